This design comes from an exercise in tuning for small area, a short achievable clock period and few clock cycles on the open sky130 flow, not from production work. Order is by start time. A run may have started before the one above it ended, and the first run may already hold edits. Some runs may be left out. An edit can pass the tests and still lose a function that they never use. Function was not checked in any run shown here: the RTL went through the layout flow alone. No activity file was given, so power comes from the tool's default toggle rates.

$ cat flow/design.v
`timescale 1ns/1ns
module FullAdder( input a,input b, input cin , output S, output cout);
wire  p,r,s,t;
	xor (p,a,b);
	xor (S,p,cin);
	or (t,a,b);
	and(r,t,cin);
	and(s,a,b);
	or(cout,r,s);
endmodule
`timescale 1ns/1ns
module mux2to1( input dataA, input dataB, input sel, output dataOut );
wire selb ;
wire output1 ;
wire output2 ;
wire out ;
and (output1, dataA, ~sel);
and (output2, dataB, sel);
or (out, output1, output2);
assign dataOut = out ;
endmodule
`timescale 1ns/1ns
module mux4to1( input dataA, input dataB, input dataC, input dataD, input [1:0]control, output dataOut );
wire Jmux1 ;  
wire Jmux2 ;  
wire out;
mux2to1 mux1( .dataA(dataA), .dataB(dataB), .sel(control[0]), .dataOut(Jmux1) ) ;  
mux2to1 mux2( .dataA(dataC), .dataB(dataD), .sel(control[0]), .dataOut(Jmux2) ) ;  
mux2to1 mux3( .dataA(Jmux1), .dataB(Jmux2), .sel(control[1]), .dataOut(out) ) ;  
assign dataOut = out;
endmodule
`timescale 1ns/1ns
module ALU1bit( input dataA, input dataB, input carryin, input [2:0]control, input less, output dataOut, output carryOut );
wire  Tand ;  
wire  Tor ;  
wire  Tadder ;  
wire  Tslt ;  
wire  temp ;  
wire  Tless  ;  
wire  selB  ;  
assign temp = 1'b0 ;
wire out;
buf( Tless, less) ;
mux2to1 mux1( .dataA(dataB), .dataB(~dataB), .sel(control[2]), .dataOut(selB) ) ;  
and ( Tand, dataA, selB ) ;
or ( Tor, dataA, selB);
FullAdder al( .a(dataA), .b(selB), .cin(carryin), .S(Tadder), .cout(carryOut) ) ;  
mux2to1 mux2(  .dataA(temp), .dataB(Tless), .sel(control[2]), .dataOut(Tslt) );  
mux4to1 mux3( .dataA(Tand), .dataB(Tor), .dataC(Tadder), .dataD(Tslt), .control(control[1:0]), .dataOut(out) );  
assign dataOut = out;
endmodule
`timescale 1ns/1ns
module ALU( input [31:0]dataA, input [31:0]dataB, input [2:0]control, output [31:0]sum, output Cout );
wire [30:0]tempCout ;
wire Cin=1'b0;
wire Cinsel ;
wire Tless ;
wire [31:0]tempsum ;
assign Tless = 1'b0 ;
mux2to1 mux87(Cin,~Cin,control[2],Cinsel);
ALU1bit ALUbit1( .dataA(dataA[0]), .dataB(dataB[0]), .carryin(Cinsel),      .control(control[2:0]),.less(~Cout), .dataOut(tempsum[0]), .carryOut(tempCout[0]));
ALU1bit ALUbit2( .dataA(dataA[1]), .dataB(dataB[1]), .carryin(tempCout[0]), .control(control[2:0]),.less(Tless), .dataOut(tempsum[1]), .carryOut(tempCout[1]));
ALU1bit ALUbit3( .dataA(dataA[2]), .dataB(dataB[2]), .carryin(tempCout[1]), .control(control[2:0]),.less(Tless), .dataOut(tempsum[2]), .carryOut(tempCout[2]));
ALU1bit ALUbit4( .dataA(dataA[3]), .dataB(dataB[3]), .carryin(tempCout[2]), .control(control[2:0]),.less(Tless), .dataOut(tempsum[3]), .carryOut(tempCout[3]));
ALU1bit ALUbit5( .dataA(dataA[4]), .dataB(dataB[4]), .carryin(tempCout[3]), .control(control[2:0]),.less(Tless), .dataOut(tempsum[4]), .carryOut(tempCout[4]));
ALU1bit ALUbit6( .dataA(dataA[5]), .dataB(dataB[5]), .carryin(tempCout[4]), .control(control[2:0]),.less(Tless), .dataOut(tempsum[5]), .carryOut(tempCout[5]));
ALU1bit ALUbit7( .dataA(dataA[6]), .dataB(dataB[6]), .carryin(tempCout[5]), .control(control[2:0]),.less(Tless), .dataOut(tempsum[6]), .carryOut(tempCout[6]));
ALU1bit ALUbit8( .dataA(dataA[7]), .dataB(dataB[7]), .carryin(tempCout[6]), .control(control[2:0]),.less(Tless), .dataOut(tempsum[7]), .carryOut(tempCout[7]));
ALU1bit ALUbit9( .dataA(dataA[8]), .dataB(dataB[8]), .carryin(tempCout[7]), .control(control[2:0]),.less(Tless), .dataOut(tempsum[8]), .carryOut(tempCout[8]));
ALU1bit ALUbit10(.dataA(dataA[9]), .dataB(dataB[9]), .carryin(tempCout[8]), .control(control[2:0]),.less(Tless), .dataOut(tempsum[9]), .carryOut(tempCout[9]));
ALU1bit ALUbit11(.dataA(dataA[10]),.dataB(dataB[10]),.carryin(tempCout[9]), .control(control[2:0]),.less(Tless), .dataOut(tempsum[10]),.carryOut(tempCout[10]));
ALU1bit ALUbit12(.dataA(dataA[11]),.dataB(dataB[11]),.carryin(tempCout[10]),.control(control[2:0]),.less(Tless), .dataOut(tempsum[11]),.carryOut(tempCout[11]));
ALU1bit ALUbit13(.dataA(dataA[12]),.dataB(dataB[12]),.carryin(tempCout[11]),.control(control[2:0]),.less(Tless), .dataOut(tempsum[12]),.carryOut(tempCout[12]));
ALU1bit ALUbit14(.dataA(dataA[13]),.dataB(dataB[13]),.carryin(tempCout[12]),.control(control[2:0]),.less(Tless), .dataOut(tempsum[13]),.carryOut(tempCout[13]));
ALU1bit ALUbit15(.dataA(dataA[14]),.dataB(dataB[14]),.carryin(tempCout[13]),.control(control[2:0]),.less(Tless), .dataOut(tempsum[14]),.carryOut(tempCout[14]));
ALU1bit ALUbit16(.dataA(dataA[15]),.dataB(dataB[15]),.carryin(tempCout[14]),.control(control[2:0]),.less(Tless), .dataOut(tempsum[15]),.carryOut(tempCout[15]));
ALU1bit ALUbit17(.dataA(dataA[16]),.dataB(dataB[16]),.carryin(tempCout[15]),.control(control[2:0]),.less(Tless), .dataOut(tempsum[16]),.carryOut(tempCout[16]));
ALU1bit ALUbit18(.dataA(dataA[17]),.dataB(dataB[17]),.carryin(tempCout[16]),.control(control[2:0]),.less(Tless), .dataOut(tempsum[17]),.carryOut(tempCout[17]));
ALU1bit ALUbit19(.dataA(dataA[18]),.dataB(dataB[18]),.carryin(tempCout[17]),.control(control[2:0]),.less(Tless), .dataOut(tempsum[18]),.carryOut(tempCout[18]));
ALU1bit ALUbit20(.dataA(dataA[19]),.dataB(dataB[19]),.carryin(tempCout[18]),.control(control[2:0]),.less(Tless), .dataOut(tempsum[19]),.carryOut(tempCout[19]));
ALU1bit ALUbit21(.dataA(dataA[20]),.dataB(dataB[20]),.carryin(tempCout[19]),.control(control[2:0]),.less(Tless), .dataOut(tempsum[20]),.carryOut(tempCout[20]));
ALU1bit ALUbit22(.dataA(dataA[21]),.dataB(dataB[21]),.carryin(tempCout[20]),.control(control[2:0]),.less(Tless), .dataOut(tempsum[21]),.carryOut(tempCout[21]));
ALU1bit ALUbit23(.dataA(dataA[22]),.dataB(dataB[22]),.carryin(tempCout[21]),.control(control[2:0]),.less(Tless), .dataOut(tempsum[22]),.carryOut(tempCout[22]));
ALU1bit ALUbit24(.dataA(dataA[23]),.dataB(dataB[23]),.carryin(tempCout[22]),.control(control[2:0]),.less(Tless), .dataOut(tempsum[23]),.carryOut(tempCout[23]));
ALU1bit ALUbit25(.dataA(dataA[24]),.dataB(dataB[24]),.carryin(tempCout[23]),.control(control[2:0]),.less(Tless), .dataOut(tempsum[24]),.carryOut(tempCout[24]));
ALU1bit ALUbit26(.dataA(dataA[25]),.dataB(dataB[25]),.carryin(tempCout[24]),.control(control[2:0]),.less(Tless), .dataOut(tempsum[25]),.carryOut(tempCout[25]));
ALU1bit ALUbit27(.dataA(dataA[26]),.dataB(dataB[26]),.carryin(tempCout[25]),.control(control[2:0]),.less(Tless), .dataOut(tempsum[26]),.carryOut(tempCout[26]));
ALU1bit ALUbit28(.dataA(dataA[27]),.dataB(dataB[27]),.carryin(tempCout[26]),.control(control[2:0]),.less(Tless), .dataOut(tempsum[27]),.carryOut(tempCout[27]));
ALU1bit ALUbit29(.dataA(dataA[28]),.dataB(dataB[28]),.carryin(tempCout[27]),.control(control[2:0]),.less(Tless), .dataOut(tempsum[28]),.carryOut(tempCout[28]));
ALU1bit ALUbit30(.dataA(dataA[29]),.dataB(dataB[29]),.carryin(tempCout[28]),.control(control[2:0]),.less(Tless), .dataOut(tempsum[29]),.carryOut(tempCout[29]));
ALU1bit ALUbit31(.dataA(dataA[30]),.dataB(dataB[30]),.carryin(tempCout[29]),.control(control[2:0]),.less(Tless), .dataOut(tempsum[30]),.carryOut(tempCout[30]));
ALU1bit ALUbit32(.dataA(dataA[31]),.dataB(dataB[31]),.carryin(tempCout[30]),.control(control[2:0]),.less(Tless), .dataOut(tempsum[31]),.carryOut(Cout));
assign sum = tempsum ;
endmodule
`timescale 1ns/1ns
module shifter ( input[31:0]datain, input[31:0] shiftnum, output[31:0] dataout ) ;
wire[4:0] shift_num ;
wire[31:0] temp1 ;
wire[31:0] temp2 ;
wire[31:0] temp3 ;
wire[31:0] temp4 ;
assign shift_num = shiftnum[4:0] ;
mux2to1 a0 (datain[0], 1'b0, shift_num[0], temp1[0]); 
mux2to1 a1 (datain[1], datain[0], shift_num[0], temp1[1]); 
mux2to1 a2 (datain[2], datain[1], shift_num[0], temp1[2]); 
mux2to1 a3 (datain[3], datain[2], shift_num[0], temp1[3]); 
mux2to1 a4 (datain[4], datain[3], shift_num[0], temp1[4]); 
mux2to1 a5 (datain[5], datain[4], shift_num[0], temp1[5]); 
mux2to1 a6 (datain[6], datain[5], shift_num[0], temp1[6]); 
mux2to1 a7 (datain[7], datain[6], shift_num[0], temp1[7]); 
mux2to1 a8 (datain[8], datain[7], shift_num[0], temp1[8]);
mux2to1 a9 (datain[9], datain[8], shift_num[0], temp1[9]);
mux2to1 a10 (datain[10], datain[9], shift_num[0], temp1[10]);
mux2to1 a11 (datain[11], datain[10], shift_num[0], temp1[11]);
mux2to1 a12 (datain[12], datain[11], shift_num[0], temp1[12]);
mux2to1 a13 (datain[13], datain[12], shift_num[0], temp1[13]);
mux2to1 a14 (datain[14], datain[13], shift_num[0], temp1[14]);
mux2to1 a15 (datain[15], datain[14], shift_num[0], temp1[15]);
mux2to1 a16 (datain[16], datain[15], shift_num[0], temp1[16]);
mux2to1 a17 (datain[17], datain[16], shift_num[0], temp1[17]);
mux2to1 a18 (datain[18], datain[17], shift_num[0], temp1[18]);
mux2to1 a19 (datain[19], datain[18], shift_num[0], temp1[19]);
mux2to1 a20 (datain[20], datain[19], shift_num[0], temp1[20]);
mux2to1 a21 (datain[21], datain[20], shift_num[0], temp1[21]);
mux2to1 a22 (datain[22], datain[21], shift_num[0], temp1[22]);
mux2to1 a23 (datain[23], datain[22], shift_num[0], temp1[23]);
mux2to1 a24 (datain[24], datain[23], shift_num[0], temp1[24]);
mux2to1 a25 (datain[25], datain[24], shift_num[0], temp1[25]);
mux2to1 a26 (datain[26], datain[25], shift_num[0], temp1[26]);
mux2to1 a27 (datain[27], datain[26], shift_num[0], temp1[27]);
mux2to1 a28 (datain[28], datain[27], shift_num[0], temp1[28]);
mux2to1 a29 (datain[29], datain[28], shift_num[0], temp1[29]);
mux2to1 a30 (datain[30], datain[29], shift_num[0], temp1[30]);
mux2to1 a31 (datain[31], datain[30], shift_num[0], temp1[31]);
mux2to1 b0 (temp1[0], 1'b0, shift_num[1], temp2[0]); 
mux2to1 b1 (temp1[1], 1'b0, shift_num[1], temp2[1]); 
mux2to1 b2 (temp1[2], temp1[0], shift_num[1], temp2[2]); 
mux2to1 b3 (temp1[3], temp1[1], shift_num[1], temp2[3]); 
mux2to1 b4 (temp1[4], temp1[2], shift_num[1], temp2[4]); 
mux2to1 b5 (temp1[5], temp1[3], shift_num[1], temp2[5]); 
mux2to1 b6 (temp1[6], temp1[4], shift_num[1], temp2[6]); 
mux2to1 b7 (temp1[7], temp1[5], shift_num[1], temp2[7]);
mux2to1 b8 (temp1[8], temp1[6], shift_num[1], temp2[8]);
mux2to1 b9 (temp1[9], temp1[7], shift_num[1], temp2[9]);
mux2to1 b10 (temp1[10], temp1[8], shift_num[1], temp2[10]);
mux2to1 b11 (temp1[11], temp1[9], shift_num[1], temp2[11]);
mux2to1 b12 (temp1[12], temp1[10], shift_num[1], temp2[12]);
mux2to1 b13 (temp1[13], temp1[11], shift_num[1], temp2[13]);
mux2to1 b14 (temp1[14], temp1[12], shift_num[1], temp2[14]);
mux2to1 b15 (temp1[15], temp1[13], shift_num[1], temp2[15]);
mux2to1 b16 (temp1[16], temp1[14], shift_num[1], temp2[16]);
mux2to1 b17 (temp1[17], temp1[15], shift_num[1], temp2[17]);
mux2to1 b18 (temp1[18], temp1[16], shift_num[1], temp2[18]);
mux2to1 b19 (temp1[19], temp1[17], shift_num[1], temp2[19]);
mux2to1 b20 (temp1[20], temp1[18], shift_num[1], temp2[20]);
mux2to1 b21 (temp1[21], temp1[19], shift_num[1], temp2[21]);
mux2to1 b22 (temp1[22], temp1[20], shift_num[1], temp2[22]);
mux2to1 b23 (temp1[23], temp1[21], shift_num[1], temp2[23]);
mux2to1 b24 (temp1[24], temp1[22], shift_num[1], temp2[24]);
mux2to1 b25 (temp1[25], temp1[23], shift_num[1], temp2[25]);
mux2to1 b26 (temp1[26], temp1[24], shift_num[1], temp2[26]);
mux2to1 b27 (temp1[27], temp1[25], shift_num[1], temp2[27]);
mux2to1 b28 (temp1[28], temp1[26], shift_num[1], temp2[28]);
mux2to1 b29 (temp1[29], temp1[27], shift_num[1], temp2[29]);
mux2to1 b30 (temp1[30], temp1[28], shift_num[1], temp2[30]);
mux2to1 b31 (temp1[31], temp1[29], shift_num[1], temp2[31]);
mux2to1 c0 ( temp2[0], 1'b0, shift_num[2], temp3[0]); 
mux2to1 c1 ( temp2[1], 1'b0, shift_num[2], temp3[1]); 
mux2to1 c2 ( temp2[2], 1'b0, shift_num[2], temp3[2]); 
mux2to1 c3 ( temp2[3], 1'b0, shift_num[2], temp3[3]); 
mux2to1 c4 (temp2[4], temp2[0], shift_num[2], temp3[4]); 
mux2to1 c5 (temp2[5], temp2[1], shift_num[2], temp3[5]); 
mux2to1 c6 (temp2[6], temp2[2], shift_num[2], temp3[6]); 
mux2to1 c7 (temp2[7], temp2[3], shift_num[2], temp3[7]);
mux2to1 c8 (temp2[8], temp2[4], shift_num[2], temp3[8]);
mux2to1 c9 (temp2[9], temp2[5], shift_num[2], temp3[9]);
mux2to1 c10 (temp2[10], temp2[6], shift_num[2], temp3[10]);
mux2to1 c11 (temp2[11], temp2[7], shift_num[2], temp3[11]);
mux2to1 c12 (temp2[12], temp2[8], shift_num[2], temp3[12]);
mux2to1 c13 (temp2[13], temp2[9], shift_num[2], temp3[13]);
mux2to1 c14 (temp2[14], temp2[10], shift_num[2], temp3[14]);
mux2to1 c15 (temp2[15], temp2[11], shift_num[2], temp3[15]);
mux2to1 c16 (temp2[16], temp2[12], shift_num[2], temp3[16]);
mux2to1 c17 (temp2[17], temp2[13], shift_num[2], temp3[17]);
mux2to1 c18 (temp2[18], temp2[14], shift_num[2], temp3[18]);
mux2to1 c19 (temp2[19], temp2[15], shift_num[2], temp3[19]);
mux2to1 c20 (temp2[20], temp2[16], shift_num[2], temp3[20]);
mux2to1 c21 (temp2[21], temp2[17], shift_num[2], temp3[21]);
mux2to1 c22 (temp2[22], temp2[18], shift_num[2], temp3[22]);
mux2to1 c23 (temp2[23], temp2[19], shift_num[2], temp3[23]);
mux2to1 c24 (temp2[24], temp2[20], shift_num[2], temp3[24]);
mux2to1 c25 (temp2[25], temp2[21], shift_num[2], temp3[25]);
mux2to1 c26 (temp2[26], temp2[22], shift_num[2], temp3[26]);
mux2to1 c27 (temp2[27], temp2[23], shift_num[2], temp3[27]);
mux2to1 c28 (temp2[28], temp2[24], shift_num[2], temp3[28]);
mux2to1 c29 (temp2[29], temp2[25], shift_num[2], temp3[29]);
mux2to1 c30 (temp2[30], temp2[26], shift_num[2], temp3[30]);
mux2to1 c31 (temp2[31], temp2[27], shift_num[2], temp3[31]);
mux2to1 d0 (temp3[0], 1'b0, shift_num[3], temp4[0]); 
mux2to1 d1 (temp3[1], 1'b0, shift_num[3], temp4[1]); 
mux2to1 d2 (temp3[2], 1'b0, shift_num[3], temp4[2]); 
mux2to1 d3 (temp3[3], 1'b0, shift_num[3], temp4[3]); 
mux2to1 d4 (temp3[4], 1'b0, shift_num[3], temp4[4]); 
mux2to1 d5 (temp3[5], 1'b0, shift_num[3], temp4[5]); 
mux2to1 d6 (temp3[6], 1'b0, shift_num[3], temp4[6]); 
mux2to1 d7 (temp3[7], 1'b0, shift_num[3], temp4[7]);
mux2to1 d8 (temp3[8], temp3[0], shift_num[3], temp4[8]);
mux2to1 d9 (temp3[9], temp3[1], shift_num[3], temp4[9]);
mux2to1 d10 (temp3[10], temp3[2], shift_num[3], temp4[10]);
mux2to1 d11 (temp3[11], temp3[3], shift_num[3], temp4[11]);
mux2to1 d12 (temp3[12], temp3[4], shift_num[3], temp4[12]);
mux2to1 d13 (temp3[13], temp3[5], shift_num[3], temp4[13]);
mux2to1 d14 (temp3[14], temp3[6], shift_num[3], temp4[14]);
mux2to1 d15 (temp3[15], temp3[7], shift_num[3], temp4[15]);
mux2to1 d16 (temp3[16], temp3[8], shift_num[3], temp4[16]);
mux2to1 d17 (temp3[17], temp3[9], shift_num[3], temp4[17]);
mux2to1 d18 (temp3[18], temp3[10], shift_num[3], temp4[18]);
mux2to1 d19 (temp3[19], temp3[11], shift_num[3], temp4[19]);
mux2to1 d20 (temp3[20], temp3[12], shift_num[3], temp4[20]);
mux2to1 d21 (temp3[21], temp3[13], shift_num[3], temp4[21]);
mux2to1 d22 (temp3[22], temp3[14], shift_num[3], temp4[22]);
mux2to1 d23 (temp3[23], temp3[15], shift_num[3], temp4[23]);
mux2to1 d24 (temp3[24], temp3[16], shift_num[3], temp4[24]);
mux2to1 d25 (temp3[25], temp3[17], shift_num[3], temp4[25]);
mux2to1 d26 (temp3[26], temp3[18], shift_num[3], temp4[26]);
mux2to1 d27 (temp3[27], temp3[19], shift_num[3], temp4[27]);
mux2to1 d28 (temp3[28], temp3[20], shift_num[3], temp4[28]);
mux2to1 d29 (temp3[29], temp3[21], shift_num[3], temp4[29]);
mux2to1 d30 (temp3[30], temp3[22], shift_num[3], temp4[30]);
mux2to1 d31 (temp3[31], temp3[23], shift_num[3], temp4[31]);
mux2to1 e0 (temp4[0], 1'b0, shift_num[4], dataout[0]); 
mux2to1 e1 (temp4[1], 1'b0, shift_num[4], dataout[1]); 
mux2to1 e2 (temp4[2], 1'b0, shift_num[4], dataout[2]); 
mux2to1 e3 (temp4[3], 1'b0, shift_num[4], dataout[3]); 
mux2to1 e4 (temp4[4], 1'b0, shift_num[4], dataout[4]); 
mux2to1 e5 (temp4[5], 1'b0, shift_num[4], dataout[5]); 
mux2to1 e6 (temp4[6], 1'b0, shift_num[4], dataout[6]); 
mux2to1 e7 (temp4[7], 1'b0, shift_num[4], dataout[7]);
mux2to1 e8 (temp4[8], 1'b0, shift_num[4], dataout[8]);
mux2to1 e9 (temp4[9], 1'b0, shift_num[4], dataout[9]);
mux2to1 e10 (temp4[10], 1'b0, shift_num[4], dataout[10]);
mux2to1 e11 (temp4[11], 1'b0, shift_num[4], dataout[11]);
mux2to1 e12 (temp4[12], 1'b0, shift_num[4], dataout[12]);
mux2to1 e13 (temp4[13], 1'b0, shift_num[4], dataout[13]);
mux2to1 e14 (temp4[14], 1'b0, shift_num[4], dataout[14]);
mux2to1 e15 (temp4[15], 1'b0, shift_num[4], dataout[15]);
mux2to1 e16 (temp4[16], temp4[0], shift_num[4], dataout[16]);
mux2to1 e17 (temp4[17], temp4[1], shift_num[4], dataout[17]);
mux2to1 e18 (temp4[18], temp4[2], shift_num[4], dataout[18]);
mux2to1 e19 (temp4[19], temp4[3], shift_num[4], dataout[19]);
mux2to1 e20 (temp4[20], temp4[4], shift_num[4], dataout[20]);
mux2to1 e21 (temp4[21], temp4[5], shift_num[4], dataout[21]);
mux2to1 e22 (temp4[22], temp4[6], shift_num[4], dataout[22]);
mux2to1 e23 (temp4[23], temp4[7], shift_num[4], dataout[23]);
mux2to1 e24 (temp4[24], temp4[8], shift_num[4], dataout[24]);
mux2to1 e25 (temp4[25], temp4[9], shift_num[4], dataout[25]);
mux2to1 e26 (temp4[26], temp4[10], shift_num[4], dataout[26]);
mux2to1 e27 (temp4[27], temp4[11], shift_num[4], dataout[27]);
mux2to1 e28 (temp4[28], temp4[12], shift_num[4], dataout[28]);
mux2to1 e29 (temp4[29], temp4[13], shift_num[4], dataout[29]);
mux2to1 e30 (temp4[30], temp4[14], shift_num[4], dataout[30]);
mux2to1 e31 (temp4[31], temp4[15], shift_num[4], dataout[31]);
endmodule
`timescale 1ns/1ns
module multiplier ( input[31:0] multiplicand, input[31:0] multiplier, input clk, input start, output[63:0] dataout, input reset ) ;
	reg [63:0]    tempproduct;
	reg [31:0]    multiplier_copy;
	reg [63:0]    multiplicand_copy;
	reg [5:0]     nowbit;
	always @( posedge clk )
	begin
		if ( reset )
		begin
			tempproduct <= 64'b0 ;
			nowbit <= 6'd0;
		end
		else
		begin
			if ( start )
				begin
					nowbit <= 6'd32;
					tempproduct <= 64'd0;
					multiplicand_copy <= { 32'd0, multiplicand };
					multiplier_copy <= multiplier;
				end
			else if ( nowbit != 6'd0 )
				begin
					if ( multiplier_copy[0] == 1'b1 )
						tempproduct <= tempproduct + multiplicand_copy;
					multiplier_copy <= multiplier_copy >> 1;
					multiplicand_copy <= multiplicand_copy << 1;
					nowbit <= nowbit - 6'd1;
				end
		end
	end
	assign dataout = tempproduct ;
endmodule
`timescale 1ns/1ns
module HiLo( clk, MulAns, HiOut, LoOut, reset );
input clk ;
input reset ;
input [63:0] MulAns ;
output [31:0] HiOut ;
output [31:0] LoOut ;
reg [63:0] HiLo ;
always@( posedge clk )
begin
  if ( reset )
    HiLo <= 64'b0 ;
  else
    HiLo <= MulAns ;
end
assign HiOut = HiLo[63:32] ;
assign LoOut = HiLo[31:0] ;
endmodule
`timescale 1ns/1ns
module MUX( ALUOut, HiOut, LoOut, Shifter, Cout, Signal, dataOut );
input [31:0] ALUOut ;
input [31:0] HiOut ;
input [31:0] LoOut ;
input [31:0] Shifter ;
input Cout ;
input [5:0] Signal ;
output [31:0] dataOut ;
reg [31:0] temp ;
reg[31:0] tempSlt ;
parameter AND = 6'b100100;
parameter OR  = 6'b100101;
parameter ADD = 6'b100000;
parameter SUB = 6'b100010;
parameter SLT = 6'b101010;
parameter SLL = 6'b000000;
parameter MULTU= 6'b011001;
parameter MFHI= 6'b010000;
parameter MFLO= 6'b010010;
always@( ALUOut or HiOut or LoOut or Shifter or Signal or Cout )
begin
	tempSlt = 32'd0 ;
	tempSlt[0] = ~Cout ;
	case ( Signal )
	AND:  temp = ALUOut ;
	OR:   temp = ALUOut ;
	ADD:  temp = ALUOut ;
	SUB:  temp = ALUOut ;
	SLT:  temp = tempSlt ;
	MFHI: temp = HiOut ;
	MFLO: temp = LoOut ;
	SLL:  temp = Shifter ;
	default: temp = 32'b0 ;
	endcase
end
assign dataOut = temp ;
endmodule
`timescale 1ns/1ns
module ALUControl( clk, reset, Signal, busy, mulStart, SignaltoMUX );
input clk ;
input reset ;
input [5:0] Signal ;
output busy ;
output mulStart ;
output [5:0] SignaltoMUX ;
reg [6:0] counter ;
parameter MULTU= 6'b011001;
always@( posedge clk )
begin
  if ( reset )
    counter <= 7'd0 ;
  else if ( counter != 7'd0 )
    counter <= counter - 7'd1 ;
  else if ( Signal == MULTU )
    counter <= 7'd33 ;
end
assign busy = ( counter != 7'd0 ) ;
assign mulStart = ( Signal == MULTU ) && !busy ;
assign SignaltoMUX = Signal ;
endmodule
`timescale 1ns/1ns
module TotalALU( clk, dataA, dataB, Signal, control, Output, Busy, reset );
input reset ;
input clk ;
input[2:0] control ;
input [31:0] dataA ;
input [31:0] dataB ;
input [5:0] Signal ;
output [31:0] Output ;
output Busy ;
wire Cout ;
wire mulStart ;
wire [5:0]  SignaltoMUX ;
wire [31:0] ALUOut, HiOut, LoOut, ShifterOut ;
wire [31:0] dataOut ;
wire [63:0] MulAns ;
ALUControl ALUControl( .clk(clk), .reset(reset), .Signal(Signal), .busy(Busy), .mulStart(mulStart), .SignaltoMUX(SignaltoMUX) );
ALU alu( .dataA(dataA), .dataB(dataB), .control(control), .sum(ALUOut), .Cout(Cout) );
multiplier multiplier( .multiplicand(dataA), .multiplier(dataB), .clk(clk), .start(mulStart), .dataout(MulAns), .reset(reset) ) ;
shifter shifter( .datain(dataA), .shiftnum(dataB), .dataout(ShifterOut) ) ;
HiLo HiLo( .clk(clk), .MulAns(MulAns), .HiOut(HiOut), .LoOut(LoOut), .reset(reset) );
MUX MUX( .ALUOut(ALUOut), .HiOut(HiOut), .LoOut(LoOut), .Shifter(ShifterOut), .Cout(Cout), .Signal(SignaltoMUX), .dataOut(dataOut) );
assign Output = dataOut ;
endmodule
$ cat flow/run.sh
#!/bin/bash
# synth_recipe.tcl (not shown) runs the flow's synth.tcl, then flattens the netlist and writes it again
# the make line also repeats each setting of config.mk as NAME=value (left out here)
make -C /OpenROAD-flow-scripts/flow DESIGN_CONFIG=/design/flow/config.mk WORK_HOME=/design/flow/orfs CLKGATE_MAP_FILE= SYNTH_SCRIPT=/design/flow/synth_recipe.tcl finish
$ cat flow/config.mk
export PLATFORM = sky130hd
export DESIGN_NAME = TotalALU
export DESIGN_NICKNAME = TotalALU
export VERILOG_FILES = /design/flow/design.v
export SDC_FILE = /design/flow/constraint.sdc
export NUM_CORES = 4
export LEC_CHECK = 0
export CAP_MARGIN = 20
export CORE_MARGIN = 2
export CORE_UTILIZATION = 40
export SLEW_MARGIN = 20
$ cat flow/constraint.sdc
create_clock -name core_clock -period 24.0 [get_ports {clk}]
set_input_delay 4.8000 -clock core_clock [delete_from_list [all_inputs] [get_ports {clk}]]
set_output_delay 4.8000 -clock core_clock [all_outputs]
set_load 0.01 [all_outputs]
==> results of run 1 <==
==> power by group through the flow <==
stage | registers [mW] | clock network [mW] | logic, mW
after floorplan | 0.642 | 0 | 0.743
after detailed placement | 0.682 | 0 | 0.962
after CTS | 0.676 | 0.445 | 0.969
after global routing | 0.690 | 0.464 | 1.08
after global placement | 0.682 | 0 | 0.950
final | 0.676 | 0.435 | 0.976
==> state kept, by name, indices dropped and copies added (netlist names) <==
register and count:
HiLo.HiLo 64, multiplier.multiplier_copy 32, ALUControl.counter 7, multiplier.nowbit 6, multiplier.multiplicand_copy 64, multiplier.tempproduct 64
==> cell families (layout without fill, tap and decap cells) <==
family | count (synthesis) | in the layout
and+or+nand+nor | 633 | 633
AOI/OAI and AO/OA | 460 | 460
DFF | 237 | 237
buffers and inverters | 223 | 279
adders and majority gates | 161 | 161
xor gates and xnor gates | 89 | 89
muxes | 82 | 82
==> layer usage <==
layer / vias to the layer above / GRT usage (%) / wire [um] / share of wire [%]
li1: 6744 / - / - / -
met1: 6912 / 32.7 / 23500 / 45
met2: 400 / 39.4 / 24600 / 47
met3: 72 / 2.84 / 2710 / 5.1
met4: 0 / 8.14 / 1940 / 3.7
met5: - / 0 / 0 / 0
==> worst min path at each step <==
stage	start	to	cells after the start
detailed placement	multiplier.tempproduct[60]	multiplier.tempproduct[60]	2
floorplan	multiplier.tempproduct[60]	multiplier.tempproduct[60]	2
global route	multiplier.tempproduct[17]	multiplier.tempproduct[17]	2
global placement	multiplier.nowbit[3]	multiplier.nowbit[3]	2
CTS	multiplier.tempproduct[60]	multiplier.tempproduct[60]	2
finish	multiplier.tempproduct[60]	multiplier.tempproduct[60]	2
==> through the flow <==
step	power, mW	hold slack, ps
after CTS	2.09	468
after global routing	2.24	484
final	2.09	471
after global placement	1.63	456
after floorplan	1.39	438
after detailed placement	1.64	459
==> cells in the final DEF, fill, tap and decap left out, types with 6 or more instances in the layout <==
cell type	netlist	final
o211ai_1	13	13
dfxtp_1	141	141
nand3_1	31	31
xnor2_1	38	38
nor2b_1	69	69
or3_1	7	7
a222oi_1	31	31
ha_1	129	129
xor2_1	51	51
edfxtp_1	96	96
inv_1	99	99
nor2_1	92	89
nand2_1	309	307
o21ai_0	98	98
a31oi_1	23	23
nand4_1	21	21
o22ai_1	36	36
clkbuf_16	0	31
and2_1	42	41
buf_4	1	20
a211oi_1	18	18
clkbuf_1	102	11
o21a_1	6	6
mux2i_1	54	54
o21bai_1	9	9
clkdlybuf4s50_1	0	101
o221ai_1	11	11
a21oi_1	128	128
nor3_1	17	17
mux4_2	20	20
a21o_1	39	39
and3_1	12	12
nand2b_1	7	6
mux2_2	8	8
fa_1	32	32
==> area by class of cell <==
class,instances,area [sq um],area share [%]
clock inverter,8,95.1,0.500
clock buffer,44,845,4.44
sequential,237,5710,30.0
timing repair buffer,127,1200,6.30
inverter,100,375,1.97
tap,532,666,3.50
multi-input combinational,1425,10100,53.3
==> tightest hold or removal path, cell delays in order (launching register included) <==
cell,delay [ps]
dfxtp_1,320
nand2_1,50
o21ai_1,50
==> cells in the mapped netlist, types with 20 or more instances <==
cell type / count / area share [%]
a21o_1: 39 / 1.8
a21oi_1: 128 / 3.9
a222oi_1: 31 / 1.9
a31oi_1: 23 / 0.87
and2_1: 42 / 1.6
clkbuf_1: 102 / 2.3
dfxtp_1: 141 / 17
edfxtp_1: 96 / 17
fa_1: 32 / 3.9
ha_1: 129 / 9.7
inv_1: 99 / 2.2
mux2i_1: 54 / 3.3
mux4_2: 20 / 2.7
nand2_1: 309 / 7.0
nand3_1: 31 / 0.93
nand4_1: 21 / 0.79
nor2_1: 92 / 2.1
nor2b_1: 69 / 2.6
o21ai_0: 98 / 3.0
o22ai_1: 36 / 1.4
xnor2_1: 38 / 2.0
xor2_1: 51 / 2.7
==> what timing repair did <==
item,4_1_cts,5_1_grt
resized for setup,0,2
setup buffers,0,0
hold buffers,0,0
endpoints found under the setup margin,0,2
==> impl_metrics.toml, run 1 <==
[global_route]
antenna_found_initial = 0
track_usage_pct = 24.0
grt_pass1_wl_mm = 81.7
grt_max_degree = 73
overflow = 0
grt_pass1_vias = 13700

[layout]
n_antenna_cell = 0
fin_util_pct = 46.5
fin_nets = 2155
layout.cells.non_filler = 2473
stdcell_area_sq_um = 19000
area_growth_pct = 14.4
fillers = 4037
drive_above_1_share_pct = 6.08

[sta]
worst_slew_pin_slew_ps = 1010
layout_min_cycle_time_ps = 23530
setup_viol = 0
setup_tns_ps = 0
period_share_pct = 98.1
drv_slew = 0
hold_viol_final = 0
max_slew_margin_pct = 32.6
max_freq_mhz = 42.5
rsz0062_at_grt = "false"
setup_ws_ps = 468
finClkSkew_ps = 19.0

[cts]
cts_sinks = 237
clock_path_buffers = 3
cts_tree = "yes"
worst_skew_pair.late_latency_ps = 560
h-tree-depth = 1
cts-root-buf = "clkbuf_16"
clkSlewWorstSetupHoldPaths_ps = 60
numCtsBuffers = 28

[detailed_routing]
drc = 0
wl_per_cell_um = 21.3
drt_first_pass_iters = 8
postRouteAntennaNets = 0
drt-total-wl_mm = 52.7
initialDrtViolationCount = 1138
post_drt_via_cell_ratio = 5.71
via_count = 14100

[power]
power_frac_seq_pct = 32.4
p_leak_nw = 8.08
p_int_mw = 1.23
swShare_pct = 41.2
power_density_nw_per_um2 = 110
vdd_ir_drop_max_mv = 0.0602
power.share.combinational_pct = 46.8
switching_power_uw = 860
power.share.clock_pct = 20.8

[placed_design]
gp_congestion = 0.941
preCtsSetupSlack_ps = 376
io_buffers = 107
place.detailed.hpwl_mm = 40.0
dp.cells = 2421
placed_cell_area_sq_um = 18100

[floorplan]
start_util_pct = 40.6
core_area_sq_um = 40900
die_x_um = 208
die_h_um = 208
rows = 74
die-area_sq_um = 43200
io_pins = 108

[setup_path]
critPathCaptureType = "output pin"
critical_path_class = "input pin to output pin"
r2r-start = "multiplier.multiplicand_copy[4]"
critPathBufInv = 6
setup.worst_path.start_class = "input pin"
crit_path_end = "Output[0]"
cpMostUsedCell = "fa_1"
reg2reg_depth = 12
r2r_end = "multiplier.tempproduct[57]"
cpMaxStageDelayCell = "clkdlybuf4s50_1"
cp_data_required_time_ps = 19200
cpPeakStageDelay_ps = 620
crit_start = "dataA[0]"
crit_cells = 43
rrSetupSlack_ps = 20180
critPathTopFamily = "adder cells"
crit_arrival_ps = 18730
cp_max_fo = 2

[flow_run]
drv_cap = 0

[yosys]
syn_inst = 1885
synth_fa_ha_area_share_pct = 13.6
synth_xor_xnor_area_share_pct = 4.69
synthMuxAreaShare_pct = 6.50
synth_top_family_by_area = "compound AO/OA/AOI/OAI gates"
synthArstFlopShare_pct = 0
ys_seq_elements = 237
ys_warn_count = 4
synth_seq_area_share_pct = 34.3
synth_edf_count = 96
synth-simple-area-share_pct = 17.7
syn_area_per_cell_sq_um = 8.82
ys.flop_type = "dfxtp_1"
syn-cell-area_sq_um = 16600
synth_cell_types = 78
synth_compound_area_share_pct = 18.2

[outcome]
status = "finished clean"

[min_path]
hp-class = "flop to flop"
==> run 2, diff against run 1 <==
==> flow/design.v (replaced) <==
`timescale 1ns/1ns
module FullAdder( input a, input b, input cin, output S, output cout );
assign S = a ^ b ^ cin;
assign cout = ( a & b ) | ( a & cin ) | ( b & cin );
endmodule
module HalfAdder( input a, input b, output S, output cout );
assign S = a ^ b;
assign cout = a & b;
endmodule
`timescale 1ns/1ns
module TotalALU( clk, dataA, dataB, Signal, control, Output, Busy, reset );
input reset ;
input clk ;
input [2:0] control ;
input [31:0] dataA ;
input [31:0] dataB ;
input [5:0] Signal ;
output [31:0] Output ;
output Busy ;
wire sub = control[2];
wire subH = Signal[1];
wire [31:0] bx = dataB ^ { {16{subH}}, {16{sub}} };
wire [31:0] sum;
wire cout;
wire [31:0] a_g = dataA & bx;
wire [31:0] a_p = dataA ^ bx;
wire a_g0c = sub ? ( dataA[0] | ~dataB[0] ) : ( dataA[0] & dataB[0] );
wire a_G1 = a_g[1] | (a_p[1] & a_g0c);
wire a_G2 = a_g[3] | (a_p[3] & a_g[2]);
wire a_P2 = a_p[3] & a_p[2];
wire a_G3 = a_g[5] | (a_p[5] & a_g[4]);
wire a_P3 = a_p[5] & a_p[4];
wire a_G4 = a_g[7] | (a_p[7] & a_g[6]);
wire a_P4 = a_p[7] & a_p[6];
wire a_G5 = a_g[9] | (a_p[9] & a_g[8]);
wire a_P5 = a_p[9] & a_p[8];
wire a_G6 = a_g[11] | (a_p[11] & a_g[10]);
wire a_P6 = a_p[11] & a_p[10];
wire a_G7 = a_g[13] | (a_p[13] & a_g[12]);
wire a_P7 = a_p[13] & a_p[12];
wire a_G8 = a_g[15] | (a_p[15] & a_g[14]);
wire a_P8 = a_p[15] & a_p[14];
wire a_G9 = a_g[17] | (a_p[17] & a_g[16]);
wire a_P9 = a_p[17] & a_p[16];
wire a_G10 = a_g[19] | (a_p[19] & a_g[18]);
wire a_P10 = a_p[19] & a_p[18];
wire a_G11 = a_g[21] | (a_p[21] & a_g[20]);
wire a_P11 = a_p[21] & a_p[20];
wire a_G12 = a_g[23] | (a_p[23] & a_g[22]);
wire a_P12 = a_p[23] & a_p[22];
wire a_G13 = a_g[25] | (a_p[25] & a_g[24]);
wire a_P13 = a_p[25] & a_p[24];
wire a_G14 = a_g[27] | (a_p[27] & a_g[26]);
wire a_P14 = a_p[27] & a_p[26];
wire a_G15 = a_g[29] | (a_p[29] & a_g[28]);
wire a_P15 = a_p[29] & a_p[28];
wire a_G16 = a_g[31] | (a_p[31] & a_g[30]);
wire a_P16 = a_p[31] & a_p[30];
wire a_G17 = a_g[2] | (a_p[2] & a_G1);
wire a_G18 = a_G2 | (a_P2 & a_G1);
wire a_G19 = a_g[6] | (a_p[6] & a_G3);
wire a_P19 = a_p[6] & a_P3;
wire a_G20 = a_G4 | (a_P4 & a_G3);
wire a_P20 = a_P4 & a_P3;
wire a_G21 = a_g[10] | (a_p[10] & a_G5);
wire a_P21 = a_p[10] & a_P5;
wire a_G22 = a_G6 | (a_P6 & a_G5);
wire a_P22 = a_P6 & a_P5;
wire a_G23 = a_g[14] | (a_p[14] & a_G7);
wire a_P23 = a_p[14] & a_P7;
wire a_G24 = a_G8 | (a_P8 & a_G7);
wire a_P24 = a_P8 & a_P7;
wire a_G25 = a_g[18] | (a_p[18] & a_G9);
wire a_P25 = a_p[18] & a_P9;
wire a_G26 = a_G10 | (a_P10 & a_G9);
wire a_P26 = a_P10 & a_P9;
wire a_G27 = a_g[22] | (a_p[22] & a_G11);
wire a_P27 = a_p[22] & a_P11;
wire a_G28 = a_G12 | (a_P12 & a_G11);
wire a_P28 = a_P12 & a_P11;
wire a_G29 = a_g[26] | (a_p[26] & a_G13);
wire a_P29 = a_p[26] & a_P13;
wire a_G30 = a_G14 | (a_P14 & a_G13);
wire a_P30 = a_P14 & a_P13;
wire a_G31 = a_g[30] | (a_p[30] & a_G15);
wire a_P31 = a_p[30] & a_P15;
wire a_G32 = a_G16 | (a_P16 & a_G15);
wire a_P32 = a_P16 & a_P15;
wire a_G33 = a_g[4] | (a_p[4] & a_G18);
wire a_G34 = a_G3 | (a_P3 & a_G18);
wire a_G35 = a_G19 | (a_P19 & a_G18);
wire a_G36 = a_G20 | (a_P20 & a_G18);
wire a_G37 = a_g[12] | (a_p[12] & a_G22);
wire a_P37 = a_p[12] & a_P22;
wire a_G38 = a_G7 | (a_P7 & a_G22);
wire a_P38 = a_P7 & a_P22;
wire a_G39 = a_G23 | (a_P23 & a_G22);
wire a_P39 = a_P23 & a_P22;
wire a_G40 = a_G24 | (a_P24 & a_G22);
wire a_P40 = a_P24 & a_P22;
wire a_G41 = a_g[20] | (a_p[20] & a_G26);
wire a_P41 = a_p[20] & a_P26;
wire a_G42 = a_G11 | (a_P11 & a_G26);
wire a_P42 = a_P11 & a_P26;
wire a_G43 = a_G27 | (a_P27 & a_G26);
wire a_P43 = a_P27 & a_P26;
wire a_G44 = a_G28 | (a_P28 & a_G26);
wire a_P44 = a_P28 & a_P26;
wire a_G45 = a_g[28] | (a_p[28] & a_G30);
wire a_P45 = a_p[28] & a_P30;
wire a_G46 = a_G15 | (a_P15 & a_G30);
wire a_P46 = a_P15 & a_P30;
wire a_G47 = a_G31 | (a_P31 & a_G30);
wire a_P47 = a_P31 & a_P30;
wire a_G48 = a_G32 | (a_P32 & a_G30);
wire a_P48 = a_P32 & a_P30;
wire a_G49 = a_g[8] | (a_p[8] & a_G36);
wire a_G50 = a_G5 | (a_P5 & a_G36);
wire a_G51 = a_G21 | (a_P21 & a_G36);
wire a_G52 = a_G22 | (a_P22 & a_G36);
wire a_G53 = a_G37 | (a_P37 & a_G36);
wire a_G54 = a_G38 | (a_P38 & a_G36);
wire a_G55 = a_G39 | (a_P39 & a_G36);
wire a_G56 = a_G40 | (a_P40 & a_G36);
wire a_G57 = a_g[24] | (a_p[24] & a_G44);
wire a_P57 = a_p[24] & a_P44;
wire a_G58 = a_G13 | (a_P13 & a_G44);
wire a_P58 = a_P13 & a_P44;
wire a_G59 = a_G29 | (a_P29 & a_G44);
wire a_P59 = a_P29 & a_P44;
wire a_G60 = a_G30 | (a_P30 & a_G44);
wire a_P60 = a_P30 & a_P44;
wire a_G61 = a_G45 | (a_P45 & a_G44);
wire a_P61 = a_P45 & a_P44;
wire a_G62 = a_G46 | (a_P46 & a_G44);
wire a_P62 = a_P46 & a_P44;
wire a_G63 = a_G47 | (a_P47 & a_G44);
wire a_P63 = a_P47 & a_P44;
wire a_G64 = a_G48 | (a_P48 & a_G44);
wire a_P64 = a_P48 & a_P44;
wire a_G65 = a_g[16] | (a_p[16] & a_G56);
wire a_G66 = a_G9 | (a_P9 & a_G56);
wire a_G67 = a_G25 | (a_P25 & a_G56);
wire a_G68 = a_G26 | (a_P26 & a_G56);
wire a_G69 = a_G41 | (a_P41 & a_G56);
wire a_G70 = a_G42 | (a_P42 & a_G56);
wire a_G71 = a_G43 | (a_P43 & a_G56);
wire a_G72 = a_G44 | (a_P44 & a_G56);
wire a_G73 = a_G57 | (a_P57 & a_G56);
wire a_G74 = a_G58 | (a_P58 & a_G56);
wire a_G75 = a_G59 | (a_P59 & a_G56);
wire a_G76 = a_G60 | (a_P60 & a_G56);
wire a_G77 = a_G61 | (a_P61 & a_G56);
wire a_G78 = a_G62 | (a_P62 & a_G56);
wire a_G79 = a_G63 | (a_P63 & a_G56);
wire a_G80 = a_G64 | (a_P64 & a_G56);
wire [31:0] a_c = {a_G79, a_G78, a_G77, a_G76, a_G75, a_G74, a_G73, a_G72, a_G71, a_G70, a_G69, a_G68, a_G67, a_G66, a_G65, a_G56, a_G55, a_G54, a_G53, a_G52, a_G51, a_G50, a_G49, a_G36, a_G35, a_G34, a_G33, a_G18, a_G17, a_G1, a_g0c, sub};
assign sum = a_p ^ a_c;
assign cout = a_G80;
wire lt = ~cout;
wire [31:0] shl = dataA << dataB[4:0];
reg [64:0] P;
reg [31:0] A;
reg [1:0]  cnt;
assign Busy = cnt != 2'd0;
wire accept = ( Signal == 6'd25 ) & ~Busy;
wire [31:0] mc = accept ? dataA : A;
wire [8:0] mb = Busy ? { P[8] & ( cnt != 2'd1 ), P[7:0] } : { dataB[8:1], 1'b0 };
wire [32:0] acc = Busy ? P[64:32] : { 1'b0, mc & {32{dataB[0]}} };
wire neg0 = mb[2];
wire one0 = mb[1] ^ mb[0];
wire two0 = ( mb[2] & ~mb[1] & ~mb[0] ) | ( ~mb[2] & mb[1] & mb[0] );
wire [32:0] x0 = ( ( {1'b0, mc} & {33{one0}} ) | ( {mc, 1'b0} & {33{two0}} ) ) ^ {33{neg0}};
wire neg1 = mb[4];
wire one1 = mb[3] ^ mb[2];
wire two1 = ( mb[4] & ~mb[3] & ~mb[2] ) | ( ~mb[4] & mb[3] & mb[2] );
wire [32:0] x1 = ( ( {1'b0, mc} & {33{one1}} ) | ( {mc, 1'b0} & {33{two1}} ) ) ^ {33{neg1}};
wire neg2 = mb[6];
wire one2 = mb[5] ^ mb[4];
wire two2 = ( mb[6] & ~mb[5] & ~mb[4] ) | ( ~mb[6] & mb[5] & mb[4] );
wire [32:0] x2 = ( ( {1'b0, mc} & {33{one2}} ) | ( {mc, 1'b0} & {33{two2}} ) ) ^ {33{neg2}};
wire neg3 = mb[8];
wire one3 = mb[7] ^ mb[6];
wire two3 = ( mb[8] & ~mb[7] & ~mb[6] ) | ( ~mb[8] & mb[7] & mb[6] );
wire [32:0] x3 = ( ( {1'b0, mc} & {33{one3}} ) | ( {mc, 1'b0} & {33{two3}} ) ) ^ {33{neg3}};
wire [23:0] rest = Busy ? P[31:8] : dataB[31:8];
wire s1;
wire c2;
wire s3;
wire c4;
wire s5;
wire c6;
wire s7;
wire c8;
wire s9;
wire c10;
wire s11;
wire c12;
wire s13;
wire c14;
wire s15;
wire c16;
wire s17;
wire c18;
wire s19;
wire c20;
wire s21;
wire c22;
wire s23;
wire c24;
wire s25;
wire c26;
wire s27;
wire c28;
wire s29;
wire c30;
wire s31;
wire c32;
wire s33;
wire c34;
wire s35;
wire c36;
wire s37;
wire c38;
wire s39;
wire c40;
wire s41;
wire c42;
wire s43;
wire c44;
wire s45;
wire c46;
wire s47;
wire c48;
wire s49;
wire c50;
wire s51;
wire c52;
wire s53;
wire c54;
wire s55;
wire c56;
wire s57;
wire c58;
wire s59;
wire c60;
wire s61;
wire c62;
wire s63;
wire c64;
wire s65;
wire c66;
wire s67;
wire c68;
wire s69;
wire c70;
wire s71;
wire c72;
wire s73;
wire c74;
wire s75;
wire c76;
wire s77;
wire c78;
wire s79;
wire c80;
wire s81;
wire c82;
wire s83;
wire c84;
wire s85;
wire c86;
wire s87;
wire c88;
wire s89;
wire c90;
wire s91;
wire c92;
wire s93;
wire c94;
wire s95;
wire c96;
wire s97;
wire c98;
wire s99;
wire c100;
wire s101;
wire c102;
wire s103;
wire c104;
wire s105;
wire c106;
wire s107;
wire c108;
wire s109;
wire c110;
wire s111;
wire c112;
wire s113;
wire c114;
wire s115;
wire c116;
wire s117;
wire c118;
wire s119;
wire c120;
wire s121;
wire c122;
wire s123;
wire c124;
wire s125;
wire c126;
wire s127;
wire c128;
wire s129;
wire c130;
wire s131;
wire c132;
wire s133;
wire c134;
wire s135;
wire c136;
wire s137;
wire c138;
wire s139;
wire c140;
wire s141;
wire c142;
wire s143;
wire c144;
wire s145;
wire c146;
wire s147;
wire c148;
wire s149;
wire c150;
wire s151;
wire c152;
wire s153;
wire c154;
wire s155;
wire c156;
wire s157;
wire c158;
wire s159;
wire c160;
wire s161;
wire c162;
wire s163;
wire c164;
wire s165;
wire c166;
wire s167;
wire c168;
wire s169;
wire c170;
wire s171;
wire c172;
wire s173;
wire c174;
wire s175;
wire c176;
wire s177;
wire c178;
wire s179;
wire c180;
wire s181;
wire c182;
wire s183;
wire c184;
wire s185;
wire c186;
wire s187;
wire c188;
wire s189;
wire c190;
wire s191;
wire c192;
wire s193;
wire c194;
wire s195;
wire c196;
wire s197;
wire c198;
wire s199;
wire c200;
wire s201;
wire c202;
wire s203;
wire c204;
wire s205;
wire c206;
wire s207;
wire c208;
wire s209;
wire c210;
wire s211;
wire c212;
wire s213;
wire c214;
wire s215;
wire c216;
wire s217;
wire c218;
wire s219;
wire c220;
wire s221;
wire c222;
wire s223;
wire c224;
wire s225;
wire c226;
wire s227;
wire c228;
wire s229;
wire c230;
wire s231;
wire c232;
wire s233;
wire c234;
wire s235;
wire c236;
wire s237;
wire c238;
wire s239;
wire c240;
wire s241;
wire c242;
wire s243;
wire c244;
wire s245;
wire c246;
wire s247;
wire c248;
wire s249;
wire c250;
wire s251;
wire c252;
wire s253;
wire c254;
wire s255;
wire c256;
wire s257;
wire c258;
wire s259;
wire c260;
wire s261;
wire c262;
wire s263;
wire c264;
wire s265;
wire c266;
wire s267;
wire c268;
wire s269;
wire c270;
wire s271;
wire c272;
HalfAdder u_s1 ( .a(acc[5]), .b(x0[4]), .S(s1), .cout(c2) );
HalfAdder u_s3 ( .a(acc[6]), .b(x0[5]), .S(s3), .cout(c4) );
FullAdder u_s5 ( .a(acc[7]), .b(x0[6]), .cin(x1[4]), .S(s5), .cout(c6) );
HalfAdder u_s7 ( .a(x2[2]), .b(x3[0]), .S(s7), .cout(c8) );
FullAdder u_s9 ( .a(acc[8]), .b(x0[7]), .cin(x1[5]), .S(s9), .cout(c10) );
HalfAdder u_s11 ( .a(x2[3]), .b(x3[1]), .S(s11), .cout(c12) );
FullAdder u_s13 ( .a(acc[9]), .b(x0[8]), .cin(x1[6]), .S(s13), .cout(c14) );
HalfAdder u_s15 ( .a(x2[4]), .b(x3[2]), .S(s15), .cout(c16) );
FullAdder u_s17 ( .a(acc[10]), .b(x0[9]), .cin(x1[7]), .S(s17), .cout(c18) );
HalfAdder u_s19 ( .a(x2[5]), .b(x3[3]), .S(s19), .cout(c20) );
FullAdder u_s21 ( .a(acc[11]), .b(x0[10]), .cin(x1[8]), .S(s21), .cout(c22) );
HalfAdder u_s23 ( .a(x2[6]), .b(x3[4]), .S(s23), .cout(c24) );
FullAdder u_s25 ( .a(acc[12]), .b(x0[11]), .cin(x1[9]), .S(s25), .cout(c26) );
HalfAdder u_s27 ( .a(x2[7]), .b(x3[5]), .S(s27), .cout(c28) );
FullAdder u_s29 ( .a(acc[13]), .b(x0[12]), .cin(x1[10]), .S(s29), .cout(c30) );
HalfAdder u_s31 ( .a(x2[8]), .b(x3[6]), .S(s31), .cout(c32) );
FullAdder u_s33 ( .a(acc[14]), .b(x0[13]), .cin(x1[11]), .S(s33), .cout(c34) );
HalfAdder u_s35 ( .a(x2[9]), .b(x3[7]), .S(s35), .cout(c36) );
FullAdder u_s37 ( .a(acc[15]), .b(x0[14]), .cin(x1[12]), .S(s37), .cout(c38) );
HalfAdder u_s39 ( .a(x2[10]), .b(x3[8]), .S(s39), .cout(c40) );
FullAdder u_s41 ( .a(acc[16]), .b(x0[15]), .cin(x1[13]), .S(s41), .cout(c42) );
HalfAdder u_s43 ( .a(x2[11]), .b(x3[9]), .S(s43), .cout(c44) );
FullAdder u_s45 ( .a(acc[17]), .b(x0[16]), .cin(x1[14]), .S(s45), .cout(c46) );
HalfAdder u_s47 ( .a(x2[12]), .b(x3[10]), .S(s47), .cout(c48) );
FullAdder u_s49 ( .a(acc[18]), .b(x0[17]), .cin(x1[15]), .S(s49), .cout(c50) );
HalfAdder u_s51 ( .a(x2[13]), .b(x3[11]), .S(s51), .cout(c52) );
FullAdder u_s53 ( .a(acc[19]), .b(x0[18]), .cin(x1[16]), .S(s53), .cout(c54) );
HalfAdder u_s55 ( .a(x2[14]), .b(x3[12]), .S(s55), .cout(c56) );
FullAdder u_s57 ( .a(acc[20]), .b(x0[19]), .cin(x1[17]), .S(s57), .cout(c58) );
HalfAdder u_s59 ( .a(x2[15]), .b(x3[13]), .S(s59), .cout(c60) );
FullAdder u_s61 ( .a(acc[21]), .b(x0[20]), .cin(x1[18]), .S(s61), .cout(c62) );
HalfAdder u_s63 ( .a(x2[16]), .b(x3[14]), .S(s63), .cout(c64) );
FullAdder u_s65 ( .a(acc[22]), .b(x0[21]), .cin(x1[19]), .S(s65), .cout(c66) );
HalfAdder u_s67 ( .a(x2[17]), .b(x3[15]), .S(s67), .cout(c68) );
FullAdder u_s69 ( .a(acc[23]), .b(x0[22]), .cin(x1[20]), .S(s69), .cout(c70) );
HalfAdder u_s71 ( .a(x2[18]), .b(x3[16]), .S(s71), .cout(c72) );
FullAdder u_s73 ( .a(acc[24]), .b(x0[23]), .cin(x1[21]), .S(s73), .cout(c74) );
HalfAdder u_s75 ( .a(x2[19]), .b(x3[17]), .S(s75), .cout(c76) );
FullAdder u_s77 ( .a(acc[25]), .b(x0[24]), .cin(x1[22]), .S(s77), .cout(c78) );
HalfAdder u_s79 ( .a(x2[20]), .b(x3[18]), .S(s79), .cout(c80) );
FullAdder u_s81 ( .a(acc[26]), .b(x0[25]), .cin(x1[23]), .S(s81), .cout(c82) );
HalfAdder u_s83 ( .a(x2[21]), .b(x3[19]), .S(s83), .cout(c84) );
FullAdder u_s85 ( .a(acc[27]), .b(x0[26]), .cin(x1[24]), .S(s85), .cout(c86) );
HalfAdder u_s87 ( .a(x2[22]), .b(x3[20]), .S(s87), .cout(c88) );
FullAdder u_s89 ( .a(acc[28]), .b(x0[27]), .cin(x1[25]), .S(s89), .cout(c90) );
HalfAdder u_s91 ( .a(x2[23]), .b(x3[21]), .S(s91), .cout(c92) );
FullAdder u_s93 ( .a(acc[29]), .b(x0[28]), .cin(x1[26]), .S(s93), .cout(c94) );
HalfAdder u_s95 ( .a(x2[24]), .b(x3[22]), .S(s95), .cout(c96) );
FullAdder u_s97 ( .a(acc[30]), .b(x0[29]), .cin(x1[27]), .S(s97), .cout(c98) );
HalfAdder u_s99 ( .a(x2[25]), .b(x3[23]), .S(s99), .cout(c100) );
FullAdder u_s101 ( .a(acc[31]), .b(x0[30]), .cin(x1[28]), .S(s101), .cout(c102) );
HalfAdder u_s103 ( .a(x2[26]), .b(x3[24]), .S(s103), .cout(c104) );
FullAdder u_s105 ( .a(~acc[32]), .b(x0[31]), .cin(x1[29]), .S(s105), .cout(c106) );
HalfAdder u_s107 ( .a(x2[27]), .b(~x3[25]), .S(s107), .cout(c108) );
FullAdder u_s109 ( .a(x0[32]), .b(x1[30]), .cin(x2[28]), .S(s109), .cout(c110) );
HalfAdder u_s111 ( .a(x3[26]), .b(~x3[25]), .S(s111), .cout(c112) );
FullAdder u_s113 ( .a(~neg0), .b(x1[31]), .cin(x2[29]), .S(s113), .cout(c114) );
HalfAdder u_s115 ( .a(x3[27]), .b(x3[25]), .S(s115), .cout(c116) );
HalfAdder u_s117 ( .a(x1[32]), .b(x2[30]), .S(s117), .cout(c118) );
HalfAdder u_s119 ( .a(~neg1), .b(x2[31]), .S(s119), .cout(c120) );
HalfAdder u_s121 ( .a(acc[3]), .b(x0[2]), .S(s121), .cout(c122) );
HalfAdder u_s123 ( .a(acc[4]), .b(x0[3]), .S(s123), .cout(c124) );
FullAdder u_s125 ( .a(x1[2]), .b(x2[0]), .cin(neg2), .S(s125), .cout(c126) );
FullAdder u_s127 ( .a(x1[3]), .b(x2[1]), .cin(c2), .S(s127), .cout(c128) );
FullAdder u_s129 ( .a(neg3), .b(c4), .cin(s5), .S(s129), .cout(c130) );
FullAdder u_s131 ( .a(c6), .b(c8), .cin(s9), .S(s131), .cout(c132) );
FullAdder u_s133 ( .a(c10), .b(c12), .cin(s13), .S(s133), .cout(c134) );
FullAdder u_s135 ( .a(c14), .b(c16), .cin(s17), .S(s135), .cout(c136) );
FullAdder u_s137 ( .a(c18), .b(c20), .cin(s21), .S(s137), .cout(c138) );
FullAdder u_s139 ( .a(c22), .b(c24), .cin(s25), .S(s139), .cout(c140) );
FullAdder u_s141 ( .a(c26), .b(c28), .cin(s29), .S(s141), .cout(c142) );
FullAdder u_s143 ( .a(c30), .b(c32), .cin(s33), .S(s143), .cout(c144) );
FullAdder u_s145 ( .a(c34), .b(c36), .cin(s37), .S(s145), .cout(c146) );
FullAdder u_s147 ( .a(c38), .b(c40), .cin(s41), .S(s147), .cout(c148) );
FullAdder u_s149 ( .a(c42), .b(c44), .cin(s45), .S(s149), .cout(c150) );
FullAdder u_s151 ( .a(c46), .b(c48), .cin(s49), .S(s151), .cout(c152) );
FullAdder u_s153 ( .a(c50), .b(c52), .cin(s53), .S(s153), .cout(c154) );
FullAdder u_s155 ( .a(c54), .b(c56), .cin(s57), .S(s155), .cout(c156) );
FullAdder u_s157 ( .a(c58), .b(c60), .cin(s61), .S(s157), .cout(c158) );
FullAdder u_s159 ( .a(c62), .b(c64), .cin(s65), .S(s159), .cout(c160) );
FullAdder u_s161 ( .a(c66), .b(c68), .cin(s69), .S(s161), .cout(c162) );
FullAdder u_s163 ( .a(c70), .b(c72), .cin(s73), .S(s163), .cout(c164) );
FullAdder u_s165 ( .a(c74), .b(c76), .cin(s77), .S(s165), .cout(c166) );
FullAdder u_s167 ( .a(c78), .b(c80), .cin(s81), .S(s167), .cout(c168) );
FullAdder u_s169 ( .a(c82), .b(c84), .cin(s85), .S(s169), .cout(c170) );
FullAdder u_s171 ( .a(c86), .b(c88), .cin(s89), .S(s171), .cout(c172) );
FullAdder u_s173 ( .a(c90), .b(c92), .cin(s93), .S(s173), .cout(c174) );
FullAdder u_s175 ( .a(c94), .b(c96), .cin(s97), .S(s175), .cout(c176) );
FullAdder u_s177 ( .a(c98), .b(c100), .cin(s101), .S(s177), .cout(c178) );
FullAdder u_s179 ( .a(c102), .b(c104), .cin(s105), .S(s179), .cout(c180) );
FullAdder u_s181 ( .a(c106), .b(c108), .cin(s109), .S(s181), .cout(c182) );
FullAdder u_s183 ( .a(c110), .b(c112), .cin(s113), .S(s183), .cout(c184) );
FullAdder u_s185 ( .a(~x3[28]), .b(c114), .cin(c116), .S(s185), .cout(c186) );
FullAdder u_s187 ( .a(x3[29]), .b(x3[28]), .cin(c118), .S(s187), .cout(c188) );
HalfAdder u_s189 ( .a(x2[32]), .b(~x3[30]), .S(s189), .cout(c190) );
HalfAdder u_s191 ( .a(~neg2), .b(x3[31]), .S(s191), .cout(c192) );
HalfAdder u_s193 ( .a(acc[1]), .b(x0[0]), .S(s193), .cout(c194) );
HalfAdder u_s195 ( .a(acc[2]), .b(x0[1]), .S(s195), .cout(c196) );
FullAdder u_s197 ( .a(x1[0]), .b(neg1), .cin(s121), .S(s197), .cout(c198) );
FullAdder u_s199 ( .a(x1[1]), .b(c122), .cin(s123), .S(s199), .cout(c200) );
FullAdder u_s201 ( .a(s1), .b(c124), .cin(s125), .S(s201), .cout(c202) );
FullAdder u_s203 ( .a(s3), .b(c126), .cin(s127), .S(s203), .cout(c204) );
FullAdder u_s205 ( .a(s7), .b(c128), .cin(s129), .S(s205), .cout(c206) );
FullAdder u_s207 ( .a(s11), .b(c130), .cin(s131), .S(s207), .cout(c208) );
FullAdder u_s209 ( .a(s15), .b(c132), .cin(s133), .S(s209), .cout(c210) );
FullAdder u_s211 ( .a(s19), .b(c134), .cin(s135), .S(s211), .cout(c212) );
FullAdder u_s213 ( .a(s23), .b(c136), .cin(s137), .S(s213), .cout(c214) );
FullAdder u_s215 ( .a(s27), .b(c138), .cin(s139), .S(s215), .cout(c216) );
FullAdder u_s217 ( .a(s31), .b(c140), .cin(s141), .S(s217), .cout(c218) );
FullAdder u_s219 ( .a(s35), .b(c142), .cin(s143), .S(s219), .cout(c220) );
FullAdder u_s221 ( .a(s39), .b(c144), .cin(s145), .S(s221), .cout(c222) );
FullAdder u_s223 ( .a(s43), .b(c146), .cin(s147), .S(s223), .cout(c224) );
FullAdder u_s225 ( .a(s47), .b(c148), .cin(s149), .S(s225), .cout(c226) );
FullAdder u_s227 ( .a(s51), .b(c150), .cin(s151), .S(s227), .cout(c228) );
FullAdder u_s229 ( .a(s55), .b(c152), .cin(s153), .S(s229), .cout(c230) );
FullAdder u_s231 ( .a(s59), .b(c154), .cin(s155), .S(s231), .cout(c232) );
FullAdder u_s233 ( .a(s63), .b(c156), .cin(s157), .S(s233), .cout(c234) );
FullAdder u_s235 ( .a(s67), .b(c158), .cin(s159), .S(s235), .cout(c236) );
FullAdder u_s237 ( .a(s71), .b(c160), .cin(s161), .S(s237), .cout(c238) );
FullAdder u_s239 ( .a(s75), .b(c162), .cin(s163), .S(s239), .cout(c240) );
FullAdder u_s241 ( .a(s79), .b(c164), .cin(s165), .S(s241), .cout(c242) );
FullAdder u_s243 ( .a(s83), .b(c166), .cin(s167), .S(s243), .cout(c244) );
FullAdder u_s245 ( .a(s87), .b(c168), .cin(s169), .S(s245), .cout(c246) );
FullAdder u_s247 ( .a(s91), .b(c170), .cin(s171), .S(s247), .cout(c248) );
FullAdder u_s249 ( .a(s95), .b(c172), .cin(s173), .S(s249), .cout(c250) );
FullAdder u_s251 ( .a(s99), .b(c174), .cin(s175), .S(s251), .cout(c252) );
FullAdder u_s253 ( .a(s103), .b(c176), .cin(s177), .S(s253), .cout(c254) );
FullAdder u_s255 ( .a(s107), .b(c178), .cin(s179), .S(s255), .cout(c256) );
FullAdder u_s257 ( .a(s111), .b(c180), .cin(s181), .S(s257), .cout(c258) );
FullAdder u_s259 ( .a(s115), .b(c182), .cin(s183), .S(s259), .cout(c260) );
FullAdder u_s261 ( .a(s117), .b(c184), .cin(s185), .S(s261), .cout(c262) );
FullAdder u_s263 ( .a(s119), .b(c186), .cin(s187), .S(s263), .cout(c264) );
FullAdder u_s265 ( .a(c120), .b(c188), .cin(s189), .S(s265), .cout(c266) );
FullAdder u_s267 ( .a(x3[30]), .b(c190), .cin(s191), .S(s267), .cout(c268) );
HalfAdder u_s269 ( .a(~x3[32]), .b(c192), .S(s269), .cout(c270) );
HalfAdder u_s271 ( .a(~neg3), .b(x3[32]), .S(s271), .cout(c272) );
wire [40:0] ra = {c270, c268, c266, c264, c262, c260, c258, c256, c254, c252, c250, c248, c246, c244, c242, c240, c238, c236, c234, c232, c230, c228, c226, c224, c222, c220, c218, c216, c214, c212, c210, c208, c206, c204, c202, c200, c198, c196, c194, neg0, acc[0]};
wire [40:0] rb = {s271, s269, s267, s265, s263, s261, s259, s257, s255, s253, s251, s249, s247, s245, s243, s241, s239, s237, s235, s233, s231, s229, s227, s225, s223, s221, s219, s217, s215, s213, s211, s209, s207, s205, s203, s201, s199, s197, s195, s193, 1'b0};
wire [40:0] t;
wire [40:0] m_g = ra & rb;
wire [40:0] m_p = ra ^ rb;
wire m_G1 = m_g[1] | (m_p[1] & m_g[0]);
wire m_G2 = m_g[3] | (m_p[3] & m_g[2]);
wire m_P2 = m_p[3] & m_p[2];
wire m_G3 = m_g[5] | (m_p[5] & m_g[4]);
wire m_P3 = m_p[5] & m_p[4];
wire m_G4 = m_g[7] | (m_p[7] & m_g[6]);
wire m_P4 = m_p[7] & m_p[6];
wire m_G5 = m_g[9] | (m_p[9] & m_g[8]);
wire m_P5 = m_p[9] & m_p[8];
wire m_G6 = m_g[11] | (m_p[11] & m_g[10]);
wire m_P6 = m_p[11] & m_p[10];
wire m_G7 = m_g[13] | (m_p[13] & m_g[12]);
wire m_P7 = m_p[13] & m_p[12];
wire m_G8 = m_g[15] | (m_p[15] & m_g[14]);
wire m_P8 = m_p[15] & m_p[14];
wire m_G9 = m_g[17] | (m_p[17] & m_g[16]);
wire m_P9 = m_p[17] & m_p[16];
wire m_G10 = m_g[19] | (m_p[19] & m_g[18]);
wire m_P10 = m_p[19] & m_p[18];
wire m_G11 = m_g[21] | (m_p[21] & m_g[20]);
wire m_P11 = m_p[21] & m_p[20];
wire m_G12 = m_g[23] | (m_p[23] & m_g[22]);
wire m_P12 = m_p[23] & m_p[22];
wire m_G13 = m_g[25] | (m_p[25] & m_g[24]);
wire m_P13 = m_p[25] & m_p[24];
wire m_G14 = m_g[27] | (m_p[27] & m_g[26]);
wire m_P14 = m_p[27] & m_p[26];
wire m_G15 = m_g[29] | (m_p[29] & m_g[28]);
wire m_P15 = m_p[29] & m_p[28];
wire m_G16 = m_g[31] | (m_p[31] & m_g[30]);
wire m_P16 = m_p[31] & m_p[30];
wire m_G17 = m_g[33] | (m_p[33] & m_g[32]);
wire m_P17 = m_p[33] & m_p[32];
wire m_G18 = m_g[35] | (m_p[35] & m_g[34]);
wire m_P18 = m_p[35] & m_p[34];
wire m_G19 = m_g[37] | (m_p[37] & m_g[36]);
wire m_P19 = m_p[37] & m_p[36];
wire m_G20 = m_g[39] | (m_p[39] & m_g[38]);
wire m_P20 = m_p[39] & m_p[38];
wire m_G21 = m_g[2] | (m_p[2] & m_G1);
wire m_G22 = m_G2 | (m_P2 & m_G1);
wire m_G23 = m_g[6] | (m_p[6] & m_G3);
wire m_P23 = m_p[6] & m_P3;
wire m_G24 = m_G4 | (m_P4 & m_G3);
wire m_P24 = m_P4 & m_P3;
wire m_G25 = m_g[10] | (m_p[10] & m_G5);
wire m_P25 = m_p[10] & m_P5;
wire m_G26 = m_G6 | (m_P6 & m_G5);
wire m_P26 = m_P6 & m_P5;
wire m_G27 = m_g[14] | (m_p[14] & m_G7);
wire m_P27 = m_p[14] & m_P7;
wire m_G28 = m_G8 | (m_P8 & m_G7);
wire m_P28 = m_P8 & m_P7;
wire m_G29 = m_g[18] | (m_p[18] & m_G9);
wire m_P29 = m_p[18] & m_P9;
wire m_G30 = m_G10 | (m_P10 & m_G9);
wire m_P30 = m_P10 & m_P9;
wire m_G31 = m_g[22] | (m_p[22] & m_G11);
wire m_P31 = m_p[22] & m_P11;
wire m_G32 = m_G12 | (m_P12 & m_G11);
wire m_P32 = m_P12 & m_P11;
wire m_G33 = m_g[26] | (m_p[26] & m_G13);
wire m_P33 = m_p[26] & m_P13;
wire m_G34 = m_G14 | (m_P14 & m_G13);
wire m_P34 = m_P14 & m_P13;
wire m_G35 = m_g[30] | (m_p[30] & m_G15);
wire m_P35 = m_p[30] & m_P15;
wire m_G36 = m_G16 | (m_P16 & m_G15);
wire m_P36 = m_P16 & m_P15;
wire m_G37 = m_g[34] | (m_p[34] & m_G17);
wire m_P37 = m_p[34] & m_P17;
wire m_G38 = m_G18 | (m_P18 & m_G17);
wire m_P38 = m_P18 & m_P17;
wire m_G39 = m_g[38] | (m_p[38] & m_G19);
wire m_P39 = m_p[38] & m_P19;
wire m_G40 = m_G20 | (m_P20 & m_G19);
wire m_P40 = m_P20 & m_P19;
wire m_G41 = m_g[4] | (m_p[4] & m_G22);
wire m_G42 = m_G3 | (m_P3 & m_G22);
wire m_G43 = m_G23 | (m_P23 & m_G22);
wire m_G44 = m_G24 | (m_P24 & m_G22);
wire m_G45 = m_g[12] | (m_p[12] & m_G26);
wire m_P45 = m_p[12] & m_P26;
wire m_G46 = m_G7 | (m_P7 & m_G26);
wire m_P46 = m_P7 & m_P26;
wire m_G47 = m_G27 | (m_P27 & m_G26);
wire m_P47 = m_P27 & m_P26;
wire m_G48 = m_G28 | (m_P28 & m_G26);
wire m_P48 = m_P28 & m_P26;
wire m_G49 = m_g[20] | (m_p[20] & m_G30);
wire m_P49 = m_p[20] & m_P30;
wire m_G50 = m_G11 | (m_P11 & m_G30);
wire m_P50 = m_P11 & m_P30;
wire m_G51 = m_G31 | (m_P31 & m_G30);
wire m_P51 = m_P31 & m_P30;
wire m_G52 = m_G32 | (m_P32 & m_G30);
wire m_P52 = m_P32 & m_P30;
wire m_G53 = m_g[28] | (m_p[28] & m_G34);
wire m_P53 = m_p[28] & m_P34;
wire m_G54 = m_G15 | (m_P15 & m_G34);
wire m_P54 = m_P15 & m_P34;
wire m_G55 = m_G35 | (m_P35 & m_G34);
wire m_P55 = m_P35 & m_P34;
wire m_G56 = m_G36 | (m_P36 & m_G34);
wire m_P56 = m_P36 & m_P34;
wire m_G57 = m_g[36] | (m_p[36] & m_G38);
wire m_P57 = m_p[36] & m_P38;
wire m_G58 = m_G19 | (m_P19 & m_G38);
wire m_P58 = m_P19 & m_P38;
wire m_G59 = m_G39 | (m_P39 & m_G38);
wire m_P59 = m_P39 & m_P38;
wire m_G60 = m_G40 | (m_P40 & m_G38);
wire m_P60 = m_P40 & m_P38;
wire m_G61 = m_g[8] | (m_p[8] & m_G44);
wire m_G62 = m_G5 | (m_P5 & m_G44);
wire m_G63 = m_G25 | (m_P25 & m_G44);
wire m_G64 = m_G26 | (m_P26 & m_G44);
wire m_G65 = m_G45 | (m_P45 & m_G44);
wire m_G66 = m_G46 | (m_P46 & m_G44);
wire m_G67 = m_G47 | (m_P47 & m_G44);
wire m_G68 = m_G48 | (m_P48 & m_G44);
wire m_G69 = m_g[24] | (m_p[24] & m_G52);
wire m_P69 = m_p[24] & m_P52;
wire m_G70 = m_G13 | (m_P13 & m_G52);
wire m_P70 = m_P13 & m_P52;
wire m_G71 = m_G33 | (m_P33 & m_G52);
wire m_P71 = m_P33 & m_P52;
wire m_G72 = m_G34 | (m_P34 & m_G52);
wire m_P72 = m_P34 & m_P52;
wire m_G73 = m_G53 | (m_P53 & m_G52);
wire m_P73 = m_P53 & m_P52;
wire m_G74 = m_G54 | (m_P54 & m_G52);
wire m_P74 = m_P54 & m_P52;
wire m_G75 = m_G55 | (m_P55 & m_G52);
wire m_P75 = m_P55 & m_P52;
wire m_G76 = m_G56 | (m_P56 & m_G52);
wire m_P76 = m_P56 & m_P52;
wire m_G77 = m_g[40] | (m_p[40] & m_G60);
wire m_P77 = m_p[40] & m_P60;
wire m_G78 = m_g[16] | (m_p[16] & m_G68);
wire m_G79 = m_G9 | (m_P9 & m_G68);
wire m_G80 = m_G29 | (m_P29 & m_G68);
wire m_G81 = m_G30 | (m_P30 & m_G68);
wire m_G82 = m_G49 | (m_P49 & m_G68);
wire m_G83 = m_G50 | (m_P50 & m_G68);
wire m_G84 = m_G51 | (m_P51 & m_G68);
wire m_G85 = m_G52 | (m_P52 & m_G68);
wire m_G86 = m_G69 | (m_P69 & m_G68);
wire m_G87 = m_G70 | (m_P70 & m_G68);
wire m_G88 = m_G71 | (m_P71 & m_G68);
wire m_G89 = m_G72 | (m_P72 & m_G68);
wire m_G90 = m_G73 | (m_P73 & m_G68);
wire m_G91 = m_G74 | (m_P74 & m_G68);
wire m_G92 = m_G75 | (m_P75 & m_G68);
wire m_G93 = m_G76 | (m_P76 & m_G68);
wire m_G94 = m_g[32] | (m_p[32] & m_G93);
wire m_G95 = m_G17 | (m_P17 & m_G93);
wire m_G96 = m_G37 | (m_P37 & m_G93);
wire m_G97 = m_G38 | (m_P38 & m_G93);
wire m_G98 = m_G57 | (m_P57 & m_G93);
wire m_G99 = m_G58 | (m_P58 & m_G93);
wire m_G100 = m_G59 | (m_P59 & m_G93);
wire m_G101 = m_G60 | (m_P60 & m_G93);
wire m_G102 = m_G77 | (m_P77 & m_G93);
wire [40:0] m_c = {m_G101, m_G100, m_G99, m_G98, m_G97, m_G96, m_G95, m_G94, m_G93, m_G92, m_G91, m_G90, m_G89, m_G88, m_G87, m_G86, m_G85, m_G84, m_G83, m_G82, m_G81, m_G80, m_G79, m_G78, m_G68, m_G67, m_G66, m_G65, m_G64, m_G63, m_G62, m_G61, m_G44, m_G43, m_G42, m_G41, m_G22, m_G21, m_G1, m_g[0], 1'b0};
assign t = m_p ^ m_c;
always @( posedge clk ) begin
  A <= mc;
  if ( reset ) begin
    P <= 65'd0;
    cnt <= 2'd0;
  end else if ( accept | Busy ) begin
    P <= { t, rest };
    cnt <= cnt - 2'd1;
  end
end
wire isAND = Signal == 6'd36;
wire isOR  = Signal == 6'd37;
wire isAS  = ( Signal == 6'd32 ) | ( Signal == 6'd34 );
wire isSLT = Signal == 6'd42;
wire isSLL = Signal == 6'd0;
wire isHI  = Signal == 6'd16;
wire isLO  = Signal == 6'd18;
assign Output = ( {32{isAND}} & ( dataA & dataB ) )
              | ( {32{isOR}}  & ( dataA | dataB ) )
              | ( {32{isAS}}  & sum )
              | { 31'd0, isSLT & lt }
              | ( {32{isSLL}} & shl )
              | ( {32{isHI}}  & P[63:32] )
              | ( {32{isLO}}  & P[31:0] );
endmodule
==> flow/flow/run.sh (new file) <==
#!/bin/bash
# Layout: the standard flow (standard.sh: standard synthesis, floorplan,
# placement, CTS, routing), with two changes:
#  - the port buffers are buf_1 cells (repair_timing upsizes the critical ones) rather than the delay cells buffer_ports
#    picks by default (every input and output port still gets a buffer);
#  - repair_timing aims for SETUP_SLACK_MARGIN ns more setup slack than the
#    clock needs, so it shortens the port-to-port paths that set the period.
# The clock, its period and the I/O constraints are the standard flow's, unchanged.
set -euo pipefail
MARGIN=${MARGIN:-11}
bash standard.sh "SETUP_SLACK_MARGIN=$MARGIN" \
  "BUFFER_PORTS_ARGS=-buffer_cell sky130_fd_sc_hd__buf_1" REMOVE_ABC_BUFFERS=1 finish > standard_flow.log 2>&1
==> flow/standard.sh (new file) <==
#!/bin/bash
# synth_recipe.tcl (not shown) runs the flow's synth.tcl, then flattens the netlist and writes it again
# the make line also repeats each setting of config.mk as NAME=value (left out here)
make -C /OpenROAD-flow-scripts/flow DESIGN_CONFIG=/design/flow/config.mk WORK_HOME=/design/flow/orfs CLKGATE_MAP_FILE= SYNTH_SCRIPT=/design/flow/synth_recipe.tcl "${@:-finish}"
--- a/flow/config.mk
+++ b/flow/config.mk
@@ -9,3 +9,5 @@
 export CORE_MARGIN = 2
 export CORE_UTILIZATION = 40
 export SLEW_MARGIN = 20
+export SYNTH_HIERARCHICAL = 1
+export SYNTH_MINIMUM_KEEP_SIZE = 0
removed: flow/run.sh
==> run 2 against run 1 <==
Against the previous run:
- hold slack lost 17 ps
- wire length grew 6.7%
- flip-flop and latch count shrank 138
- register-to-register slack lost 4400 ps
- area after synthesis shrank 11%
- count of clock-buffer cells in the layout shrank 33
- critical path depth shrank 31
- fmax grew 82%
- non-clock buffer count grew 37
- synthesized cell count shrank 5.4%
- utilization shrank 1.3 points
- die area shrank 11%
==> impl_metrics.toml, run 2 <==
[layout]
top_register = "P"
largestRegisters = "P: 65 flops, A: 32 flops, cnt: 2 flops"
largest_reg_flops = 65
mostFrequentLayoutCells = "nand2_1, xnor2_1, o22ai_1"
area_growth_pct = 11.2
fin_nets = 2133
final_common_cell = "nand2_1"
drive_above_1_share_pct = 9.12

[floorplan]
die-area_sq_um = 38600
rows = 70
start_util_pct = 40.6
io_pins = 108
core_area_sq_um = 36500
die_x_um = 196
die_h_um = 196

[cts]
worst_skew_pair.late_latency_ps = 380
numCtsBuffers = 9
h-tree-depth = 3
cts_sinks = 99
clock_path_buffers = 2
cts_tree = "yes"
cts-root-buf = "clkbuf_16"
clkSlewWorstSetupHoldPaths_ps = 70

[yosys]
ys.flop_type = "dfxtp_1"
synth.most_common_cell = "nand2_1"
synth_edf_count = 0
synth_top_area_cell = "fa_1"
syn_inst = 1783
synth_seq_area_share_pct = 13.4
synth_common_cells = "nand2_1, xnor2_1, o22ai_1"
ys_warn_count = 7
synthTopCellsByArea = "fa_1, dfxtp_1, ha_1"
syn-cell-area_sq_um = 14800
synthArstFlopShare_pct = 0
netlist.area_leader.share_pct = 14.3
ys_seq_elements = 99
syn_area_per_cell_sq_um = 8.31
synth_cell_types = 76

[sta]
layout_min_cycle_time_ps = 12940
rsz0062_at_grt = "false"
max_slew_margin_pct = 24.4
setup_tns_ps = 0
drv_slew = 0
worst_slew_pin_slew_ps = 1100
max_freq_mhz = 77.3
hold_viol_final = 0
setup_viol = 0
finClkSkew_ps = 15.9
period_share_pct = 53.9

[setup_path]
cpPeakStageDelay_ps = 460
crit_arrival_ps = 8140
reg2reg_depth = 24
crit_cells = 12
setup.worst_path.start_class = "input pin"
cp_data_required_time_ps = 19200
cpMostUsedCell = "buf_1"
critPathBufInv = 2
cp_max_fo = 8
critPathTopFamily = "compound AO/OA/AOI/OAI gates"
cpMaxStageDelayCell = "a2111oi_4"
critical_path.cell_chain = "buf_1 -> ha_1 -> a21o_1 -> a21oi_2 -> o311ai_4 -> a221oi_2 -> a21boi_2 -> a221o_1 -> a2111oi_4 -> nor3_2 -> o31ai_1 -> buf_1"
critPathCaptureType = "output pin"
critical_path_class = "input pin to output pin"

[detailed_routing]
initialDrtViolationCount = 1850
postRouteAntennaNets = 0
drc = 0
drt-total-wl_mm = 56.2
wl_per_cell_um = 24.3
post_drt_via_cell_ratio = 6.33
via_count = 14600
drt_first_pass_iters = 10

[global_route]
overflow = 0
track_usage_pct = 28.8
antenna_found_initial = 1
grt_max_degree = 68
grt_pass1_vias = 14000
grt_pass1_wl_mm = 85.4

[outcome]
status = "finished clean"

[min_path]
hp-class = "flop to flop"
whs_path_depth = 2

[placed_design]
gp_congestion = 0.938
io_buffers = 105
place.detailed.hpwl_mm = 41.2

[flow_run]
drv_cap = 0
run 2: cell types whose count changed in the layout (fill, tap and decap cells not counted), moves of 42 or more:
cell	delta
edfxtp_1	-96
xnor2_1	+108
nor2b_1	-54
dfxtp_1	-42
buf_1	+97
clkdlybuf4s50_1	-101
o22ai_1	+101
nand2_1	-95
fa_1	+73
run 2: modules after synthesis, one instance, submodules excluded:
module / cells / flops+latches
TotalALU: 1647 / 99
HalfAdder: 1 / 0
FullAdder: 1 / 0
run 2: cells by family (layout without fill, tap and decap cells):
kind of cell               after synthesis  after routing  share of synthesized area (%)
muxes                                  116            116                           9.28
and+or+nand+nor                        433            433                           12.9
adders and majority gates              220            220                           23.9
buffers and inverters                  202            262                           5.18
other                                    0              1                              0
xor gates and xnor gates               197            197                           11.6
DFF                                     99             99                           13.4
AOI/OAI and AO/OA                      516            516                           23.7
run 2: area by class of cell:
cell class	instances	area [sq um]
fill	3634	20000
multi-input combinational	1482	12300
timing repair buffer	164	995
clock inverter	5	61.3
antenna	1	2.50
inverter	82	308
clock buffer	11	243
tap	468	586
sequential	99	1980
run 2: metrics by stage:
step | hold slack (ps) | cells | setup slack [ps] | instance area (sq um) | util, %
CTS | 455 | 2292 | 11000 | 16200 | 44.3
global route | 479 | 2311 | 10990 | 16500 | 45.1
finish | 453 | 2312 | 11060 | 16500 | 45.1
detailed placement | 447 | 2271 | 10280 | 15700 | 43.0
global placement | 440 | 2271 | 10240 | 15700 | 43.0
floorplan | 426 | 1663 | 10620 | 14400 | -
run 2: repair_timing:
action,4_1_cts,5_1_grt
endpoints found under the setup margin,17,12
gates cloned,2,2
setup buffers,3,17
hold buffers,0,0
resized for setup,16,30
hold endpoints to repair,0,0
pin swaps,5,10
run 2: layer usage:
| layer | vias to the layer above | GRT usage (%) | wire length (um) |
|---|---|---|---|
| met1 | 7131 | 40.0 | 23700 |
| met3 | 95 | 3.92 | 5310 |
| met2 | 811 | 46.6 | 25800 |
| met5 | - | 0 | 0 |
| li1 | 6592 | - | - |
| met4 | 0 | 8.92 | 1390 |
run 2: worst register-to-register path, delay by kind of cell, from the launching register on:
family / cells / cell delay, ps
xor gates and xnor gates: 1 / 180
buffers and inverters: 4 / 1460
adders and majority gates: 5 / 2240
and+or+nand+nor: 3 / 840
DFF: 1 / 340
AOI/OAI and AO/OA: 11 / 3030
run 2: path summary, 6_finish.rpt:
kind | to | slack, ps | from
max | Output[0] | 11060 | dataA[9]
min | P[42] | 450 | P[42]
max reg2reg | P[63] | 15790 | cnt[0]
min reg2reg | P[42] | 450 | P[42]
Power of run 2 is left out: the tool's default activity adds up to more than one toggle a clock period on the data nets, which glitch-free logic cannot reach.

re-timing with driven ports:
No port has a modelled driver above. Below, the same layouts with a new extraction and two added sets of constraints. Step 1 (the two cells are an assumption about what drives the block):
set clk [get_ports {clk}]
set_driving_cell -lib_cell sky130_fd_sc_hd__clkbuf_16 $clk
set_driving_cell -lib_cell sky130_fd_sc_hd__buf_2 [delete_from_list [all_inputs] $clk]
Step 2 times the ports against the registers' clock, not the clock port: input delays grow and output delays shrink by t, the midpoint of the rising clock arrivals with the driver on. a / b / c = ideal / step 1 / step 2; a / b = the first two.
run | t, ns | setup slack, ns | hold slack, ns | worst setup path after step 2 | slew at the worst register clock pin (ns)
run 1 | 0.605 | 0.468 / 0.439 / 0.439 | 0.471 / 0.471 / 0.471 | input to output | 0.06 / 0.06
run 2 | 0.419 | 11.064 / 11.037 / 11.037 | 0.453 / 0.453 / 0.453 | input to output | 0.08 / 0.08
After both steps every run listed still meets setup and hold. For run 1, which loses most, drivers alone change the setup slack by -0.029 ns; drivers and shift together by -0.029 ns.
